This design comes from an exercise in tuning for small area, a short achievable clock period and few clock cycles on the open sky130 flow, not from production work. At most, simulation tests tie the RTL to the original design; equivalence was not proved. Runs are listed by start time; runs that overlapped did not see each other's results, and the first one shown may already differ from the original design. The series may have gaps, and a smaller design here may also do less where the tests do not look. Only the layout flow was run in run 2; the RTL was not checked for function there. Power is estimated from default activity; no workload was simulated.

`design.v`:
```
package torrence_params;
    typedef enum logic[1:0] {
        BYTE = 2'b00,
        HALF,
        WORD
    } memory_operation_size_e;
    typedef enum logic [1:0] {
        STORE = 2'b00,
        LOAD = 2'b01,
        CLFLUSH = 2'b11,
        MO_UNKNOWN = 2'bxx
    } memory_operation_e;
    typedef enum bit [1:0] {
        UNASSIGNED,
        ICACHE,
        DCACHE,
        L2CACHE
    } cache_type_e;
    parameter LINE_SIZE = 32;
    parameter ICACHE_SIZE = 1024;
    parameter ICACHE_ASSOC = 1;
    parameter DCACHE_SIZE = 1024;
    parameter DCACHE_ASSOC = 1;
    parameter L2_SIZE = 4096;
    parameter L2_ASSOC = 4;
    parameter XLEN = 32;
endpackage
module counter #(
    parameter WIDTH = 8,
    parameter COUNT_UP = 0,
    parameter CHECK_FOR_DONE = 1
) (
    input wire clk,
    input wire reset,
    input wire counter_tick,
    output wire done,
    output logic [WIDTH-1:0] count
);
generate;
    if (COUNT_UP == 0) begin
        always_ff @(posedge clk) begin
            if (reset) begin
                count <= '1;
            end else if (counter_tick) begin
                count <= count - 'd1;
            end
        end
        if (CHECK_FOR_DONE) assign done = ~(|count);
        else                assign done = 'x;
    end else begin
        always_ff @(posedge clk) begin
            if (reset) begin
                count <= '0;
            end else if (counter_tick) begin
                count <= count + 'd1;
            end
        end
        if (CHECK_FOR_DONE) assign done = &count;
        else                assign done = 'x;
    end
endgenerate
endmodule
module dirty_bits #(
    parameter NUM_SETS = 1,
    parameter ASSOC = 1
) (
    clk,
    set,
    way,
    clear_selected_dirty_bit,
    set_selected_dirty_bit,
    selected_dirty_bit
);
localparam SET_SIZE = $clog2(NUM_SETS);
localparam ASSOC_SIZE = $clog2(ASSOC);
input wire clk;
input wire [SET_SIZE-1:0] set;
input wire [ASSOC_SIZE-1:0] way;
input wire clear_selected_dirty_bit;
input wire set_selected_dirty_bit;
output wire selected_dirty_bit;
logic [NUM_SETS-1:0][ASSOC-1:0] dirty_array;
always_ff @(posedge clk) begin
    if (clear_selected_dirty_bit) begin
        dirty_array[set][way] <= 1'b0;
    end else if (set_selected_dirty_bit) begin
        dirty_array[set][way] <= 1'b1;
    end
end
assign selected_dirty_bit = (dirty_array[set][way]);
endmodule
module metadata #(
    parameter NUM_SETS = 4,
    parameter SET_SIZE = 2,
    parameter TAG_SIZE = 30,
    parameter READ_ONLY = 0,
    parameter ASSOC = 1
) (
    clk,
    reset,
    set,
    tag,
    miss_recovery_mode,
    process_lru_counters,
    clear_selected_valid_bit,
    finish_new_line_install,
    clear_selected_dirty_bit,
    set_selected_dirty_bit,
    valid_dirty_bit,
    valid_block_match,
    selected_tag,
    selected_way
);
localparam ASSOC_SIZE = $clog2(ASSOC);
input wire clk;
input wire reset;
input wire [SET_SIZE-1:0] set;
input wire [TAG_SIZE-1:0] tag;
input wire miss_recovery_mode;
input wire process_lru_counters;
input wire clear_selected_valid_bit;
input wire finish_new_line_install;
input wire clear_selected_dirty_bit;
input wire set_selected_dirty_bit;
output wire valid_dirty_bit;
output wire valid_block_match;
output wire [TAG_SIZE-1:0] selected_tag;
output wire [ASSOC_SIZE-1:0] selected_way;
logic [NUM_SETS-1:0][ASSOC-1:0] valid_array;
logic [NUM_SETS-1:0][ASSOC-1:0][TAG_SIZE-1:0] tag_array;
logic [ASSOC-1:0] tag_comparisons;
logic [ASSOC-1:0] one_hot_valid_block_matches;
always_ff @(posedge clk) begin
    if (reset) begin
        valid_array <= '0;
    end else begin
        if (clear_selected_valid_bit) begin
            valid_array[set][selected_way] <= 1'b0;
        end else if (finish_new_line_install) begin
            valid_array[set][selected_way] <= 1'b1;
            tag_array[set][selected_way] <= tag;
        end
    end
end
always_comb begin
    for (int i = 0; i < ASSOC; i++) begin
        tag_comparisons[i] = (tag_array[set][i] == tag);
        one_hot_valid_block_matches[i] = (valid_array[set][i] & tag_comparisons[i]);
    end
end
assign valid_block_match = |one_hot_valid_block_matches;
generate;
    if (READ_ONLY == 0) begin
        wire selected_dirty_bit;
        dirty_bits #(
            .NUM_SETS(NUM_SETS),
            .ASSOC(ASSOC)
        ) dirty_bits (
            .clk(clk),
            .set(set),
            .way(selected_way),
            .clear_selected_dirty_bit(clear_selected_dirty_bit),
            .set_selected_dirty_bit(set_selected_dirty_bit),
            .selected_dirty_bit(selected_dirty_bit)
        );
        assign valid_dirty_bit = (valid_array[set][selected_way] & selected_dirty_bit);
    end else begin
        assign valid_dirty_bit = 1'b0;
    end
    if (ASSOC > 1) begin
        wire [ASSOC_SIZE-1:0] matching_way;
        wire [ASSOC_SIZE-1:0] victim_way;
        lru_counters #(
            .NUM_SETS(NUM_SETS),
            .ASSOC(ASSOC)
        ) lru_counters (
            .clk(clk),
            .reset(reset),
            .set(set),
            .selected_way(selected_way),
            .process_lru_counters(process_lru_counters),
            .victim_way(victim_way)
        );
        onehot0_to_binary #(
            .ONEHOT_WIDTH(ASSOC)
        ) matching_block_converter (
            .onehot0(one_hot_valid_block_matches),
            .binary(matching_way)
        );
        assign selected_way = (miss_recovery_mode) ? victim_way : matching_way;
    end else begin
        assign selected_way = 1'b0;
    end
endgenerate
assign selected_tag = (tag_array[set][selected_way]);
endmodule
module perf_counters #(
    parameter COUNTER_WIDTHS = 32
) (
    input wire clk,
    input wire reset,
    input wire count_hit,
    input wire count_miss,
    input wire count_read,
    input wire count_write,
    input wire count_writeback,
    output wire [COUNTER_WIDTHS-1:0] hit_value,
    output wire [COUNTER_WIDTHS-1:0] miss_value,
    output wire [COUNTER_WIDTHS-1:0] read_value,
    output wire [COUNTER_WIDTHS-1:0] write_value,
    output wire [COUNTER_WIDTHS-1:0] writeback_value
);
localparam NUM_COUNTERS = 5;  
wire [NUM_COUNTERS-1:0] count_controls;
wire [NUM_COUNTERS-1:0][COUNTER_WIDTHS-1:0] count_values;
assign count_controls = {count_hit, count_miss, count_read, count_write, count_writeback};
assign {hit_value, miss_value, read_value, write_value, writeback_value} = count_values;
genvar i;
generate;
    for (i = 0; i < NUM_COUNTERS; i = i + 1) begin
        counter #(
            .WIDTH(COUNTER_WIDTHS),
            .COUNT_UP(1),
            .CHECK_FOR_DONE(0)
        ) counter_i (
            .clk(clk),
            .reset(reset),
            .counter_tick(count_controls[i]),
            .done(),
            .count(count_values[i])
        );
    end
endgenerate
endmodule
import torrence_params::*;
module datalines #(
    parameter XLEN = 32,
    parameter NUM_SETS = 4,
    parameter SET_SIZE = 2,
    parameter WORDS_PER_LINE = 8,
    parameter FIXED_OP_SIZE = 0,
    parameter ASSOC = 1
) (
    clk,
    perform_write,
    set,
    op_size,
    word_select,
    byte_select,
    selected_way,
    word_to_store,
    fetched_word
);
generate
    if (FIXED_OP_SIZE != 0) begin
        if (FIXED_OP_SIZE % 2 != 0) $error("FIXED_OP_SIZE must be divisible by 2");
        if (FIXED_OP_SIZE != (32) && FIXED_OP_SIZE != 0) $error("FIXED_OP_SIZE value is only supported as {0, 32}");
    end
endgenerate
localparam WORD_SELECT_SIZE = $clog2(WORDS_PER_LINE);
localparam BYTE_SELECT_SIZE = $clog2((((32)) / ((8))));
localparam ASSOC_SIZE = $clog2(ASSOC);
input wire clk;
input wire perform_write;
input wire [SET_SIZE-1:0] set;
input torrence_params::memory_operation_size_e op_size;
input wire [WORD_SELECT_SIZE-1:0] word_select;
input wire [BYTE_SELECT_SIZE-1:0] byte_select;
input wire [ASSOC_SIZE-1:0] selected_way;
input wire [XLEN-1:0] word_to_store;
output logic [XLEN-1:0] fetched_word;
logic [NUM_SETS-1:0][ASSOC-1:0][WORDS_PER_LINE-1:0][(((32)) / ((8)))-1:0][(8)-1:0] data_lines;
logic [(32)-1:0] word_read;
logic [ASSOC-1:0][(32)-1:0] words_read;
logic [NUM_SETS-1:0]       w_set_active;
logic [ASSOC-1:0]          w_way_active;
logic [WORDS_PER_LINE-1:0] w_word_active;
logic [(((32)) / ((8)))-1:0] w_byte_active;
logic [(((32)) / ((8)))-1:0][(8)-1:0] write_bus;
always_comb begin : word_read_logic
    for (int i = 0; i < ASSOC; i++) begin
        words_read[i] = data_lines[set][i][word_select];
    end
    word_read = words_read[selected_way];
end
generate
    if (FIXED_OP_SIZE == 0) begin
        logic [(8)-1:0] byte_read;
        logic [(16)-1:0] half_read;
        always_comb begin : word_mapping_logic
            byte_read = word_read[byte_select*(8) +: (8)];
            half_read = word_read[byte_select[1]*(16) +: (16)];
            case (op_size)
                BYTE:    fetched_word = {24'd0, byte_read};
                HALF:    fetched_word = {16'd0, half_read};
                WORD:    fetched_word = word_read;
                default: fetched_word = 'x;
            endcase
        end
    end else if (FIXED_OP_SIZE == (32)) begin
        always_comb begin : word_mapping_logic
            fetched_word = word_read;
        end
    end
endgenerate
always_comb begin : write_matrix_logic
    for (int i_set = 0; i_set < NUM_SETS; i_set = i_set + 1) begin
        w_set_active[i_set] = set == i_set;
    end
    for (int i_way = 0; i_way < ASSOC; i_way++) begin
        w_way_active[i_way] = (selected_way == i_way);
    end
    for (int i_word = 0; i_word < WORDS_PER_LINE; i_word = i_word + 1) begin
        w_word_active[i_word] = word_select == i_word;
    end
end
generate
    if (FIXED_OP_SIZE == 0) begin
        always_comb begin : write_matrix_byte_active_logic
            case (op_size)
                BYTE:    w_byte_active = (4'b0001 << byte_select);
                HALF:    w_byte_active = (4'b0011 << {byte_select[1], 1'b0});
                WORD:    w_byte_active = (4'b1111);
                default: w_byte_active = 'x;
            endcase
        end
        always_comb begin : write_bus_logic
            unique casez (op_size)
                BYTE:    write_bus = {(((32)) / ((8))){word_to_store[(8)-1:0]}};
                HALF:    write_bus = {(((32)) / ((16))){word_to_store[(16)-1:0]}};
                WORD:    write_bus = word_to_store;
                default: write_bus = 'x;
            endcase
        end
    end else if (FIXED_OP_SIZE == (32)) begin
        assign w_byte_active = '1;
        assign write_bus = word_to_store;
    end
endgenerate
always_ff @(posedge clk) begin
    for (int s = 0; s < NUM_SETS; s++) begin
        for (int way = 0; way < ASSOC; way++) begin
            for (int w = 0; w < WORDS_PER_LINE; w++) begin
                for (int b = 0; b < (((32)) / ((8))); b++) begin
                    if (perform_write & w_set_active[s] & w_way_active[way] & w_word_active[w] & w_byte_active[b]) begin
                        data_lines[s][way][w][b] <= write_bus[b];
                    end
                end
            end
        end
    end
end
endmodule
import torrence_params::*;
module cache_controller (
    input wire clk,
    input wire reset,
    input wire req_valid,
    input torrence_params::memory_operation_e req_operation,
    output logic req_fulfilled,
    output torrence_params::memory_operation_e hmem_req_operation,
    output logic hmem_req_valid,
    input wire hmem_req_fulfilled,
    output logic miss_recovery_mode,
    output logic process_lru_counters,
    output logic clear_selected_dirty_bit,
    output logic set_selected_dirty_bit,
    output logic perform_write,
    output logic clear_selected_valid_bit,
    output logic finish_new_line_install,
    output logic set_hmem_block_address,
    output logic use_victim_tag_for_hmem_block_address,
    output logic reset_counter,
    output logic decrement_counter,
    output logic count_hit,
    output logic count_miss,
    output logic count_read,
    output logic count_write,
    output logic count_writeback,
    input wire counter_done,
    input wire valid_block_match,
    input wire valid_dirty_bit
);
typedef enum logic[1:0] {
    ST_IDLE = 2'b00,
    ST_FLUSH = 2'b01,
    ST_ALLOCATE = 2'b11,
    ST_WRITEBACK = 2'b10,
    ST_UNKNOWN = 2'bxx
} cache_state_e;
cache_state_e state, next_state, prev_state;
logic mealy_perform_write, moore_perform_write;
assign perform_write = mealy_perform_write | moore_perform_write;
always_comb begin
    {
        miss_recovery_mode,
        clear_selected_dirty_bit,
        set_selected_dirty_bit,
        mealy_perform_write,
        clear_selected_valid_bit,
        finish_new_line_install,
        set_hmem_block_address,
        use_victim_tag_for_hmem_block_address,
        reset_counter,
        req_fulfilled,
        decrement_counter,
        process_lru_counters,
        count_hit,
        count_miss,
        count_read,
        count_write,
        count_writeback
    } = '0;
    case (state)
        ST_IDLE: begin
            if (req_valid) begin
                if (req_operation == CLFLUSH) begin
                    unique casez ({valid_block_match, valid_dirty_bit})
                        2'b0?: begin : clflush_block_not_present
                            next_state = ST_IDLE;
                            req_fulfilled = 1'b1;
                        end
                        2'b10: begin : clflush_block_present_and_clean
                            next_state = ST_IDLE;
                            clear_selected_valid_bit = 1'b1;
                            req_fulfilled = 1'b1;
                        end
                        2'b11: begin : clflush_block_present_and_dirty
                            next_state = ST_FLUSH;
                            use_victim_tag_for_hmem_block_address = 1'b1;
                            set_hmem_block_address = 1'b1;
                            reset_counter = 1'b1;
                        end
                        default: begin
                            next_state = ST_UNKNOWN;
                        end
                    endcase
                end else begin
                    unique casez ({valid_block_match, valid_dirty_bit})
                        2'b00: begin : clean_miss
                            next_state = ST_ALLOCATE;
                            set_hmem_block_address = 1'b1;
                            reset_counter = 1'b1;
                            count_miss = 1'b1;
                            miss_recovery_mode = 1'b1;
                        end
                        2'b1?: begin : hit
                            next_state = ST_IDLE;
                            req_fulfilled = 1'b1;
                            process_lru_counters = 1'b1;
                            if (req_operation == STORE) begin
                                mealy_perform_write = 1'b1;
                                set_selected_dirty_bit = 1'b1;
                                count_write = 1'b1;
                            end else if (req_operation == LOAD) begin
                                count_read = 1'b1;
                            end
                            if (prev_state != ST_ALLOCATE) begin
                                count_hit = 1'b1;
                            end
                        end
                        2'b01: begin : dirty_miss
                            next_state = ST_WRITEBACK;
                            use_victim_tag_for_hmem_block_address = 1'b1;
                            set_hmem_block_address = 1'b1;
                            reset_counter = 1'b1;
                            count_miss = 1'b1;
                            count_writeback = 1'b1;
                            miss_recovery_mode = 1'b1;
                        end
                        default: begin
                            next_state = ST_UNKNOWN;
                        end
                    endcase
                end
            end else begin
                next_state = ST_IDLE;
            end
        end
        ST_WRITEBACK: begin
            if (counter_done & hmem_req_fulfilled) begin
                next_state = ST_ALLOCATE;
                set_hmem_block_address = 1'b1;
                reset_counter = 1'b1;
                clear_selected_dirty_bit = 1'b1;
                clear_selected_valid_bit = 1'b1;
            end else begin
                next_state = ST_WRITEBACK;
            end
            if (hmem_req_fulfilled) begin
                decrement_counter = 1'b1;
            end
            miss_recovery_mode = 1'b1;
        end
        ST_ALLOCATE: begin
            if (counter_done & hmem_req_fulfilled) begin
                next_state = ST_IDLE;
                finish_new_line_install = 1'b1;
                clear_selected_dirty_bit = 1'b1;
                process_lru_counters = 1'b1;
            end else begin
                next_state = ST_ALLOCATE;
            end
            if (hmem_req_fulfilled) begin
                decrement_counter = 1'b1;
            end
            miss_recovery_mode = 1'b1;
        end
        ST_FLUSH: begin
            if (counter_done & hmem_req_fulfilled) begin
                next_state = ST_IDLE;
                clear_selected_dirty_bit = 1'b1;
                clear_selected_valid_bit = 1'b1;
                req_fulfilled = 1'b1;
            end else begin
                next_state = ST_FLUSH;
            end
            if (hmem_req_fulfilled) begin
                decrement_counter = 1'b1;
            end
            miss_recovery_mode = 1'b1;
        end
        default: begin
            next_state = ST_UNKNOWN;
            {
                miss_recovery_mode,
                clear_selected_dirty_bit,
                set_selected_dirty_bit,
                mealy_perform_write,
                clear_selected_valid_bit,
                finish_new_line_install,
                set_hmem_block_address,
                use_victim_tag_for_hmem_block_address,
                reset_counter,
                req_fulfilled,
                decrement_counter,
                process_lru_counters
            } = 'x;
        end
    endcase
end
always_comb begin
    hmem_req_operation = LOAD;
    hmem_req_valid = 1'b0;
    moore_perform_write = 1'b0;
    case (state)
        ST_IDLE: begin
        end
        ST_ALLOCATE: begin
            hmem_req_operation = LOAD;
            hmem_req_valid = 1'b1;
            moore_perform_write = 1'b1;
        end
        ST_FLUSH, ST_WRITEBACK: begin
            hmem_req_operation = STORE;
            hmem_req_valid = 1'b1;
        end
        default: begin
            hmem_req_operation = MO_UNKNOWN;
            hmem_req_valid = 1'bx;
            moore_perform_write = 1'bx;
        end
    endcase
end
always_ff @(posedge clk) begin
    if (reset) begin
        state <= ST_IDLE;
        prev_state <= ST_IDLE;
    end else begin
        state <= next_state;
        prev_state <= state;
    end
end
endmodule
import torrence_params::*;
module cache_datapath #(
    parameter LINE_SIZE = 32,  
    parameter CACHE_SIZE = 1024,
    parameter XLEN = 32,
    parameter READ_ONLY = 0,
    parameter FIXED_OP_SIZE = 0,
    parameter ASSOC = 1
) (
    input wire clk,
    input wire reset,
    input wire [XLEN-1:0] req_address,
    input torrence_params::memory_operation_size_e req_size,
    input wire [XLEN-1:0] req_store_word,
    output wire [XLEN-1:0] req_loaded_word,
    output wire [XLEN-1:0] hmem_req_address,
    output wire [XLEN-1:0] hmem_req_store_word,
    input wire [XLEN-1:0] hmem_req_loaded_word,
    input wire miss_recovery_mode,
    input wire process_lru_counters,
    input wire clear_selected_dirty_bit,
    input wire set_selected_dirty_bit,
    input wire perform_write,
    input wire clear_selected_valid_bit,
    input wire finish_new_line_install,
    input wire set_hmem_block_address,
    input wire use_victim_tag_for_hmem_block_address,
    input wire reset_counter,
    input wire decrement_counter,
    input wire count_hit,
    input wire count_miss,
    input wire count_read,
    input wire count_write,
    input wire count_writeback,
    output wire counter_done,
    output wire valid_block_match,
    output wire valid_dirty_bit,
    output wire [XLEN-1:0] hit_value,
    output wire [XLEN-1:0] miss_value,
    output wire [XLEN-1:0] read_value,
    output wire [XLEN-1:0] write_value,
    output wire [XLEN-1:0] writeback_value
);
generate;
    if ((LINE_SIZE % 4 != 0)  || (CACHE_SIZE % 4 != 0)) $error("LINE_SIZE (", LINE_SIZE, ") and CACHE_SIZE (", CACHE_SIZE, ") MUST BE DIVISIBLE BY 4");
    if (LINE_SIZE > CACHE_SIZE) $error("LINE_SIZE (", LINE_SIZE, ") MAY NOT EXCEED CACHE_SIZE (", CACHE_SIZE, ")");
    if (XLEN != (32)) $error("XLEN VALUES OTHER THAN `WORD (", (32), ") ARE NOT SUPPORTED");
endgenerate
localparam NUM_SETS = CACHE_SIZE / (LINE_SIZE * ASSOC);
localparam OFS_SIZE = $clog2(LINE_SIZE),
           SET_SIZE = $clog2(NUM_SETS),
           TAG_SIZE = XLEN - (SET_SIZE + OFS_SIZE);
localparam WORDS_PER_LINE = LINE_SIZE / (((32)) / ((8)));
localparam BYTE_SELECT_SIZE = $clog2((((32)) / ((8))));
localparam WORD_SELECT_SIZE = OFS_SIZE - BYTE_SELECT_SIZE;
localparam ASSOC_WIDTH = $clog2(ASSOC);
wire [WORD_SELECT_SIZE-1:0] req_word_select, word_select;
wire [BYTE_SELECT_SIZE-1:0] req_byte_select, byte_select;
torrence_params::memory_operation_size_e op_size;
logic [XLEN-OFS_SIZE-1:0] hmem_block_address;
wire [XLEN-1:0] word_to_store;
wire [SET_SIZE-1:0] req_set;
wire [TAG_SIZE-1:0] req_tag;
wire [XLEN-1:0] fetched_word;
wire [WORD_SELECT_SIZE-1:0] counter_out;
wire [TAG_SIZE-1:0] selected_tag;
wire [ASSOC_WIDTH-1:0] selected_way;
assign {req_tag, req_set, req_word_select, req_byte_select} = req_address;
assign word_select   = miss_recovery_mode ? counter_out             : req_word_select;
assign byte_select   = miss_recovery_mode ? '0                      : req_byte_select;
assign word_to_store = miss_recovery_mode ? hmem_req_loaded_word : req_store_word;
assign op_size       = miss_recovery_mode ? WORD                    : req_size;
generate
    if (READ_ONLY == 0) begin
        always_ff @(posedge clk) begin
            if (set_hmem_block_address) begin
                hmem_block_address <= {
                    use_victim_tag_for_hmem_block_address ? selected_tag : req_tag,
                    req_set
                };
            end
        end
    end else begin
        always_ff @(posedge clk) begin
            if (set_hmem_block_address) begin
                hmem_block_address <= {req_tag, req_set};
            end
        end
    end
endgenerate
assign hmem_req_address = {hmem_block_address, counter_out, {BYTE_SELECT_SIZE{1'b0}}};
metadata #(
    .NUM_SETS(NUM_SETS),
    .SET_SIZE(SET_SIZE),
    .TAG_SIZE(TAG_SIZE),
    .READ_ONLY(READ_ONLY),
    .ASSOC(ASSOC)
) metadata (
    .clk(clk),
    .reset(reset),
    .set(req_set),
    .tag(req_tag),
    .miss_recovery_mode(miss_recovery_mode),
    .process_lru_counters(process_lru_counters),
    .clear_selected_valid_bit(clear_selected_valid_bit),
    .finish_new_line_install(finish_new_line_install),
    .clear_selected_dirty_bit(clear_selected_dirty_bit),
    .set_selected_dirty_bit(set_selected_dirty_bit),
    .valid_dirty_bit(valid_dirty_bit),
    .valid_block_match(valid_block_match),
    .selected_tag(selected_tag),
    .selected_way(selected_way)
);
datalines #(
    .XLEN(XLEN),
    .NUM_SETS(NUM_SETS),
    .SET_SIZE(SET_SIZE),
    .WORDS_PER_LINE(WORDS_PER_LINE),
    .FIXED_OP_SIZE(FIXED_OP_SIZE),
    .ASSOC(ASSOC)
) data (
    .clk(clk),
    .set(req_set),
    .perform_write(perform_write),
    .op_size(op_size),
    .word_select(word_select),
    .byte_select(byte_select),
    .selected_way(selected_way),
    .word_to_store(word_to_store),
    .fetched_word(fetched_word)
);
counter #(
    .WIDTH(WORD_SELECT_SIZE),
    .COUNT_UP(0),
    .CHECK_FOR_DONE(1)
) count (
    .clk(clk),
    .reset(reset_counter),
    .counter_tick(decrement_counter),
    .done(counter_done),
    .count(counter_out)
);
assign req_loaded_word = fetched_word;
assign hmem_req_store_word = fetched_word;
perf_counters #(
    .COUNTER_WIDTHS(XLEN)
) perf (
    .clk(clk),
    .reset(reset),
    .count_hit(count_hit),
    .count_miss(count_miss),
    .count_read(count_read),
    .count_write(count_write),
    .count_writeback(count_writeback),
    .hit_value(hit_value),
    .miss_value(miss_value),
    .read_value(read_value),
    .write_value(write_value),
    .writeback_value(writeback_value)
);
endmodule
import torrence_params::*;
module dcache #(
    parameter LINE_SIZE = 32,  
    parameter CACHE_SIZE = 512,  
    parameter XLEN = 32  
) (
    input wire clk,
    input wire reset,
    input wire [XLEN-1:0] req_address,
    input wire [1:0] req_operation,
    input wire [1:0] req_size,
    input wire [XLEN-1:0] req_store_word,
    input wire req_valid,
    output wire [XLEN-1:0] req_loaded_word,
    output wire req_fulfilled,
    output wire [XLEN-1:0] hmem_req_address,
    output wire [1:0] hmem_req_operation,
    output wire [XLEN-1:0] hmem_req_store_word,
    output wire hmem_req_valid,
    input wire [XLEN-1:0] hmem_req_loaded_word,
    input wire hmem_req_fulfilled,
    output wire [XLEN-1:0] hit_value,
    output wire [XLEN-1:0] miss_value,
    output wire [XLEN-1:0] read_value,
    output wire [XLEN-1:0] write_value,
    output wire [XLEN-1:0] writeback_value
);
localparam READ_ONLY = 0;
localparam FIXED_OP_SIZE = 0;
localparam ASSOC = 1;
wire miss_recovery_mode;
wire process_lru_counters;
wire clear_selected_dirty_bit;
wire set_selected_dirty_bit;
wire perform_write;
wire clear_selected_valid_bit;
wire finish_new_line_install;
wire set_hmem_block_address;
wire use_victim_tag_for_hmem_block_address;
wire reset_counter;
wire decrement_counter;
wire count_hit;
wire count_miss;
wire count_read;
wire count_write;
wire count_writeback;
wire counter_done;
wire valid_block_match;
wire valid_dirty_bit;
torrence_params::memory_operation_e req_operation_e;
torrence_params::memory_operation_size_e req_size_e;
torrence_params::memory_operation_e hmem_req_operation_e;
assign req_operation_e = torrence_params::memory_operation_e'(req_operation);
assign req_size_e = torrence_params::memory_operation_size_e'(req_size);
assign hmem_req_operation = hmem_req_operation_e;
cache_datapath #(
    .LINE_SIZE(LINE_SIZE),
    .CACHE_SIZE(CACHE_SIZE),
    .XLEN(XLEN),
    .READ_ONLY(READ_ONLY),
    .FIXED_OP_SIZE(FIXED_OP_SIZE),
    .ASSOC(ASSOC)
) datapath (
    .clk(clk),
    .reset(reset),
    .req_address(req_address),
    .req_size(req_size_e),
    .req_store_word(req_store_word),
    .req_loaded_word(req_loaded_word),
    .hmem_req_address(hmem_req_address),
    .hmem_req_store_word(hmem_req_store_word),
    .hmem_req_loaded_word(hmem_req_loaded_word),
    .miss_recovery_mode(miss_recovery_mode),
    .process_lru_counters(process_lru_counters),
    .clear_selected_dirty_bit(clear_selected_dirty_bit),
    .set_selected_dirty_bit(set_selected_dirty_bit),
    .perform_write(perform_write),
    .clear_selected_valid_bit(clear_selected_valid_bit),
    .finish_new_line_install(finish_new_line_install),
    .set_hmem_block_address(set_hmem_block_address),
    .use_victim_tag_for_hmem_block_address(use_victim_tag_for_hmem_block_address),
    .reset_counter(reset_counter),
    .decrement_counter(decrement_counter),
    .count_hit(count_hit),
    .count_miss(count_miss),
    .count_read(count_read),
    .count_write(count_write),
    .count_writeback(count_writeback),
    .counter_done(counter_done),
    .valid_block_match(valid_block_match),
    .valid_dirty_bit(valid_dirty_bit),
    .hit_value(hit_value),
    .miss_value(miss_value),
    .read_value(read_value),
    .write_value(write_value),
    .writeback_value(writeback_value)
);
cache_controller controller (
    .clk(clk),
    .reset(reset),
    .req_valid(req_valid),
    .req_operation(req_operation_e),
    .req_fulfilled(req_fulfilled),
    .hmem_req_operation(hmem_req_operation_e),
    .hmem_req_valid(hmem_req_valid),
    .hmem_req_fulfilled(hmem_req_fulfilled),
    .miss_recovery_mode(miss_recovery_mode),
    .process_lru_counters(process_lru_counters),
    .clear_selected_dirty_bit(clear_selected_dirty_bit),
    .set_selected_dirty_bit(set_selected_dirty_bit),
    .perform_write(perform_write),
    .clear_selected_valid_bit(clear_selected_valid_bit),
    .finish_new_line_install(finish_new_line_install),
    .set_hmem_block_address(set_hmem_block_address),
    .use_victim_tag_for_hmem_block_address(use_victim_tag_for_hmem_block_address),
    .reset_counter(reset_counter),
    .decrement_counter(decrement_counter),
    .count_hit(count_hit),
    .count_miss(count_miss),
    .count_read(count_read),
    .count_write(count_write),
    .count_writeback(count_writeback),
    .counter_done(counter_done),
    .valid_block_match(valid_block_match),
    .valid_dirty_bit(valid_dirty_bit)
);
endmodule
```
`constraint.sdc`:
```
create_clock -name core_clock -period 13.0 [get_ports {clk}]
set_input_delay 2.6000 -clock core_clock [delete_from_list [all_inputs] [get_ports {clk}]]
set_output_delay 2.6000 -clock core_clock [all_outputs]
set_load 0.01 [all_outputs]
```
`config.mk`:
```
export PLATFORM = sky130hd
export DESIGN_NAME = dcache
export DESIGN_NICKNAME = dcache
export VERILOG_FILES = /design/flow/design.v
export SDC_FILE = /design/flow/constraint.sdc
export NUM_CORES = 8
export LEC_CHECK = 0
export CAP_MARGIN = 20
export CORE_MARGIN = 2
export CORE_UTILIZATION = 45
export PLACE_DENSITY = 0.6
export SETUP_SLACK_MARGIN = 0.2
export SLEW_MARGIN = 20
```
`run.sh`:
```
#!/bin/bash
# synth_recipe.tcl (not shown) runs the flow's synth.tcl, then flattens the netlist and writes it again
# the make line also repeats each setting of config.mk as NAME=value (left out here)
make -C /OpenROAD-flow-scripts/flow DESIGN_CONFIG=/design/flow/config.mk WORK_HOME=/design/flow/orfs CLKGATE_MAP_FILE= SYNTH_SCRIPT=/design/flow/synth_recipe.tcl finish
```
==> notes.md, run 1 <==
Ports: 364
count of flip-flops with a built-in enable after synthesis: 4507
hold_sp: datapath.perf.genblk1[0].counter_i.count[31]
Main synth FF type: edfxtp_1
initial drt markers: 21500
Skew-Pair Late Insertion Delay: 1050 ps
vias in the first global route: 123000
Synth Instances: 13700
1st-pass router iterations: 11
Die Span X: 655 um
P&R area growth vs syn: 15.4%
CTS max path bufs: 4
Rows: 239
most frequent cells in the layout: 4507 x edfxtp_1, 2462 x nand2_1, 851 x nor2_1, 630 x buf_4, 618 x o221ai_1
initial antenna violation count: 103
Worst path max stage delay: 730 ps
final WL: 720 mm
Die Height: 655 um
layout cell share with drive strength beyond 1: 12.4%
Global Route Usage Sum: 32.6%
CTS HTree Levels: 5
Post-CTS Hold Fix Bufs: 0
HP Class: reg -> reg
VDD IR max: 0.149 mV
delay-heaviest family, CP: simple AND/OR/NAND/NOR gates
number of max-cap violations: 0
startpoint type of the worst setup path: input port
fin nets: 14300
synthesized area: 191000 um^2
full die area: 429000 um^2
r2r setup slk: 5030 ps
fin util: 52.1%
DR vias/cell: 6.59
Reg2Reg Launch Point: datapath.metadata.tag_array[200]
CTS Buf Count: 469
Final Critical Period: 12870 ps
commonest non-fill, non-tap cell in the layout: edfxtp_1
status: complete, no violations
period utilization: 99.0%
Synth cell types: 99
Crit path top cell by count: buf_4
cells along the critical path: buf_4, inv_2, mux2i_1, mux2i_1, xnor2_1, buf_4, nand3_1, or4b_4, or4_4, nand3_4, buf_12, buf_12, buf_4, nand2_1, nand4_1, a31oi_1, or4_4, nor4_4, buf_12, nand2_1, a31o_1, a221oi_4, buf_4, clkdlybuf4s50_1
DRC: 0
Crit Path Category: in -> out
worst-path fanout max: 27
R2R depth: 21
Slowest cell on crit path: nor4_4
Slew Limit Fails: 0
Ys Warns: 7
worst slew pin tran: 1360 ps
Mean Syn Cell Area: 14.0 um^2
CTS Root Buffer Type: clkbuf_16
WP data required: 10400 ps
largest net degree at the start of global routing: 129
first-pass GRT wire length: 987 mm
WP buf/inv: 9
leakage power: 71.9 nW
WL per Instance: 35.3 um
GRT overflow: 0
core area: 423000 um^2
asr flop ratio synth: 0%
sequential area share after synthesis: 72.8%
setup TNS: 0 ps
Critical Path Sink Type: output pin
Final setup violation count: 0
ANT nets after route: 0
Vias: 134000
Final GP Congestion: 0.959
clock slew at reported path FFs: 60 ps
FF+latch count, synth: 4690
Port Buffer Count: 360
Final HPWL DP: 456 mm
CTS tree: yes
Hold Crit Depth: 2
Hold Path End: datapath.perf.genblk1[0].counter_i.count[31]
Worst slew margin: 9.41%
power per cell area: 169 nW/um^2
RSZ-0062 raised after global routing: yes
Critical Path AT: 10270 ps
Max Clk Rate: 77.7 MHz
Initial Util: 45.1%
Clock Skew: 133 ps
clock sinks: 4690
final hold violations: 0
worst r2r dst: datapath.data.data_lines[2859]
-- state kept, by name, indices dropped and copies added, names as in the netlist, named ones only --
name	flops
controller.prev_state	2
datapath.count.count	3
controller.state	2
datapath.perf.genblk1.counter_i.count	160
datapath.metadata.tag_array	368
datapath.hmem_block_address	27
datapath.data.data_lines	4096
-- per-layer routing --
metal	global-route usage [%]	up-vias	share of wire [%]
met3	9.93	1877	14
met2	47.2	10200	43
li1	-	54400	-
met4	18.5	50	6.3
met1	43.5	67600	37
met5	0.459	-	0.087
-- worst min-delay path, cell delays in order, from the launching register on --
cell	delay (ps)
dfxtp_1	310
o21ai_0	70
a21oi_1	60
-- layout make-up --
cell class / instances / area, um^2
sequential: 4690 / 139000
antenna: 124 / 310
inverter: 51 / 219
multi-input combinational: 7831 / 47700
clock inverter: 257 / 2260
fill: 35200 / 203000
clock buffer: 606 / 12400
timing repair buffer: 1141 / 11400
tap: 5663 / 7090
-- metrics by stage --
stage / power [mW] / std cells / area, um^2 / worst slack, ps / hold WS [ps]
after CTS: 37.0 / 20200 / 220000 / 218 / 489
after detailed placement: 24.1 / 19400 / 205000 / -1220 / 482
after global routing: 38.0 / 20300 / 220000 / 161 / 512
after global placement: 24.0 / 19400 / 205000 / -1420 / 463
after floorplan: 21.0 / 13700 / 191000 / -1460 / 478
final: 37.3 / 20400 / 220000 / 125 / 488
-- how the worst max path moves through the flow --
stage,to,slack (ps),start,cells after the start
3_3_place_gp,hmem_req_store_word[0],-1420,req_address[6],26
5_1_grt,req_loaded_word[5],160,req_address[6],26
4_1_cts,req_loaded_word[5],220,req_address[8],24
2_1_floorplan,datapath.metadata.tag_array[0],-1460,req_address[6],14
3_5_place_dp,hmem_req_store_word[0],-1220,req_address[6],26
6_report,req_loaded_word[5],130,req_address[7],24
-- synthesized netlist by cell type, drive strengths merged, types with 20 or more instances --
master / instances / area share (%)
a211oi: 205 / 0.82
nand4: 62 / 0.20
o221ai: 619 / 2.8
nand2: 2491 / 4.9
o211ai: 28 / 0.11
a21oi: 124 / 0.33
and2: 20 / 0.066
buf: 677 / 2.0
a31oi: 566 / 1.9
o32ai: 79 / 0.36
o221a: 28 / 0.17
and4: 148 / 0.68
nor3: 204 / 0.55
mux2: 83 / 0.49
xnor2: 48 / 0.22
clkbuf: 414 / 0.82
a2111oi: 56 / 0.26
a311o: 35 / 0.18
inv: 50 / 0.098
nor2: 884 / 1.7
o21ai: 445 / 1.2
a22oi: 54 / 0.21
nand3: 314 / 0.83
or3: 43 / 0.14
a311oi: 177 / 0.82
edfxtp: 4507 / 71
dfxtp: 183 / 1.9
nor4: 63 / 0.22
mux2i: 290 / 1.5
and3: 73 / 0.24
mux4: 65 / 0.77
o22ai: 168 / 0.55
o31ai: 43 / 0.17
xor2: 114 / 0.52
-- cells by family (layout without fill, tap and decap cells) --
family,Yosys count,in the layout,synth area share [%]
AO/OA/AOI/OAI,2834,2834,10.8
XOR/XNOR,162,162,0.743
adder cells (fa/ha/maj),17,17,0.111
buffers and inverters,1142,2055,2.90
flip-flops,4690,4690,72.8
multiplexers,438,438,2.78
other,1,127,0.00196
AND/OR/NAND/NOR,4377,4377,9.85
-- timing repair --
item	CTS	global route
setup endpoints to repair	48	18
gates cloned	1	4
pin swaps	4	10
gates resized for setup	34	35
setup buffers	13	3
-- power by group --
part           switching [mW]  internal [mW]
Sequential            0.00702           17.2
Combinational            4.93           1.91
Clock                    5.97           7.23
Testbench counts, summed over its fixed seeds: cycles 297,341.
==> run 2: changes to the inputs <==
==> design.v (replaced) <==
package torrence_params;
    typedef enum logic[1:0] {
        BYTE = 2'b00,
        HALF,
        WORD
    } memory_operation_size_e;
    typedef enum logic [1:0] {
        STORE = 2'b00,
        LOAD = 2'b01,
        CLFLUSH = 2'b11,
        MO_UNKNOWN = 2'bxx
    } memory_operation_e;
    typedef enum bit [1:0] {
        UNASSIGNED,
        ICACHE,
        DCACHE,
        L2CACHE
    } cache_type_e;
    parameter LINE_SIZE = 32;
    parameter ICACHE_SIZE = 1024;
    parameter ICACHE_ASSOC = 1;
    parameter DCACHE_SIZE = 1024;
    parameter DCACHE_ASSOC = 1;
    parameter L2_SIZE = 4096;
    parameter L2_ASSOC = 4;
    parameter XLEN = 32;
endpackage
module dcache #(
    parameter LINE_SIZE = 32,
    parameter CACHE_SIZE = 512,
    parameter XLEN = 32
) (
    input wire clk,
    input wire reset,
    input wire [XLEN-1:0] req_address,
    input wire [1:0] req_operation,
    input wire [1:0] req_size,
    input wire [XLEN-1:0] req_store_word,
    input wire req_valid,
    output wire [XLEN-1:0] req_loaded_word,
    output wire req_fulfilled,
    output wire [XLEN-1:0] hmem_req_address,
    output wire [1:0] hmem_req_operation,
    output wire [XLEN-1:0] hmem_req_store_word,
    output wire hmem_req_valid,
    input wire [XLEN-1:0] hmem_req_loaded_word,
    input wire hmem_req_fulfilled,
    output wire [XLEN-1:0] hit_value,
    output wire [XLEN-1:0] miss_value,
    output wire [XLEN-1:0] read_value,
    output wire [XLEN-1:0] write_value,
    output wire [XLEN-1:0] writeback_value
);
localparam [1:0] OP_STORE = 2'd0, OP_LOAD = 2'd1;
localparam [1:0] SZ_BYTE = 2'd0, SZ_HALF = 2'd1, SZ_WORD = 2'd2;
function automatic [31:0] align_load(input [31:0] w, input [1:0] ofs, input [1:0] sz);
    reg [7:0] b;
    reg [15:0] h;
    begin
        case (ofs)
            2'd0: b = w[7:0];
            2'd1: b = w[15:8];
            2'd2: b = w[23:16];
            default: b = w[31:24];
        endcase
        h = ofs[1] ? w[31:16] : w[15:0];
        case (sz)
            SZ_BYTE: align_load = {24'd0, b};
            SZ_HALF: align_load = {16'd0, h};
            default: align_load = w;
        endcase
    end
endfunction
function automatic [2:0] first8(input [7:0] m);
    begin
        casez (m)
            8'b???????1: first8 = 3'd0;
            8'b??????10: first8 = 3'd1;
            8'b?????100: first8 = 3'd2;
            8'b????1000: first8 = 3'd3;
            8'b???10000: first8 = 3'd4;
            8'b??100000: first8 = 3'd5;
            8'b?1000000: first8 = 3'd6;
            default:     first8 = 3'd7;
        endcase
    end
endfunction
reg [22:0] tag_r [0:15];
reg [15:0] lv;
reg [15:0] ldirty;   
reg [127:0] V;    
reg [127:0] D;    
reg [3:0]  vset0, vset1;
reg [22:0] vtag0, vtag1;
reg [7:0]  vmask0, vmask1;
reg        st;         
reg        ful_q;      
reg [31:0] a_q;
reg [1:0]  op_q, sz_q;
reg [31:0] sd_q;
reg        hitfirst_q, wb_q, rdreq_q;
reg [31:0] rdata_q;
reg        hm_valid, hm_write, hm_dem, hm_cancel;
reg [1:0]  hm_kind;    
reg [29:0] hm_addr;
reg [31:0] hm_wdata;
reg        vb_valid;
reg [29:0] vb_addr;
reg [31:0] vb_data;
reg        psb_valid;
reg [6:0]  psb_slot;
reg [3:0]  psb_be;
reg [31:0] psb_data;
reg        topsb_q;
reg [3:0]  pf_set, rr_set;
reg [15:0] touched;    
reg [5:0]  age_cnt;
reg [31:0] c_hit, c_miss, c_read, c_write, c_wb;
function automatic [31:0] inc32(input [31:0] x);
    integer k;
    begin
        for (k = 0; k < 32; k = k + 1)
            inc32[k] = x[k] ^ ((k == 0) ? 1'b1 : &(x | ~((32'd1 << k) - 32'd1)));
    end
endfunction
assign req_fulfilled = ful_q;
assign req_loaded_word = align_load(rdata_q, a_q[1:0], sz_q);
assign hmem_req_valid = hm_valid;
assign hmem_req_address = {hm_addr, 2'b00};
assign hmem_req_operation = hm_write ? OP_STORE : OP_LOAD;
assign hmem_req_store_word = hm_wdata;
assign hit_value = c_hit;
assign miss_value = c_miss;
assign read_value = c_read;
assign write_value = c_write;
assign writeback_value = c_wb;
wire [31:0] slot_q [0:127];
wire        use_int = st & ~rdreq_q;
reg        wcq_valid;
reg [1:0]  wcq_kind;
reg [22:0] wcq_tag;
reg [6:0]  wcq_slot;
wire [6:0]  p1_slot = use_int ? wcq_slot : req_address[8:2];
wire [31:0] p1_word = slot_q[p1_slot];
wire [22:0] in_tag = req_address[31:9];
wire [3:0]  in_set = req_address[8:5];
wire [2:0]  in_word = req_address[4:2];
wire [6:0]  in_slot = req_address[8:2];
wire [22:0] a_tag = a_q[31:9];
wire [3:0]  a_set = a_q[8:5];
wire [2:0]  a_word = a_q[4:2];
wire [6:0]  a_slot = a_q[8:2];
wire [6:0]  hm_slot = hm_addr[6:0];
wire [3:0]  hm_set = hm_addr[6:3];
wire [2:0]  hm_word = hm_addr[2:0];
wire is_flush = op_q[1];
wire is_load  = ~op_q[1] & op_q[0];
wire is_store = ~op_q[1] & ~op_q[0];
wire done      = hm_valid & hmem_req_fulfilled;
wire store_now = st & ful_q & is_store;
wire psb_aset  = psb_valid & (psb_slot[6:3] == a_q[8:5]);
wire slow      = st & ~ful_q;
wire [7:0] a_Vrow = V[a_set*8 +: 8];
wire [7:0] a_Drow = D[a_set*8 +: 8];
wire       lh     = lv[a_set] & (tag_r[a_set] == a_tag);
wire       Vl     = a_Vrow[a_word];
wire       v0_live = |vmask0;
wire       v1_live = |vmask1;
wire [7:0] a_occ  = ((v0_live && vset0 == a_set) ? vmask0 : 8'd0) |
                    ((v1_live && vset1 == a_set) ? vmask1 : 8'd0);
wire       occ_l  = a_occ[a_word];
wire       vpend_s = (v0_live && vset0 == a_set) || (v1_live && vset1 == a_set);
wire       row_dirty = lv[a_set] & (|a_Drow);
wire       a_vbhit = (vb_valid & (vb_addr[29:3] == a_q[31:5])) | psb_aset;
wire       vmatch_l = a_vbhit || (v0_live && vset0 == a_set && vtag0 == a_tag) ||
                      (v1_live && vset1 == a_set && vtag1 == a_tag);
wire a_rc0 = v0_live & (vset0 == a_set) & (vtag0 == a_tag) & ~(hm_valid & hm_write & (hm_kind == 2'd0)) &
             ~(wcq_valid & (wcq_kind == 2'd0));
wire a_rc1 = v1_live & (vset1 == a_set) & (vtag1 == a_tag) & ~(hm_valid & hm_write & (hm_kind == 2'd1)) &
             ~(wcq_valid & (wcq_kind == 2'd1));
wire a_rc  = a_rc0 | a_rc1;
wire can_install  = (~vpend_s | a_rc) & ~a_vbhit & (~row_dirty | ~v0_live | ~v1_live | a_rc);
wire install_now  = slow & ~is_flush & ~lh & can_install;
wire        inst     = inst0 | install_now;
wire [3:0]  i_set    = st ? a_set : in_set;
wire [22:0] i_tag    = st ? a_tag : in_tag;
wire [22:0] i_oldtag = tag_r[i_set];
wire        i_dirty  = st ? row_dirty : in_row_dirty;
wire        i_rc     = st ? a_rc : in_rc;
wire        i_rc1    = st ? ~a_rc0 : ~in_rc0;
wire [7:0]  i_rcmask = (st ? a_rc0 : in_rc0) ? vmask0 : vmask1;
wire [7:0]  i_Drow   = st ? a_Drow : (in_Drow & ~(vbcap ? (8'd1 << in_word) : 8'd0));
wire dem_fill_need = slow & ~is_flush & lh & ~Vl & ~occ_l & (is_load | (sz_q != SZ_WORD));
wire flush_dem     = slow & is_flush & ~vmatch_l & lh & (|a_Drow);
wire fill_ok = done & ~hm_write & ~hm_cancel & ~(store_now & ~topsb_q);
wire fill_mine = fill_ok & (hm_slot == a_slot) & lh;
wire psb_fill = psb_valid & (hm_slot == psb_slot);
reg [3:0] st_be;
always @(*) begin
    case (sz_q)
        SZ_BYTE: st_be = 4'b0001 << a_q[1:0];
        SZ_HALF: st_be = a_q[1] ? 4'b1100 : 4'b0011;
        default: st_be = 4'b1111;
    endcase
end
wire [31:0] st_bus = (sz_q == SZ_BYTE) ? {4{sd_q[7:0]}} :
                     (sz_q == SZ_HALF) ? {2{sd_q[15:0]}} : sd_q;
wire [31:0] fill_word;
genvar gb;
generate
    for (gb = 0; gb < 4; gb = gb + 1) begin : fmerge
        assign fill_word[gb*8 +: 8] = (store_now & (hm_slot == a_slot) & st_be[gb]) ? st_bus[gb*8 +: 8] :
                                      (psb_fill & psb_be[gb]) ? psb_data[gb*8 +: 8] : hmem_req_loaded_word[gb*8 +: 8];
    end
endgenerate
wire byp_fill = fill_ok & (hm_slot == in_slot);
wire line_hit_in = lv[in_set] & (tag_r[in_set] == in_tag);
wire Vin = V[in_slot] | byp_fill;
wire [7:0] in_occ = ((v0_live && vset0 == in_set) ? vmask0 : 8'd0) |
                    ((v1_live && vset1 == in_set) ? vmask1 : 8'd0);
wire occ_in = in_occ[in_word];
wire anyd_in = |D[in_set*8 +: 8];
wire in_psb_set = psb_valid & (psb_slot[6:3] == req_address[8:5]);
wire in_psb_same = psb_valid & (psb_slot == req_address[8:2]);
wire in_vbhit = (vb_valid & (vb_addr[29:3] == req_address[31:5])) | in_psb_set;
wire vmatch_in = in_vbhit || (v0_live && vset0 == in_set && vtag0 == in_tag) ||
                 (v1_live && vset1 == in_set && vtag1 == in_tag);
wire [7:0] in_Drow = D[in_set*8 +: 8];
wire in_row_dirty = lv[in_set] & (|in_Drow);
wire in_vpend = (v0_live && vset0 == in_set) || (v1_live && vset1 == in_set);
wire in_rc0 = v0_live & (vset0 == in_set) & (vtag0 == in_tag) & ~(hm_valid & hm_write & (hm_kind == 2'd0));
wire in_rc1 = v1_live & (vset1 == in_set) & (vtag1 == in_tag) & ~(hm_valid & hm_write & (hm_kind == 2'd1));
wire in_rc  = in_rc0 | in_rc1;
wire [7:0] in_rcmask = in_rc0 ? vmask0 : vmask1;
wire in_can_install = (~in_vpend | in_rc) & ~in_vbhit & (~in_row_dirty | ~v0_live | ~v1_live | in_rc);
wire inst0 = ~st & req_valid & ~req_operation[1] & ~line_hit_in & in_can_install;
wire inst0_dslot = in_row_dirty & in_Drow[in_word];
wire vbcap = inst0 & inst0_dslot & ~vb_valid;
wire inst0_vslot = inst0_dslot & vb_valid;
wire inst0_vok = inst0 & in_rc & in_rcmask[in_word];
wire df0_valid = ~st & req_valid & ~req_operation[1] & (req_operation[0] | (req_size != SZ_WORD)) &
                 ((line_hit_in & ~Vin & ~occ_in &
                   ~(hm_valid & ~hm_write & ~hm_cancel & (hm_slot == in_slot))) |
                  (inst0 & ~inst0_vslot & ~inst0_vok));
wire topsb_in = ~req_operation[1] & ~req_operation[0] & (req_size != SZ_WORD) &
                ((line_hit_in & ~Vin & ~occ_in & (~psb_valid | in_psb_same)) |
                 (inst0 & ~inst0_vslot & ~inst0_vok & ~psb_valid));
reg fast_in;
always @(*) begin
    if (req_operation[1])
        fast_in = ~vmatch_in & (~line_hit_in | ~anyd_in);
    else if (req_operation[0])
        fast_in = (line_hit_in & Vin) | inst0_vok;
    else
        fast_in = (line_hit_in & (Vin | ((req_size == SZ_WORD) & ~occ_in))) |
                  (inst0 & (req_size == SZ_WORD) & ~inst0_vslot) | topsb_in | inst0_vok;
end
wire [31:0] rd_in = byp_fill ? fill_word : p1_word;
wire [7:0] c2mask = a_Drow & ~((hm_valid && hm_write && hm_kind == 2'd2 && hm_set == a_set) ? (8'd1 << hm_word) : 8'd0);
wire [7:0] m0 = vmask0 & ~((hm_valid && hm_write && hm_kind == 2'd0) ? (8'd1 << hm_word) : 8'd0);
wire [7:0] m1 = vmask1 & ~((hm_valid && hm_write && hm_kind == 2'd1) ? (8'd1 << hm_word) : 8'd0);
wire rq_wait = slow & ~is_flush & lh & ~Vl;
wire rq_e0 = rq_wait & v0_live & (vset0 == a_set) & m0[a_word];
wire rq_e1 = rq_wait & v1_live & (vset1 == a_set) & m1[a_word];
wire prefer1 = slow & (vset1 == a_set) & (|m1) & ~((vset0 == a_set) & (|m0));
reg        wc_valid;
reg [1:0]  wc_kind;
reg [22:0] wc_tag;
reg [3:0]  wc_set;
reg [2:0]  wc_word;
always @(*) begin
    if (rq_e0 | rq_e1) begin
        wc_valid = 1'b1; wc_kind = rq_e0 ? 2'd0 : 2'd1; wc_tag = rq_e0 ? vtag0 : vtag1;
        wc_set = a_set; wc_word = a_word;
    end else if (flush_dem) begin
        wc_valid = |c2mask; wc_kind = 2'd2; wc_tag = a_tag; wc_set = a_set; wc_word = first8(c2mask);
    end else if ((|m0) & ~prefer1) begin
        wc_valid = 1'b1; wc_kind = 2'd0; wc_tag = vtag0; wc_set = vset0; wc_word = first8(m0);
    end else begin
        wc_valid = |m1; wc_kind = 2'd1; wc_tag = vtag1; wc_set = vset1; wc_word = first8(m1);
    end
end
reg wcq_bit;
always @(*) begin
    case (wcq_kind)
        2'd0: wcq_bit = vmask0[wcq_slot[2:0]] & (vset0 == wcq_slot[6:3]);
        2'd1: wcq_bit = vmask1[wcq_slot[2:0]] & (vset1 == wcq_slot[6:3]);
        default: wcq_bit = D[wcq_slot];
    endcase
end
wire wcq_ok = wcq_valid & wcq_bit & ~(hm_valid & hm_write & (hm_slot == wcq_slot));
wire df_valid = dem_fill_need & ~(hm_valid & ~hm_write & ~hm_cancel & (hm_slot == a_slot));
function automatic [7:0] pf_need(input [3:0] r);
    reg [7:0] occ;
    begin
        occ = ((v0_live && vset0 == r) ? vmask0 : 8'd0) |
              ((v1_live && vset1 == r) ? vmask1 : 8'd0);
        pf_need = ~V[r*8 +: 8] & ~occ & {8{lv[r]}} &
                  ~((hm_valid && !hm_write && !hm_cancel && hm_set == r) ? (8'd1 << hm_word) : 8'd0);
    end
endfunction
wire [7:0] pf_row1 = pf_need(pf_set);
wire [7:0] pf_row2 = pf_need(rr_set) & {8{touched[rr_set]}};
wire       pf_use1 = |pf_row1;
wire [3:0] pf_r    = pf_use1 ? pf_set : rr_set;
wire [7:0] pf_row  = pf_use1 ? pf_row1 : pf_row2;
wire pf_valid = |pf_row;
wire vb_cand = vb_valid & ~(hm_valid & hm_write & (hm_kind == 2'd3));
wire psb_cand = psb_valid & ~(hm_valid & ~hm_write & ~hm_cancel & (hm_slot == psb_slot));
reg        nx_valid, nx_write, nx_dem;
reg [1:0]  nx_kind;
reg [29:0] nx_addr;
always @(*) begin
    nx_valid = 1'b0; nx_write = 1'b0; nx_dem = 1'b0; nx_kind = 2'd0;
    nx_addr = {tag_r[pf_r], pf_r, first8(pf_row)};
    if (df_valid | df0_valid) begin
        nx_valid = 1'b1; nx_dem = 1'b1; nx_addr = st ? a_q[31:2] : req_address[31:2];
    end else if (vb_cand) begin
        nx_valid = 1'b1; nx_write = 1'b1; nx_kind = 2'd3; nx_addr = vb_addr;
    end else if (psb_cand) begin
        nx_valid = 1'b1; nx_addr = {tag_r[psb_slot[6:3]], psb_slot};
    end else if (wcq_ok & use_int) begin
        nx_valid = 1'b1; nx_write = 1'b1; nx_dem = (wcq_kind == 2'd2); nx_kind = wcq_kind;
        nx_addr = {wcq_tag, wcq_slot};
    end else if (pf_valid) begin
        nx_valid = 1'b1;
    end
end
wire cur_is_pf = hm_valid & ~hm_write & ~hm_dem;
wire preempt = hm_valid & (hm_cancel | (~hm_dem & (df_valid | df0_valid | (cur_is_pf & (vb_cand | psb_cand | (wcq_ok & use_int))))));
wire take_nx = ~hm_valid | hmem_req_fulfilled | preempt;
wire [31:0] wbus = (store_now & ~topsb_q) ? st_bus : fill_word;
genvar g;
generate
    for (g = 0; g < 128; g = g + 1) begin : slot
        reg [31:0] q;
        wire st_sel = store_now & ~topsb_q & (a_slot == g);
        wire fl_sel = fill_ok & (hm_slot == g);
        integer b;
        always @(posedge clk) begin
            for (b = 0; b < 4; b = b + 1)
                if ((st_sel & st_be[b]) | fl_sel) q[b*8 +: 8] <= wbus[b*8 +: 8];
        end
        assign slot_q[g] = q;
    end
endgenerate
integer i;
always @(posedge clk) begin
    if (reset) begin
        st <= 1'b0;
        ful_q <= 1'b0;
        rdreq_q <= 1'b0;
        lv <= 16'd0;
        vmask0 <= 8'd0;
        vmask1 <= 8'd0;
        hm_valid <= 1'b0;
        hm_cancel <= 1'b0;
        vb_valid <= 1'b0;
        psb_valid <= 1'b0;
        wcq_valid <= 1'b0;
        pf_set <= 4'd0;
        rr_set <= 4'd0;
        touched <= 16'd0;
        age_cnt <= 6'd0;
        c_hit <= 32'd0;
        c_miss <= 32'd0;
        c_read <= 32'd0;
        c_write <= 32'd0;
        c_wb <= 32'd0;
    end else begin
        if (take_nx) begin
            hm_valid <= nx_valid;
            hm_write <= nx_write;
            hm_dem <= nx_dem;
            hm_kind <= nx_kind;
            hm_addr <= nx_addr;
            hm_wdata <= (nx_kind == 2'd3) ? vb_data : p1_word;
            hm_cancel <= (inst & nx_valid & ~nx_write & ~nx_dem & (nx_addr[6:3] == i_set)) |
                         (store_now & ~topsb_q & ~nx_write & (nx_addr[6:0] == a_slot));
        end else begin
            hm_cancel <= hm_cancel | (inst & ~hm_write & (hm_set == i_set)) |
                         (store_now & ~topsb_q & ~hm_write & (hm_slot == a_slot));
        end
        wcq_valid <= wc_valid;
        wcq_kind <= wc_kind;
        wcq_tag <= wc_tag;
        wcq_slot <= {wc_set, wc_word};
        if (~|pf_row2) rr_set <= rr_set + 4'd1;
        if (done & hm_write) begin
            case (hm_kind)
                2'd0: vmask0[hm_word] <= 1'b0;
                2'd1: vmask1[hm_word] <= 1'b0;
                2'd2: D[hm_slot] <= 1'b0;
                default: vb_valid <= 1'b0;
            endcase
        end
        if (fill_ok) V[hm_slot] <= 1'b1;
        if (fill_ok & psb_fill) begin
            D[hm_slot] <= 1'b1;
            psb_valid <= 1'b0;
        end
        if (vbcap) begin
            vb_valid <= 1'b1;
            vb_addr <= {i_oldtag, in_slot};
            vb_data <= p1_word;
        end
        if (~st & req_valid & ~req_operation[1] & in_can_install)
            tag_r[in_set] <= in_tag;
        if (install_now)
            tag_r[a_set] <= a_tag;
        if (inst) begin
            lv[i_set] <= 1'b1;
            ldirty[i_set] <= 1'b0;
            for (i = 0; i < 8; i = i + 1) begin
                V[i_set*8 + i] <= i_rc & i_rcmask[i];
                D[i_set*8 + i] <= i_rc & i_rcmask[i];
            end
            pf_set <= i_set;
            if (i_rc) begin
                if (!i_rc1) begin
                    vtag0 <= i_oldtag; vmask0 <= i_dirty ? i_Drow : 8'd0;
                end else begin
                    vtag1 <= i_oldtag; vmask1 <= i_dirty ? i_Drow : 8'd0;
                end
            end else if (i_dirty) begin
                if (!v0_live) begin
                    vset0 <= i_set; vtag0 <= i_oldtag; vmask0 <= i_Drow;
                end else begin
                    vset1 <= i_set; vtag1 <= i_oldtag; vmask1 <= i_Drow;
                end
            end
        end
        if (!st) begin
            rdata_q <= rd_in;
            if (req_valid) begin
                st <= 1'b1;
                ful_q <= fast_in;
                a_q <= req_address;
                op_q <= req_operation;
                sz_q <= req_size;
                sd_q <= req_store_word;
                hitfirst_q <= line_hit_in;
                wb_q <= inst0 & lv[in_set] & ldirty[in_set];
                rdreq_q <= 1'b0;
                topsb_q <= topsb_in;
            end
        end else if (ful_q) begin
            st <= 1'b0;
            ful_q <= 1'b0;
            if (is_store & topsb_q & fill_ok & (hm_slot == a_slot)) begin
                D[a_slot] <= 1'b1;
            end else if (is_store & topsb_q) begin
                psb_valid <= 1'b1;
                psb_slot <= a_slot;
                psb_be <= st_be | ((psb_valid && psb_slot == a_slot) ? psb_be : 4'd0);
                for (i = 0; i < 4; i = i + 1)
                    if (st_be[i]) psb_data[i*8 +: 8] <= st_bus[i*8 +: 8];
            end else if (is_store) begin
                V[a_slot] <= 1'b1;
                D[a_slot] <= 1'b1;
                if (psb_valid && psb_slot == a_slot) psb_valid <= 1'b0;
            end
            if (is_flush & lh) lv[a_set] <= 1'b0;
            if (is_store) ldirty[a_set] <= 1'b1;
            age_cnt <= age_cnt + 6'd1;
            if (age_cnt == 6'd63) touched <= 16'd0;
            if (!is_flush) touched[a_set] <= 1'b1;
            if (!is_flush) begin
                if (hitfirst_q) c_hit <= inc32(c_hit);
                else c_miss <= inc32(c_miss);
                if (wb_q) c_wb <= inc32(c_wb);
                if (is_load) c_read <= inc32(c_read);
                else c_write <= inc32(c_write);
            end
        end else begin
            if (install_now) wb_q <= lv[a_set] & ldirty[a_set];
            if (fill_mine & ~is_flush) begin
                ful_q <= 1'b1;
                rdata_q <= fill_word;
            end else if (is_load & lh & Vl) begin
                if (!rdreq_q) rdreq_q <= 1'b1;
                else begin
                    rdreq_q <= 1'b0;
                    ful_q <= 1'b1;
                    rdata_q <= p1_word;
                end
            end else if (is_store & lh & (Vl | ((sz_q == SZ_WORD) & ~occ_l))) begin
                ful_q <= 1'b1;
            end else if (is_flush & ~vmatch_l & ~(lh & (|a_Drow))) begin
                ful_q <= 1'b1;
            end
        end
    end
end
endmodule
--- a/config.mk
+++ b/config.mk
@@ -10,4 +10,4 @@
 export CORE_UTILIZATION = 45
 export PLACE_DENSITY = 0.6
-export SETUP_SLACK_MARGIN = 0.2
+export SETUP_SLACK_MARGIN = 5
 export SLEW_MARGIN = 20
==> notes.md, run 2 <==
status: complete, no violations
Worst path max stage delay: 1000 ps (+270 ps)
Critical Path AT: 9370 ps (-900 ps)
Main synth FF type: edfxtp_1
Hold WS: 472 ps (-15.8 ps)
Worst slew margin: 4.37% (-5.0 points)
first-pass GRT wire length: 1710 mm (+73%)
Die Height: 724 um (+10%)
GRT overflow: 0 (unchanged)
Synth Instances: 16100 (+18%)
Synth top cells by count: 5096 x edfxtp_1, 1419 x nand2_1, 1067 x o21ai_0, 955 x a22oi_1, 909 x clkbuf_1
worst slew pin tran: 1430 ps (+74.8 ps)
Crit Path Category: in -> reg
CTS HTree Levels: 6 (+1)
synthesized area: 233000 um^2 (+22%)
clock slew at reported path FFs: 60 ps (about the same)
VDD IR max: 0.150 mV (+0.66%)
count of flip-flops with a built-in enable after synthesis: 5096 (+13%)
power per cell area: 151 nW/um^2 (-11%)
cell taking the most area after synthesis: edfxtp_1
register area: 158000 um^2 (+14%)
Post-CTS Hold Fix Bufs: 0 (unchanged)
Design Power: 40.9 mW (+9.6%)
initial drt markers: 45300 (+110%)
CTS max path bufs: 4 (unchanged)
P&R area growth vs syn: 16.3%
CTS Buf Count: 574 (+22%)
Max Clk Rate: 118 MHz (+52%)
Initial Util: 45.1% (about the same)
startpoint type of the worst setup path: input port
final hold violations: 0 (unchanged)
Ys Warns: 1 (-6)
setup TNS: 0 ps (unchanged)
WP data required: 13920 ps (+3520 ps)
DRC: 0 (unchanged)
core area: 517000 um^2 (+22%)
cells along the critical path: buf_12, inv_2, buf_4, a31oi_1, buf_4, or2_2, nor2_4, buf_4, buf_4, a22o_1, a221oi_1, nand3_1, nor4_1, nand4_1, mux2_2, mux2_2
Port Buffer Count: 360 (unchanged)
Yosys top cell area share: 65.6% (-5.3 points)
layout cell share with drive strength beyond 1: 17.7% (+5.3 points)
Final GP Congestion: 1.13 (+18%)
WL per Instance: 54.8 um (+55%)
fin nets: 17100 (+19%)
Skew-Pair Late Insertion Delay: 1210 ps (+160 ps)
max reg flops: 4096 (unchanged)
commonest non-fill, non-tap cell in the layout: edfxtp_1
final WL: 1350 mm (+87%)
Mean Syn Cell Area: 14.4 um^2 (+3.4%)
Final Critical Period: 8450 ps (-4420 ps)
clock sinks: 5334 (+14%)
Ports: 364 (unchanged)
fin util: 52.5% (+0.43 points)
HP Class: reg -> reg
Synth cell types: 95 (-4.0%)
Clock Skew: 154 ps (+20.7 ps)
initial antenna violation count: 171 (+66%)
fin worst setup slack: 4550 ps (+4420 ps)
Largest Register: slot.q
worst-path fanout max: 46 (+70%)
Critical Path Sink Type: register
ranking of synthesized cells by area: edfxtp_1 66%, mux4_2 5.6%, a22oi_1 3.1%
Final setup violation count: 0 (unchanged)
Slowest cell on crit path: nand4_1
Post-Place Worst Slack: 2720 ps (+3940 ps)
leakage power: 87.1 nW (+21%)
largest net degree at the start of global routing: 175 (+36%)
vias in the first global route: 168000 (+37%)
Regs by FF count: slot.q (4096), tag_r (368)
Fillers: 43100 (+22%)
Final HPWL DP: 883 mm (+94%)
Global Route Usage Sum: 50.1% (+17 points)
r2r setup slk: 5180 ps (+150 ps)
FF+latch count, synth: 5334 (+14%)
full die area: 524000 um^2 (+22%)
multi-input logic area: 73600 um^2 (+54%)
Vias: 193000 (+44%)
RSZ-0062 raised after global routing: no
CTS tree: yes
period utilization: 65.0% (-34 points)
ANT nets after route: 0 (unchanged)
1st-pass router iterations: 17 (+6)
DR vias/cell: 7.84 (+19%)
most frequent cells in the layout: 5096 x edfxtp_1, 1412 x nand2_1, 1007 x buf_4, 955 x a22oi_1, 584 x a221oi_1
number of max-cap violations: 0 (unchanged)
Crit path top cell by count: buf_4
Die Span X: 724 um (+10%)
Rows: 264 (+10%)
asr flop ratio synth: 0% (unchanged)
Slew Limit Fails: 0 (unchanged)
sequential area share after synthesis: 67.7% (-5.1 points)
CTS Root Buffer Type: clkbuf_16
most frequent cell after synthesis: edfxtp_1
-- run 2: cell count changes after synthesis, sizes merged, moves of 560 or more --
cell,before,now
edfxtp,4507,5096
a22oi,54,955
a221oi,15,585
o21ai,445,1070
a22o,4,564
nand2,2491,1419
-- run 2: layout make-up --
cell class,count,share of cell area [%]
clock buffers,721,5.57
well taps,6916,3.19
multi-input cells,9530,27.1
repair buffers,1401,4.33
clock inverters,307,1.21
diodes,291,0.268
flip-flops and latches,5334,58.2
inverters,93,0.133
-- run 2: final timing paths --
path	startpoint	endpoint	cells after the start
max	req_address[5]	hm_wdata[21]	16
min	c_hit[1]	c_hit[1]	2
max reg2reg	register	D[82]	17
min reg2reg	c_hit[1]	c_hit[1]	2
-- run 2: logic make-up (layout without fill, tap and decap cells) --
family | count (synthesis) | count (layout) | synth area share [%]
DFF | 5334 | 5334 | 67.7
muxes | 1071 | 1071 | 7.77
adders and majority gates | 50 | 50 | 0.268
buffers and inverters | 1279 | 2522 | 2.14
AOI/OAI and AO/OA | 4236 | 4236 | 13.0
and+or+nand+nor | 3713 | 3713 | 7.48
other | 1 | 294 | 0.00161
xor gates and xnor gates | 457 | 457 | 1.72
-- run 2: timing repair --
action	CTS	global route
buffers inserted	4	0
endpoints found under the setup margin	253	90
pin swaps	2	0
resized for setup	7	8
-- run 2: stage by stage --
step | cells | instance area, um^2
2_1_floorplan | 16100 | 233000
3_3_place_gp | 23300 | 252000
3_5_place_dp | 23300 | 252000
4_1_cts | 24300 | 270000
5_1_grt | 24400 | 271000
6_report | 24600 | 271000
-- run 2: report_power, final --
part	leakage, nW	internal (mW)	switching [mW]
sequential	48.1	19.2	0.391
clock	8.88	9.02	7.42
combinational	30.1	1.46	3.40
total	87.1	29.6	11.2
-- run 2: worst max-delay path, delay by kind of cell --
kind	cells	cell delay, ps
AOI/OAI and AO/OA	3	1010
muxes	2	940
and+or+nand+nor	5	2500
buffers and inverters	6	2060
-- run 2: routing by layer --
metal / vias up / global-route usage (%) / wire length (um)
li1: 67300 / - / -
met1: 96600 / 58.7 / 430000
met2: 22600 / 68.4 / 542000
met3: 6267 / 24.1 / 225000
met4: 90 / 42.5 / 147000
met5: - / 3.36 / 2210
==> run 3: changes to the inputs <==
--- a/design.v
+++ b/design.v
@@ -54,22 +54,4 @@
 localparam [1:0] OP_STORE = 2'd0, OP_LOAD = 2'd1;
 localparam [1:0] SZ_BYTE = 2'd0, SZ_HALF = 2'd1, SZ_WORD = 2'd2;
-function automatic [31:0] align_load(input [31:0] w, input [1:0] ofs, input [1:0] sz);
-    reg [7:0] b;
-    reg [15:0] h;
-    begin
-        case (ofs)
-            2'd0: b = w[7:0];
-            2'd1: b = w[15:8];
-            2'd2: b = w[23:16];
-            default: b = w[31:24];
-        endcase
-        h = ofs[1] ? w[31:16] : w[15:0];
-        case (sz)
-            SZ_BYTE: align_load = {24'd0, b};
-            SZ_HALF: align_load = {16'd0, h};
-            default: align_load = w;
-        endcase
-    end
-endfunction
 function automatic [2:0] first8(input [7:0] m);
     begin
@@ -102,4 +84,5 @@
 reg [31:0] rdata_q;
 reg        hm_valid, hm_write, hm_dem, hm_cancel;
+reg        hm_nf;      
 reg [1:0]  hm_kind;    
 reg [29:0] hm_addr;
@@ -110,10 +93,11 @@
 reg        psb_valid;
 reg [6:0]  psb_slot;
+reg [22:0] psb_tag;
 reg [3:0]  psb_be;
 reg [31:0] psb_data;
 reg        topsb_q;
-reg [3:0]  pf_set, rr_set;
-reg [15:0] touched;    
-reg [5:0]  age_cnt;
+reg [3:0]  pf_set;     
+reg [22:0] pf_tag;
+reg        lh_q;       
 reg [31:0] c_hit, c_miss, c_read, c_write, c_wb;
 function automatic [31:0] inc32(input [31:0] x);
@@ -125,5 +109,20 @@
 endfunction
 assign req_fulfilled = ful_q;
-assign req_loaded_word = align_load(rdata_q, a_q[1:0], sz_q);
+reg ls0, ls1, ls2, ls3, hs1, hs3, wsel;
+always @(posedge clk) begin
+    ls0 <= (req_size == SZ_WORD) | ((req_size == SZ_HALF) & ~req_address[1]) |
+           ((req_size == SZ_BYTE) & (req_address[1:0] == 2'd0));
+    ls1 <= (req_size == SZ_BYTE) & (req_address[1:0] == 2'd1);
+    ls2 <= ((req_size == SZ_HALF) & req_address[1]) |
+           ((req_size == SZ_BYTE) & (req_address[1:0] == 2'd2));
+    ls3 <= (req_size == SZ_BYTE) & (req_address[1:0] == 2'd3);
+    hs1 <= (req_size == SZ_WORD) | ((req_size == SZ_HALF) & ~req_address[1]);
+    hs3 <= (req_size == SZ_HALF) & req_address[1];
+    wsel <= (req_size == SZ_WORD);
+end
+assign req_loaded_word[31:16] = {16{wsel}} & rdata_q[31:16];
+assign req_loaded_word[15:8]  = ({8{hs1}} & rdata_q[15:8]) | ({8{hs3}} & rdata_q[31:24]);
+assign req_loaded_word[7:0]   = ({8{ls0}} & rdata_q[7:0]) | ({8{ls1}} & rdata_q[15:8]) |
+                                ({8{ls2}} & rdata_q[23:16]) | ({8{ls3}} & rdata_q[31:24]);
 assign hmem_req_valid = hm_valid;
 assign hmem_req_address = {hm_addr, 2'b00};
@@ -163,5 +162,5 @@
 wire [7:0] a_Vrow = V[a_set*8 +: 8];
 wire [7:0] a_Drow = D[a_set*8 +: 8];
-wire       lh     = lv[a_set] & (tag_r[a_set] == a_tag);
+wire       lh     = lh_q;
 wire       Vl     = a_Vrow[a_word];
 wire       v0_live = |vmask0;
@@ -180,5 +179,5 @@
              ~(wcq_valid & (wcq_kind == 2'd1));
 wire a_rc  = a_rc0 | a_rc1;
-wire can_install  = (~vpend_s | a_rc) & ~a_vbhit & (~row_dirty | ~v0_live | ~v1_live | a_rc);
+wire can_install  = ~a_vbhit & (~row_dirty | ~v0_live | ~v1_live | a_rc);
 wire install_now  = slow & ~is_flush & ~lh & can_install;
 wire        inst     = inst0 | install_now;
@@ -187,12 +186,15 @@
 wire [22:0] i_oldtag = tag_r[i_set];
 wire        i_dirty  = st ? row_dirty : in_row_dirty;
-wire        i_rc     = st ? a_rc : in_rc;
+wire        i_rc     = st & a_rc;
 wire        i_rc1    = st ? ~a_rc0 : ~in_rc0;
 wire [7:0]  i_rcmask = (st ? a_rc0 : in_rc0) ? vmask0 : vmask1;
 wire [7:0]  i_Drow   = st ? a_Drow : (in_Drow & ~(vbcap ? (8'd1 << in_word) : 8'd0));
 wire dem_fill_need = slow & ~is_flush & lh & ~Vl & ~occ_l & (is_load | (sz_q != SZ_WORD));
+wire [22:0] occ_tag_l = (v0_live & (vset0 == a_set) & vmask0[a_word]) ? vtag0 : vtag1;
+wire dem_nf_need = slow & is_load & lh & ~Vl & occ_l & (occ_tag_l != a_tag);
 wire flush_dem     = slow & is_flush & ~vmatch_l & lh & (|a_Drow);
-wire fill_ok = done & ~hm_write & ~hm_cancel & ~(store_now & ~topsb_q);
+wire fill_ok = done & ~hm_write & ~hm_cancel & ~hm_nf & ~(store_now & ~topsb_q);
 wire fill_mine = fill_ok & (hm_slot == a_slot) & lh;
+wire nf_mine = done & ~hm_write & hm_nf & ~hm_cancel & (hm_slot == a_slot) & lh & slow;
 wire psb_fill = psb_valid & (hm_slot == psb_slot);
 reg [3:0] st_be;
@@ -215,10 +217,19 @@
 endgenerate
 wire byp_fill = fill_ok & (hm_slot == in_slot);
-wire line_hit_in = lv[in_set] & (tag_r[in_set] == in_tag);
+reg [15:0] hit_vec, rdirty_vec, anyd_vec;
+integer k;
+always @(*) begin
+    for (k = 0; k < 16; k = k + 1) begin
+        hit_vec[k] = lv[k] & (tag_r[k] == in_tag);
+        anyd_vec[k] = |D[k*8 +: 8];
+        rdirty_vec[k] = lv[k] & anyd_vec[k];
+    end
+end
+wire line_hit_in = hit_vec[in_set];
 wire Vin = V[in_slot] | byp_fill;
 wire [7:0] in_occ = ((v0_live && vset0 == in_set) ? vmask0 : 8'd0) |
                     ((v1_live && vset1 == in_set) ? vmask1 : 8'd0);
 wire occ_in = in_occ[in_word];
-wire anyd_in = |D[in_set*8 +: 8];
+wire anyd_in = anyd_vec[in_set];
 wire in_psb_set = psb_valid & (psb_slot[6:3] == req_address[8:5]);
 wire in_psb_same = psb_valid & (psb_slot == req_address[8:2]);
@@ -227,5 +238,5 @@
                  (v1_live && vset1 == in_set && vtag1 == in_tag);
 wire [7:0] in_Drow = D[in_set*8 +: 8];
-wire in_row_dirty = lv[in_set] & (|in_Drow);
+wire in_row_dirty = rdirty_vec[in_set];
 wire in_vpend = (v0_live && vset0 == in_set) || (v1_live && vset1 == in_set);
 wire in_rc0 = v0_live & (vset0 == in_set) & (vtag0 == in_tag) & ~(hm_valid & hm_write & (hm_kind == 2'd0));
@@ -233,10 +244,17 @@
 wire in_rc  = in_rc0 | in_rc1;
 wire [7:0] in_rcmask = in_rc0 ? vmask0 : vmask1;
-wire in_can_install = (~in_vpend | in_rc) & ~in_vbhit & (~in_row_dirty | ~v0_live | ~v1_live | in_rc);
+reg [15:0] instok_vec;
+integer k2;
+always @(*) begin
+    for (k2 = 0; k2 < 16; k2 = k2 + 1)
+        instok_vec[k2] = ~rdirty_vec[k2] | ~v0_live | ~v1_live;
+end
+wire in_vbset = (vb_valid & (vb_addr[6:3] == in_set)) | in_psb_set;
+wire in_can_install = ~in_vbset & instok_vec[in_set];
 wire inst0 = ~st & req_valid & ~req_operation[1] & ~line_hit_in & in_can_install;
 wire inst0_dslot = in_row_dirty & in_Drow[in_word];
 wire vbcap = inst0 & inst0_dslot & ~vb_valid;
-wire inst0_vslot = inst0_dslot & vb_valid;
-wire inst0_vok = inst0 & in_rc & in_rcmask[in_word];
+wire inst0_vslot = (inst0_dslot & vb_valid) | occ_in;
+wire inst0_vok = 1'b0;
 wire df0_valid = ~st & req_valid & ~req_operation[1] & (req_operation[0] | (req_size != SZ_WORD)) &
                  ((line_hit_in & ~Vin & ~occ_in &
@@ -264,4 +282,8 @@
 wire rq_e1 = rq_wait & v1_live & (vset1 == a_set) & m1[a_word];
 wire prefer1 = slow & (vset1 == a_set) & (|m1) & ~((vset0 == a_set) & (|m0));
+reg [3:0] cl_set;
+wire [7:0] clmask = D[cl_set*8 +: 8] & {8{lv[cl_set]}} &
+                    ~((hm_valid && hm_write && hm_kind == 2'd2 && hm_set == cl_set) ? (8'd1 << hm_word) : 8'd0);
+reg        wc_clean, wcq_clean;
 reg        wc_valid;
 reg [1:0]  wc_kind;
@@ -270,4 +292,5 @@
 reg [2:0]  wc_word;
 always @(*) begin
+    wc_clean = 1'b0;
     if (rq_e0 | rq_e1) begin
         wc_valid = 1'b1; wc_kind = rq_e0 ? 2'd0 : 2'd1; wc_tag = rq_e0 ? vtag0 : vtag1;
@@ -277,6 +300,9 @@
     end else if ((|m0) & ~prefer1) begin
         wc_valid = 1'b1; wc_kind = 2'd0; wc_tag = vtag0; wc_set = vset0; wc_word = first8(m0);
+    end else if (|m1) begin
+        wc_valid = 1'b1; wc_kind = 2'd1; wc_tag = vtag1; wc_set = vset1; wc_word = first8(m1);
     end else begin
-        wc_valid = |m1; wc_kind = 2'd1; wc_tag = vtag1; wc_set = vset1; wc_word = first8(m1);
+        wc_valid = |clmask; wc_kind = 2'd2; wc_tag = tag_r[cl_set]; wc_set = cl_set; wc_word = first8(clmask);
+        wc_clean = 1'b1;
     end
 end
@@ -289,6 +315,8 @@
     endcase
 end
-wire wcq_ok = wcq_valid & wcq_bit & ~(hm_valid & hm_write & (hm_slot == wcq_slot));
-wire df_valid = dem_fill_need & ~(hm_valid & ~hm_write & ~hm_cancel & (hm_slot == a_slot));
+wire wcq_ok = wcq_valid & wcq_bit & ~(hm_valid & hm_write & (hm_slot == wcq_slot)) &
+              ~(wcq_clean & store_now & (wcq_slot == a_slot));
+wire df_valid = dem_fill_need & ~(hm_valid & ~hm_write & ~hm_nf & ~hm_cancel & (hm_slot == a_slot));
+wire dnf_valid = dem_nf_need & ~(hm_valid & ~hm_write & hm_nf & ~hm_cancel & (hm_slot == a_slot));
 function automatic [7:0] pf_need(input [3:0] r);
     reg [7:0] occ;
@@ -301,26 +329,30 @@
 endfunction
 wire [7:0] pf_row1 = pf_need(pf_set);
-wire [7:0] pf_row2 = pf_need(rr_set) & {8{touched[rr_set]}};
 wire       pf_use1 = |pf_row1;
-wire [3:0] pf_r    = pf_use1 ? pf_set : rr_set;
-wire [7:0] pf_row  = pf_use1 ? pf_row1 : pf_row2;
+wire [3:0] pf_r    = pf_set;
+wire [7:0] pf_row  = pf_row1;
 wire pf_valid = |pf_row;
 wire vb_cand = vb_valid & ~(hm_valid & hm_write & (hm_kind == 2'd3));
 wire psb_cand = psb_valid & ~(hm_valid & ~hm_write & ~hm_cancel & (hm_slot == psb_slot));
-reg        nx_valid, nx_write, nx_dem;
+reg        nx_valid, nx_write, nx_dem, nx_nf, nx_clean;
 reg [1:0]  nx_kind;
 reg [29:0] nx_addr;
 always @(*) begin
-    nx_valid = 1'b0; nx_write = 1'b0; nx_dem = 1'b0; nx_kind = 2'd0;
-    nx_addr = {tag_r[pf_r], pf_r, first8(pf_row)};
-    if (df_valid | df0_valid) begin
-        nx_valid = 1'b1; nx_dem = 1'b1; nx_addr = st ? a_q[31:2] : req_address[31:2];
+    nx_valid = 1'b0; nx_write = 1'b0; nx_dem = 1'b0; nx_nf = 1'b0; nx_clean = 1'b0; nx_kind = 2'd0;
+    nx_addr = {pf_tag, pf_r, first8(pf_row)};
+    if (df_valid | df0_valid | dnf_valid) begin
+        nx_valid = 1'b1; nx_dem = 1'b1; nx_nf = dnf_valid; nx_addr = st ? a_q[31:2] : req_address[31:2];
     end else if (vb_cand) begin
         nx_valid = 1'b1; nx_write = 1'b1; nx_kind = 2'd3; nx_addr = vb_addr;
     end else if (psb_cand) begin
-        nx_valid = 1'b1; nx_addr = {tag_r[psb_slot[6:3]], psb_slot};
-    end else if (wcq_ok & use_int) begin
+        nx_valid = 1'b1; nx_addr = {psb_tag, psb_slot};
+    end else if (wcq_ok & use_int & ~wcq_clean) begin
         nx_valid = 1'b1; nx_write = 1'b1; nx_dem = (wcq_kind == 2'd2); nx_kind = wcq_kind;
         nx_addr = {wcq_tag, wcq_slot};
+    end else if (pf_valid & pf_use1) begin
+        nx_valid = 1'b1;
+    end else if (wcq_ok & use_int) begin
+        nx_valid = 1'b1; nx_write = 1'b1; nx_kind = 2'd2; nx_clean = 1'b1;
+        nx_addr = {wcq_tag, wcq_slot};
     end else if (pf_valid) begin
         nx_valid = 1'b1;
@@ -328,5 +360,6 @@
 end
 wire cur_is_pf = hm_valid & ~hm_write & ~hm_dem;
-wire preempt = hm_valid & (hm_cancel | (~hm_dem & (df_valid | df0_valid | (cur_is_pf & (vb_cand | psb_cand | (wcq_ok & use_int))))));
+wire preempt = hm_valid & (hm_cancel | (~hm_dem & (df_valid | df0_valid | dnf_valid | (cur_is_pf & (vb_cand | psb_cand | (wcq_ok & use_int & ~wcq_clean))))) |
+                   (hm_write & (hm_kind == 2'd2) & ~hm_dem & store_now & ~topsb_q & (hm_slot == a_slot)));
 wire take_nx = ~hm_valid | hmem_req_fulfilled | preempt;
 wire [31:0] wbus = (store_now & ~topsb_q) ? st_bus : fill_word;
@@ -345,4 +378,6 @@
     end
 endgenerate
+always @(posedge clk)
+    rdata_q <= ~st ? rd_in : ((fill_mine | nf_mine) ? fill_word : p1_word);
 integer i;
 always @(posedge clk) begin
@@ -360,7 +395,5 @@
         wcq_valid <= 1'b0;
         pf_set <= 4'd0;
-        rr_set <= 4'd0;
-        touched <= 16'd0;
-        age_cnt <= 6'd0;
+        cl_set <= 4'd0;
         c_hit <= 32'd0;
         c_miss <= 32'd0;
@@ -373,23 +406,25 @@
             hm_write <= nx_write;
             hm_dem <= nx_dem;
+            hm_nf <= nx_nf;
             hm_kind <= nx_kind;
             hm_addr <= nx_addr;
             hm_wdata <= (nx_kind == 2'd3) ? vb_data : p1_word;
-            hm_cancel <= (inst & nx_valid & ~nx_write & ~nx_dem & (nx_addr[6:3] == i_set)) |
+            hm_cancel <= (inst & nx_valid & (~nx_write | (nx_kind == 2'd2)) & ~nx_dem & (nx_addr[6:3] == i_set)) |
                          (store_now & ~topsb_q & ~nx_write & (nx_addr[6:0] == a_slot));
         end else begin
-            hm_cancel <= hm_cancel | (inst & ~hm_write & (hm_set == i_set)) |
+            hm_cancel <= hm_cancel | (inst & (~hm_write | (hm_kind == 2'd2)) & (hm_set == i_set)) |
                          (store_now & ~topsb_q & ~hm_write & (hm_slot == a_slot));
         end
         wcq_valid <= wc_valid;
+        wcq_clean <= wc_clean;
         wcq_kind <= wc_kind;
         wcq_tag <= wc_tag;
         wcq_slot <= {wc_set, wc_word};
-        if (~|pf_row2) rr_set <= rr_set + 4'd1;
+        if (~|clmask) cl_set <= cl_set + 4'd1;
         if (done & hm_write) begin
             case (hm_kind)
                 2'd0: vmask0[hm_word] <= 1'b0;
                 2'd1: vmask1[hm_word] <= 1'b0;
-                2'd2: D[hm_slot] <= 1'b0;
+                2'd2: if (~hm_cancel) D[hm_slot] <= 1'b0;
                 default: vb_valid <= 1'b0;
             endcase
@@ -417,4 +452,5 @@
             end
             pf_set <= i_set;
+            pf_tag <= i_tag;
             if (i_rc) begin
                 if (!i_rc1) begin
@@ -432,5 +468,4 @@
         end
         if (!st) begin
-            rdata_q <= rd_in;
             if (req_valid) begin
                 st <= 1'b1;
@@ -444,4 +479,5 @@
                 rdreq_q <= 1'b0;
                 topsb_q <= topsb_in;
+                lh_q <= line_hit_in | inst0;
             end
         end else if (ful_q) begin
@@ -453,4 +489,5 @@
                 psb_valid <= 1'b1;
                 psb_slot <= a_slot;
+                psb_tag <= a_tag;
                 psb_be <= st_be | ((psb_valid && psb_slot == a_slot) ? psb_be : 4'd0);
                 for (i = 0; i < 4; i = i + 1)
@@ -463,7 +500,4 @@
             if (is_flush & lh) lv[a_set] <= 1'b0;
             if (is_store) ldirty[a_set] <= 1'b1;
-            age_cnt <= age_cnt + 6'd1;
-            if (age_cnt == 6'd63) touched <= 16'd0;
-            if (!is_flush) touched[a_set] <= 1'b1;
             if (!is_flush) begin
                 if (hitfirst_q) c_hit <= inc32(c_hit);
@@ -474,8 +508,10 @@
             end
         end else begin
-            if (install_now) wb_q <= lv[a_set] & ldirty[a_set];
-            if (fill_mine & ~is_flush) begin
+            if (install_now) begin
+                wb_q <= lv[a_set] & ldirty[a_set];
+                lh_q <= 1'b1;
+            end
+            if ((fill_mine | nf_mine) & ~is_flush) begin
                 ful_q <= 1'b1;
-                rdata_q <= fill_word;
             end else if (is_load & lh & Vl) begin
                 if (!rdreq_q) rdreq_q <= 1'b1;
@@ -483,5 +519,4 @@
                     rdreq_q <= 1'b0;
                     ful_q <= 1'b1;
-                    rdata_q <= p1_word;
                 end
             end else if (is_store & lh & (Vl | ((sz_q == SZ_WORD) & ~occ_l))) begin
==> flow/run.sh (new file) <==
#!/bin/bash
# Layout flow: the standard synthesis unchanged, then the standard
# layout steps with a larger setup margin for ORFS's timing repair, so that
# repair_timing keeps shortening paths well below the clock period (the SDC
# and the clock period are not changed).  Each step's output goes to its own
# log file here; ORFS's own logs are under orfs/logs/.
set -euo pipefail
MARGIN=$(cat flow/margin.txt)
bash standard.sh synth > flow_synth.log 2>&1
sed -E 's/ SETUP_SLACK_MARGIN=[^ ]*//g; s/"\$\{@:-finish\}"/SETUP_SLACK_MARGIN='"$MARGIN"' "${@:-finish}"/' standard.sh > standard_margin.sh
bash standard_margin.sh finish > flow_layout.log 2>&1
==> flow/margin.txt (new file) <==
8.0
==> standard.sh (new file) <==
#!/bin/bash
# synth_recipe.tcl (not shown) runs the flow's synth.tcl, then flattens the netlist and writes it again
# the make line also repeats each setting of config.mk as NAME=value (left out here)
make -C /OpenROAD-flow-scripts/flow DESIGN_CONFIG=/design/flow/config.mk WORK_HOME=/design/flow/orfs CLKGATE_MAP_FILE= SYNTH_SCRIPT=/design/flow/synth_recipe.tcl "${@:-finish}"
--- a/config.mk
+++ b/config.mk
@@ -8,6 +8,8 @@
 export CAP_MARGIN = 20
 export CORE_MARGIN = 2
-export CORE_UTILIZATION = 45
-export PLACE_DENSITY = 0.6
-export SETUP_SLACK_MARGIN = 5
+export CORE_UTILIZATION = 40
+export CTS_BUF_LIST = sky130_fd_sc_hd__clkbuf_8
+export CTS_CLUSTER_SIZE = 20
+export PLACE_DENSITY = 0.55
+export SETUP_SLACK_MARGIN = 0.2
 export SLEW_MARGIN = 20
removed: run.sh
==> notes.md, run 3 <==
Die Height: 763 um (+5.4%)
final hold violations: 0 (unchanged)
Mean Syn Cell Area: 13.8 um^2 (-4.2%)
VDD IR max: 0.120 mV (-20%)
number of max-cap violations: 0 (unchanged)
Final Critical Period: 5470 ps (-2980 ps)
ranking of synthesized cells by area: edfxtp_1 67%, a22oi_1 6.8%, nand2_1 3.5%
WL per Instance: 50.5 um (-7.8%)
Synth cell types: 99 (+4.2%)
startpoint type of the worst setup path: register
count of flip-flops with a built-in enable after synthesis: 5113 (+0.33%)
Design Power: 39.4 mW (-3.6%)
GRT overflow: 0 (unchanged)
ANT nets after route: 0 (unchanged)
Non-Filler Instances: 26600 (+8.2%)
delay-heaviest family, CP: simple AND/OR/NAND/NOR gates
RSZ-0062 raised after global routing: yes
CTS tree: yes
max reg flops: 4096 (unchanged)
clock sinks: 5364 (+0.56%)
cells along the critical path: nand2_2, nor3_2, buf_4, nand2_2, buf_6, nand4b_1, buf_4, buf_4, nor4_2, buf_4, nand4_1, o21ai_2
Vias: 196000 (+1.4%)
WP buf/inv: 5 (-1)
Final setup violation count: 0 (unchanged)
vias in the first global route: 170000 (+1.2%)
Largest Register: slot.q
FF+latch count, synth: 5364 (+0.56%)
full die area: 582000 um^2 (+11%)
commonest non-fill, non-tap cell in the layout: edfxtp_1
most frequent cells in the layout: 5113 x edfxtp_1, 1995 x nand2_1, 1884 x a22oi_1, 952 x buf_4, 877 x clkbuf_8
asr flop ratio synth: 0% (unchanged)
Critical Path AT: 6470 ps (-2900 ps)
cell taking the most area after synthesis: edfxtp_1
initial antenna violation count: 128 (-25%)
Yosys top cell area share: 66.6% (+0.97 points)
first-pass GRT wire length: 1690 mm (-1.1%)
power per cell area: 140 nW/um^2 (-7.3%)
core area: 574000 um^2 (+11%)
Regs by FF count: slot.q (4096), tag_r (368)
Worst slew margin: 7.86% (+3.5 points)
R2R depth: 12 (-5)
Crit Path Category: reg -> reg
Final GP Congestion: 1.07 (-5.9%)
CTS HTree Levels: 6 (unchanged)
layout cell share with drive strength beyond 1: 23.6% (+5.9 points)
largest net degree at the start of global routing: 161 (-8.0%)
Critical Path Sink Type: register
HP Class: reg -> reg
Slew Limit Fails: 0 (unchanged)
Crit path top cell by count: buf_4
Main synth FF type: edfxtp_1
Fillers: 49400 (+15%)
Skew-Pair Late Insertion Delay: 1560 ps (+350 ps)
WP data required: 14000 ps (+80 ps)
Slowest cell on crit path: o21ai_2
initial drt markers: 44400 (-1.9%)
Post-CTS Hold Fix Bufs: 0 (unchanged)
status: complete, no violations
Crit path depth: 12 (-4)
CTS Buf Count: 852 (+48%)
Worst path max stage delay: 1020 ps (+20 ps)
fin nets: 18400 (+7.4%)
Port Buffer Count: 360 (unchanged)
worst slew pin tran: 1380 ps (-48.3 ps)
most frequent cell after synthesis: edfxtp_1
fin util: 49.2% (-3.3 points)
CTS Root Buffer Type: clkbuf_8
DRC: 0 (unchanged)
Ports: 364 (unchanged)
Synth top cells by count: 5113 x edfxtp_1, 2140 x nand2_1, 2085 x a22oi_1, 797 x clkbuf_1, 792 x o21ai_0
period utilization: 42.1% (-23 points)
Hold Crit Depth: 2 (unchanged)
synthesized area: 231000 um^2 (-1.1%)
Rows: 278 (+5.3%)
Global Route Usage Sum: 44.0% (-6.1 points)
Clock Skew: 195 ps (+41.3 ps)
setup TNS: 0 ps (unchanged)
Placed Instances: 24300 (+4.7%)
Ys Warns: 1 (unchanged)
Max Clk Rate: 183 MHz (+54%)
Final HPWL DP: 863 mm (-2.3%)
Die Span X: 763 um (+5.4%)
P&R area growth vs syn: 22.4%
worst-path fanout max: 25 (-46%)
Initial Util: 40.2% (-4.9 points)
DR vias/cell: 7.35 (-6.3%)
leakage power: 95.2 nW (+9.3%)
clock slew at reported path FFs: 60 ps (about the same)
CTS max path bufs: 4 (unchanged)
final WL: 1340 mm (-0.20%)
sequential area share after synthesis: 68.8% (+1.1 points)
1st-pass router iterations: 14 (-3)
Synth Instances: 16700 (+3.2%)
[run 3: cell count changes in the layout (fill, tap and decap cells not counted), moves of 508 or more]
cell       before   now
a221oi_1      584    15
a22o_1        564    56
a22oi_1       955  1884
clkbuf_16     580    18
clkbuf_8        8   877
nand2_1      1412  1995
[run 3: worst reg2reg max path, stage by stage, from the launching register on]
cell      delay [ps]
dfxtp_4          350
nand2_2          400
nor3_2            90
buf_4            300
nand2_2          400
buf_6            400
nand4b_1         160
buf_4            200
buf_4            210
nor4_2           180
buf_4            300
nand4_1         1020
o21ai_2         1020
[run 3: worst paths after layout]
| path | startpoint | to | slack (ps) |
|---|---|---|---|
| worst max-delay path | st | slot[13].q[4] | 7530 |
| worst min-delay path | vb_data[25] | hm_wdata[25] | 420 |
| worst max register to register | st | slot[13].q[4] | 7530 |
| worst min register to register | vb_data[25] | hm_wdata[25] | 420 |
[run 3: metal layers]
layer	wire, um	vias up	track usage, %	share of wire [%]
met3	228000	6561	21.7	17
li1	-	69200	-	-
met1	435000	97100	51.9	32
met2	534000	22600	60.2	40
met4	144000	111	34.8	11
met5	3550	-	3.61	0.26
[run 3: kinds of logic after synthesis]
kind of cell               share of synthesized area (%)
and+or+nand+nor                                     8.63
buffers and inverters                               2.26
other                                            0.00163
DFF                                                 68.8
muxes                                               4.93
xor gates and xnor gates                            2.88
AOI/OAI and AO/OA                                   12.3
adders and majority gates                          0.266
[run 3: final cells by class]
| type | count | area [um^2] | share of cell area (%) |
|---|---|---|---|
| Inverter | 125 | 537 | 0.190 |
| Antenna cell | 152 | 380 | 0.135 |
| Multi-Input combinational cell | 10000 | 77300 | 27.4 |
| Sequential cell | 5364 | 159000 | 56.2 |
| Clock buffer | 874 | 12000 | 4.26 |
| Clock inverter | 688 | 4100 | 1.45 |
| Timing Repair Buffer | 1815 | 19700 | 6.97 |
| Tap cell | 7560 | 9460 | 3.35 |
[run 3: per-stage QoR]
stage / area (um^2) / setup slack [ps] / hold WS, ps
2_1_floorplan: 236000 / 4280 / 421
3_3_place_gp: 251000 / 4460 / 460
3_5_place_dp: 252000 / 4420 / 470
4_1_cts: 277000 / 7860 / 476
5_1_grt: 282000 / 7740 / 499
6_report: 282000 / 7530 / 423
[run 3: repair_timing]
item                                   in CTS  in global routing
pin swaps                                 206                209
setup endpoints to repair                6669               2828
cloned                                     53                 24
buffers inserted                          263                220
endpoints found under the hold margin       0                  0
resized for setup                        1310                599
[run 3: power by group]
| part | leakage (nW) | switching [mW] | internal, mW |
|---|---|---|---|
| Clock | 9.38 | 7.47 | 6.86 |
| Sequential | 48.3 | 0.390 | 19.3 |
| Combinational | 37.5 | 3.52 | 1.87 |
Testbench counts for the RTL of run 3, summed over its fixed seeds: cycles 95,631.
==> run 4: changes to the inputs <==
--- a/design.v
+++ b/design.v
@@ -83,9 +83,12 @@
 reg        hitfirst_q, wb_q, rdreq_q;
 reg [31:0] rdata_q;
+reg [31:0] fillw_q;
+reg        sfire_q;    
 reg        hm_valid, hm_write, hm_dem, hm_cancel;
 reg        hm_nf;      
 reg [1:0]  hm_kind;    
 reg [29:0] hm_addr;
-reg [31:0] hm_wdata;
+reg [31:0] hm_wdata;   
+reg [31:0] hm_vbw;     
 reg        vb_valid;
 reg [29:0] vb_addr;
@@ -121,12 +124,13 @@
     wsel <= (req_size == SZ_WORD);
 end
-assign req_loaded_word[31:16] = {16{wsel}} & rdata_q[31:16];
-assign req_loaded_word[15:8]  = ({8{hs1}} & rdata_q[15:8]) | ({8{hs3}} & rdata_q[31:24]);
-assign req_loaded_word[7:0]   = ({8{ls0}} & rdata_q[7:0]) | ({8{ls1}} & rdata_q[15:8]) |
-                                ({8{ls2}} & rdata_q[23:16]) | ({8{ls3}} & rdata_q[31:24]);
+wire [31:0] ld_w = rdata_q | fillw_q;
+assign req_loaded_word[31:16] = {16{wsel}} & ld_w[31:16];
+assign req_loaded_word[15:8]  = ({8{hs1}} & ld_w[15:8]) | ({8{hs3}} & ld_w[31:24]);
+assign req_loaded_word[7:0]   = ({8{ls0}} & ld_w[7:0]) | ({8{ls1}} & ld_w[15:8]) |
+                                ({8{ls2}} & ld_w[23:16]) | ({8{ls3}} & ld_w[31:24]);
 assign hmem_req_valid = hm_valid;
 assign hmem_req_address = {hm_addr, 2'b00};
 assign hmem_req_operation = hm_write ? OP_STORE : OP_LOAD;
-assign hmem_req_store_word = hm_wdata;
+assign hmem_req_store_word = hm_wdata | hm_vbw;
 assign hit_value = c_hit;
 assign miss_value = c_miss;
@@ -157,5 +161,5 @@
 wire is_store = ~op_q[1] & ~op_q[0];
 wire done      = hm_valid & hmem_req_fulfilled;
-wire store_now = st & ful_q & is_store;
+wire store_now = sfire_q;
 wire psb_aset  = psb_valid & (psb_slot[6:3] == a_q[8:5]);
 wire slow      = st & ~ful_q;
@@ -274,5 +278,4 @@
                   (inst0 & (req_size == SZ_WORD) & ~inst0_vslot) | topsb_in | inst0_vok;
 end
-wire [31:0] rd_in = byp_fill ? fill_word : p1_word;
 wire [7:0] c2mask = a_Drow & ~((hm_valid && hm_write && hm_kind == 2'd2 && hm_set == a_set) ? (8'd1 << hm_word) : 8'd0);
 wire [7:0] m0 = vmask0 & ~((hm_valid && hm_write && hm_kind == 2'd0) ? (8'd1 << hm_word) : 8'd0);
@@ -378,6 +381,9 @@
     end
 endgenerate
-always @(posedge clk)
-    rdata_q <= ~st ? rd_in : ((fill_mine | nf_mine) ? fill_word : p1_word);
+wire lsel_d = st ? (fill_mine | nf_mine) : byp_fill;
+always @(posedge clk) begin
+    rdata_q <= p1_word & ~{32{lsel_d}};
+    fillw_q <= fill_word & {32{lsel_d}};
+end
 integer i;
 always @(posedge clk) begin
@@ -394,4 +400,5 @@
         psb_valid <= 1'b0;
         wcq_valid <= 1'b0;
+        sfire_q <= 1'b0;
         pf_set <= 4'd0;
         cl_set <= 4'd0;
@@ -409,5 +416,6 @@
             hm_kind <= nx_kind;
             hm_addr <= nx_addr;
-            hm_wdata <= (nx_kind == 2'd3) ? vb_data : p1_word;
+            hm_wdata <= p1_word & ~{32{vb_cand}};
+            hm_vbw <= vb_data & {32{vb_cand}};
             hm_cancel <= (inst & nx_valid & (~nx_write | (nx_kind == 2'd2)) & ~nx_dem & (nx_addr[6:3] == i_set)) |
                          (store_now & ~topsb_q & ~nx_write & (nx_addr[6:0] == a_slot));
@@ -471,4 +479,5 @@
                 st <= 1'b1;
                 ful_q <= fast_in;
+                sfire_q <= fast_in & (req_operation == OP_STORE);
                 a_q <= req_address;
                 op_q <= req_operation;
@@ -484,4 +493,5 @@
             st <= 1'b0;
             ful_q <= 1'b0;
+            sfire_q <= 1'b0;
             if (is_store & topsb_q & fill_ok & (hm_slot == a_slot)) begin
                 D[a_slot] <= 1'b1;
@@ -514,4 +524,5 @@
             if ((fill_mine | nf_mine) & ~is_flush) begin
                 ful_q <= 1'b1;
+                sfire_q <= is_store;
             end else if (is_load & lh & Vl) begin
                 if (!rdreq_q) rdreq_q <= 1'b1;
@@ -522,4 +533,5 @@
             end else if (is_store & lh & (Vl | ((sz_q == SZ_WORD) & ~occ_l))) begin
                 ful_q <= 1'b1;
+                sfire_q <= 1'b1;
             end else if (is_flush & ~vmatch_l & ~(lh & (|a_Drow))) begin
                 ful_q <= 1'b1;
==> notes.md, run 4 <==
status: failed layout checks
violated checks: antenna rules
layout cell share with drive strength beyond 1: 24.5% (+0.86 points)
combinational share of power: 14.8% (+1.1 points)
ranking of synthesized cells by area: edfxtp_1 67%, mux4_2 3.2%, a22oi_1 2.8%
CTS tree: yes
Synth cell types: 112 (+13%)
Critical Path AT: 6580 ps (+110 ps)
Crit path top cell by count: buf_12
P&R area growth vs syn: 23.5%
sequential area share after synthesis: 69.2% (+0.41 points)
WP data required: 14100 ps (+100 ps)
Clock Skew: 185 ps (-10.1 ps)
final hold violations: 0 (unchanged)
Skew-Pair Late Insertion Delay: 1550 ps (about the same)
Die Height: 765 um (+0.21%)
commonest non-fill, non-tap cell in the layout: edfxtp_1
1st-pass router iterations: 17 (+3)
total internal power: 28.5 mW (+1.9%)
power per cell area: 142 nW/um^2 (+1.8%)
Main synth FF type: edfxtp_1
clock slew at reported path FFs: 60 ps (about the same)
VDD IR max: 0.122 mV (+2.1%)
highest routed layer: met5
Reg2Reg Launch Point: a_q[2]
Synth top cells by count: 5145 x edfxtp_1, 1392 x nand2_1, 869 x a22oi_1, 828 x nor2_1, 805 x clkbuf_1
Crit path depth: 18 (+6)
most frequent cell after synthesis: edfxtp_1
initial drt markers: 46900 (+5.6%)
Rows: 279 (+0.36%)
r2r setup slk: 7590 ps (+60 ps)
synthesized area: 232000 um^2 (+0.43%)
Synth Instances: 16100 (-3.1%)
routed wl met3: 254 mm (+11%)
Ys Warns: 1 (unchanged)
Slew Limit Fails: 0 (unchanged)
setup TNS: 0 ps (unchanged)
CTS Buf Count: 890 (+4.5%)
fin nets: 18200 (-0.73%)
first-pass GRT wire length: 1770 mm (+4.9%)
clock share of power: 35.5% (-0.9 points)
asr flop ratio synth: 0% (unchanged)
max reg flops: 4096 (unchanged)
Non-Filler Instances: 26800 (+0.54%)
Regs by FF count: slot.q (4096), tag_r (368)
cell taking the most area after synthesis: edfxtp_1
switching power: 12.1 mW (+6.4%)
metal1 wirelength: 453 mm (+4.1%)
delay-heaviest family, CP: simple AND/OR/NAND/NOR gates
R2R depth: 8 (-4)
RSZ-0062 raised after global routing: yes
Global Route Usage Sum: 46.4% (+2.5 points)
post-route cell area: 286000 um^2 (+1.3%)
fin worst setup slack: 7520 ps (-9.71 ps)
Final GP Congestion: 1.14 (+6.7%)
core area: 577000 um^2 (+0.60%)
Ports: 364 (unchanged)
Port Buffer Count: 360 (unchanged)
Final Critical Period: 5480 ps (+9.71 ps)
cells along the critical path: buf_12, buf_12, inv_6, buf_12, o32a_4, buf_12, buf_12, buf_12, nor2_4, buf_4, a22o_1, a221oi_2, nand4_1, nor4_2, nand2_2, o22ai_4, buf_12, nor2_1
period utilization: 42.2% (+0.075 points)
startpoint type of the worst setup path: input port
clock sinks: 5429 (+1.2%)
count of flip-flops with a built-in enable after synthesis: 5145 (+0.63%)
Seq pwr share: 49.7% (-0.2 points)
full die area: 585000 um^2 (+0.43%)
DR vias/cell: 7.53 (+2.5%)
vias in the first global route: 172000 (+1.5%)
worst slew pin tran: 1380 ps (+2.31 ps)
WL per Instance: 53.4 um (+5.8%)
WP buf/inv: 9 (+4)
Area after DPL: 252000 um^2 (+0.20%)
most frequent cells in the layout: 5145 x edfxtp_1, 1339 x nand2_1, 1227 x buf_4, 912 x clkbuf_8, 838 x a22oi_1
DRC: 0 (unchanged)
number of max-cap violations: 0 (unchanged)
final WL: 1430 mm (+6.3%)
Post-Place Worst Slack: 3970 ps (-446 ps)
Worst slew margin: 7.70% (-0.15 points)
Sw Share: 29.8% (+0.91 points)
Initial Util: 40.1% (-0.069 points)
ANT nets after route: 7 (+7)
CTS Root Buffer Type: clkbuf_8
Critical Path Start: req_address[8]
HP Class: reg -> reg
CTS max path bufs: 4 (unchanged)
leakage power: 95.6 nW (+0.41%)
CTS HTree Levels: 6 (unchanged)
GRT overflow: 0 (unchanged)
Worst path max stage delay: 950 ps (-70 ps)
Placed Instances: 24100 (-0.80%)
largest net degree at the start of global routing: 178 (+11%)
hold_sp: vb_data[12]
Final setup violation count: 0 (unchanged)
met2 WL post-DR: 560 mm (+5.0%)
initial antenna violation count: 177 (+38%)
Max Clk Rate: 182 MHz (-0.18%)
worst-path fanout max: 6 (-76%)
Final HPWL DP: 891 mm (+3.2%)
Die Span X: 765 um (+0.21%)
Crit Path Category: in -> reg
Critical Path Sink Type: register
Yosys top cell area share: 66.7% (+0.13 points)
Mean Syn Cell Area: 14.3 um^2 (+3.7%)
Vias: 202000 (+3.1%)
Worst Setup EP: hm_wdata[4]
Largest Register: slot.q
worst r2r dst: slot[96].q[28]
Hold Crit Depth: 1 (-1)
FF+latch count, synth: 5429 (+1.2%)
Slowest cell on crit path: nand4_1
[run 4: changes by cell type in the layout (fill, tap and decap cells not counted), sizes merged, moves of 132 or more]
cell    before   now
nand2     2144  1396
o21ai      805   665
nor2       715   847
a22oi     2086   869
a22o        56   659
nand3      455   590
buf       1427  1804
a221oi      33   672
[run 4: kinds of logic after synthesis]
logic type | after synthesis | synth area share [%]
other | 1 | 0.00162
XOR/XNOR | 762 | 2.88
buffers and inverters | 1282 | 2.28
multiplexers | 613 | 4.47
flip-flops | 5429 | 69.2
AND/OR/NAND/NOR | 3967 | 8.05
adder cells (fa/ha/maj) | 49 | 0.265
AO/OA/AOI/OAI | 4034 | 12.9
[run 4: how the worst min path moves through the flow]
| stage | slack [ps] | endpoint |
|---|---|---|
| 4_1_cts | 430 | hm_vbw[12] |
| 5_1_grt | 490 | hm_vbw[8] |
| 6_report | 410 | hm_vbw[12] |
| 2_1_floorplan | 420 | psb_tag[0] |
| 3_5_place_dp | 470 | c_miss[1] |
| 3_3_place_gp | 460 | c_miss[1] |
[run 4: cell type report]
class / count / area, um^2
antenna: 235 / 588
clock buffer: 910 / 12500
clock inverter: 719 / 3790
fill: 49400 / 291000
inverter: 125 / 524
multi-input combinational: 9452 / 74900
sequential: 5429 / 160000
tap: 7727 / 9670
timing repair buffer: 2165 / 23600
timing repair inverter: 1 / 7.51
[run 4: per-layer routing]
| layer | vias to the layer above | GRT usage (%) |
|---|---|---|
| met4 | 139 | 38.7 |
| li1 | 69400 | - |
| met3 | 7279 | 24.9 |
| met2 | 24700 | 62.6 |
| met1 | 100000 | 53.5 |
| met5 | - | 4.78 |
[run 4: power groups by stage]
stage	combinational [mW]	sequential, mW	clock (mW)
3_5_place_dp	4.84	20.5	0
3_3_place_gp	4.83	20.5	0
4_1_cts	5.39	20.2	14.2
6_report	6.01	20.2	14.4
5_1_grt	5.94	20.2	15.0
2_1_floorplan	2.59	20.2	0
[run 4: timing repair]
action	in CTS	in global routing
setup endpoints to repair	5746	2943
hold buffers	0	0
buffers inserted	411	241
pin swaps	226	245
resized for setup	1568	532
cloned	71	27
[run 4: per-stage QoR]
stage          power (mW)  hold slack [ps]  utilization [%]
2_1_floorplan        22.8              424                -
3_3_place_gp         25.4              464             43.7
3_5_place_dp         25.4              466             43.7
4_1_cts              39.8              427             48.5
5_1_grt              41.1              491             49.5
6_report             40.6              414             49.5
Testbench counts for the RTL of run 4, summed over its fixed seeds: cycles 95,631.

port drivers added, routing unchanged:
No port has a modelled driver above. Below, the same layouts with a new extraction and two added sets of constraints.
Step 1 assumes that a clkbuf_16 drives the clock port and a buf_2 every other input.
Step 2, shift: input delay + t, output delay - t, t = (earliest + latest rising clock arrival at the registers) / 2. This alone moves slack from input paths to output paths.
Slacks: no drivers / after step 1 / after step 2; pairs: no drivers / after step 1.
run | shift t [ns] | setup WS [ns] | hold WS [ns] | worst setup path at the end | latest minus earliest clock arrival (ns)
run 1 | 1.126 | 0.125 / -0.043 / -0.043 | 0.488 / 0.488 / 0.488 | input to output | 0.166 / 0.167
run 2 | 1.269 | 4.547 / 4.615 / 3.346 | 0.472 / 0.472 / 0.472 | input to register | 0.158 / 0.158
run 3 | 1.590 | 7.528 / 7.454 / 5.865 | 0.423 / 0.423 / 0.423 | input to register | 0.209 / 0.209
run 4 | 1.599 | 7.518 / 7.448 / 5.849 | 0.414 / 0.414 / 0.414 | input to register | 0.207 / 0.208
Met with ideal ports but missed after step 2: setup timing in run 1. The setup slack of run 4, which loses most, moves by -0.070 ns with the drivers and by -1.669 ns with both steps.
